Context: an optimization exercise on an open-source flow, tuned for small area. The choices shown serve that exercise and are no tape-out recipe. RTL that was checked went through simulation tests only; none was proved equivalent to the original. The runs stand in the order in which they began. Some may have run side by side, so a run need not build on the results above it, and the first need not be the original design. The series may have gaps, and a smaller design here may also do less where the tests do not look. No functional check of the RTL was part of runs 1 and 4. No activity file was given, so power comes from the tool's default toggle rates.

==> flow/design.v <==
`timescale 1ns/1ps
module apb_uart (
    input  wire        pclk,
    input  wire        presetn,
    input  wire [31:0] paddr,
    input  wire        psel,
    input  wire        penable,
    input  wire        pwrite,
    input  wire [31:0] pwdata,
    output reg  [31:0] prdata,
    output reg         pready,
    output reg  [31:0] baud_div,
    output reg         tx_start,
    output reg  [31:0] tx_data,
    output reg         rx_reset,
    input  wire [7:0]  rx_data,
    input  wire [4:0]  flags       
);
    reg [31:0] ctrl_reg;
    reg [4:0]  status_reg;
    wire acc    = psel & penable;
    wire a_hi   = ~|paddr[31:3];
    wire a_ctrl = a_hi & (paddr[2:0] == 3'd0);
    wire a_tx   = a_hi & (paddr[2:0] == 3'd2);
    wire a_baud = a_hi & (paddr[2:0] == 3'd4);
    wire wr = acc & pwrite;
    wire rd = acc & ~pwrite;
    reg [31:0] rmux;
    always @(*) begin
        rmux = 32'hDEAD_BEEF;
        if (a_hi) begin
            case (paddr[2:0])
                3'd0: rmux = ctrl_reg;
                3'd1: rmux = {27'd0, status_reg};
                3'd2: rmux = tx_data;
                3'd3: rmux = {24'd0, rx_data};
                3'd4: rmux = baud_div;
                default: rmux = 32'hDEAD_BEEF;
            endcase
        end
    end
    always @(posedge pclk) begin
        if (!presetn) begin
            pready     <= 1'b0;
            prdata     <= 32'd0;
            ctrl_reg   <= 32'd0;
            status_reg <= 5'd0;
            tx_data    <= 32'd0;
            baud_div   <= 32'd868;
            tx_start   <= 1'b0;
            rx_reset   <= 1'b0;
        end else begin
            pready     <= acc;
            status_reg <= flags;
            tx_start   <= wr & a_ctrl & pwdata[0];
            rx_reset   <= wr & a_ctrl & pwdata[3];
            if (wr & a_ctrl) ctrl_reg <= pwdata;
            if (wr & a_tx)   tx_data  <= pwdata;
            if (wr & a_baud) baud_div <= pwdata;
            if (rd)          prdata   <= rmux;
        end
    end
endmodule
`timescale 1ns/1ps
module uart_tx (
    input  wire        clk,
    input  wire        rst,
    input  wire [31:0] baud_div,
    input  wire        tx_start,
    input  wire [7:0]  tx_data,
    output reg         tx,
    output wire        tx_busy,
    output wire        tx_done
);
    reg [9:0]  sr;
    reg [31:0] cnt;
    reg        done, done_d;
    wire sending = |sr;
    wire last    = ~|sr[9:1];
    wire term    = (cnt == 32'd1);
    wire idle    = ~sending & ~done;
    wire [31:0] bit_len = {baud_div[31:2], baud_div[1] | ~|baud_div, baud_div[0]};
    always @(posedge clk) begin
        if (rst) begin
            sr     <= 10'd0;
            done   <= 1'b0;
            done_d <= 1'b0;
            tx     <= 1'b1;
        end else begin
            if (tx_start & idle)
                sr <= {1'b1, tx_data, 1'b0};
            else if (term)
                sr <= {1'b0, sr[9:1]};
            done   <= sending & last & term;
            done_d <= done;
            tx     <= sr[0] | last;
        end
    end
    always @(posedge clk)
        cnt <= (term | ~sending) ? bit_len : cnt - 32'd1;
    assign tx_busy = sending | done;
    assign tx_done = done_d;
endmodule
`timescale 1ns/1ps
module uart_rx (
    input  wire        clk,
    input  wire        rst,
    input  wire [31:0] baud_div,
    input  wire        rx_pin,
    output reg  [7:0]  rx_data,
    output wire        rx_done,
    output wire        rx_busy,
    output wire        rx_error
);
    localparam IDLE    = 3'd0;   
    localparam IDLE_FS = 3'd1;   
    localparam IDLE_AD = 3'd2;   
    localparam START   = 3'd5;
    localparam DATA    = 3'd7;   
    localparam DONE    = 3'd6;
    reg [2:0]  state;
    reg [31:0] cnt;
    reg [8:0]  sr;
    reg        bad;
    reg        rx_sync1, rx_sync2;
    wire term = (cnt == 32'd1);
    wire idle = ~state[2];
    always @(posedge clk) begin
        if (rst) begin
            rx_sync1 <= 1'b1;
            rx_sync2 <= 1'b1;
            state    <= IDLE;
            rx_data  <= 8'd0;
        end else begin
            rx_sync1 <= rx_pin;
            rx_sync2 <= rx_sync1;
            case (state)
                START:   if (term) state <= rx_sync2 ? IDLE_FS : DATA;
                DATA:    if (term & sr[0]) begin
                             state   <= DONE;
                             rx_data <= sr[8:1];
                         end
                DONE:    state <= IDLE_AD;
                default: state <= rx_sync2 ? IDLE : START;
            endcase
        end
    end
    always @(posedge clk) begin
        if (idle)
            cnt <= {1'b0, baud_div[31:1]};
        else if (term)
            cnt <= baud_div;
        else
            cnt <= cnt - 32'd1;
        if (state == START)
            sr <= 9'h100;
        else if (term)
            sr <= {rx_sync2, sr[8:1]};
        if ((state == DATA) & term & sr[0])
            bad <= ~rx_sync2;
    end
    assign rx_busy  = (state == START) | (state == DATA) | (state == DONE) | (state == IDLE_FS);
    assign rx_done  = (state == IDLE_AD);
    assign rx_error = bad & ((state == DONE) | (state == IDLE_AD));
endmodule
`timescale 1ns/1ps
module apb_uart_top (
    input  wire        pclk,
    input  wire        presetn,
    input  wire [31:0] paddr,
    input  wire        psel,
    input  wire        penable,
    input  wire        pwrite,
    input  wire [31:0] pwdata,
    output wire [31:0] prdata,
    output wire        pready,
    input  wire        uart_rx,
    output wire        uart_tx
);
    wire [31:0] baud_div;
    wire        tx_start;
    wire [31:0] tx_data;
    wire        tx_busy;
    wire        tx_done;
    wire        rx_reset;
    wire [7:0]  rx_data;
    wire        rx_done;
    wire        rx_busy;
    wire        rx_error;
    apb_uart u_apb (
        .pclk(pclk),
        .presetn(presetn),
        .paddr(paddr),
        .psel(psel),
        .penable(penable),
        .pwrite(pwrite),
        .pwdata(pwdata),
        .prdata(prdata),
        .pready(pready),
        .baud_div(baud_div),
        .tx_start(tx_start),
        .tx_data(tx_data),
        .rx_reset(rx_reset),
        .rx_data(rx_data),
        .flags({rx_error, tx_done, rx_done, tx_busy, rx_busy})
    );
    uart_tx u_tx (
        .clk(pclk),
        .rst(~presetn),
        .baud_div(baud_div),
        .tx_start(tx_start),
        .tx_data(tx_data[7:0]),
        .tx(uart_tx),
        .tx_busy(tx_busy),
        .tx_done(tx_done)
    );
    uart_rx u_rx (
        .clk(pclk),
        .rst(~presetn | rx_reset),
        .baud_div(baud_div),
        .rx_pin(uart_rx),
        .rx_data(rx_data),
        .rx_done(rx_done),
        .rx_busy(rx_busy),
        .rx_error(rx_error)
    );
endmodule
==> flow/run.sh <==
#!/bin/bash
# synth_recipe.tcl (not shown) runs the flow's synth.tcl, then flattens the netlist and writes it again
# the make line also repeats each setting of config.mk as NAME=value (left out here)
make -C /OpenROAD-flow-scripts/flow DESIGN_CONFIG=/design/flow/config.mk WORK_HOME=/design/flow/orfs CLKGATE_MAP_FILE= SYNTH_SCRIPT=/design/flow/synth_recipe.tcl finish
==> flow/config.mk <==
export PLATFORM = sky130hd
export DESIGN_NAME = apb_uart_top
export DESIGN_NICKNAME = apb_uart_top
export VERILOG_FILES = /design/flow/design.v
export SDC_FILE = /design/flow/constraint.sdc
export NUM_CORES = 4
export LEC_CHECK = 0
export CAP_MARGIN = 20
export CORE_MARGIN = 2
export CORE_UTILIZATION = 40
export SLEW_MARGIN = 20
==> flow/constraint.sdc <==
create_clock -name core_clock -period 5.0 [get_ports {pclk}]
set_input_delay 1.0000 -clock core_clock [delete_from_list [all_inputs] [get_ports {pclk}]]
set_output_delay 1.0000 -clock core_clock [all_outputs]
set_load 0.01 [all_outputs]
==> results of run 1 <==
[worst max-delay path, delay by kind of cell]
kind          cells  cell delay [ps]
buf+inv           2              780
mux               1              140
simple gates      4             1700
[layer usage]
layer / wire length [um] / global-route usage (%) / share of wire (%)
met3: 1430 / 3.45 / 5.0
met1: 14500 / 28.9 / 51
met5: 27 / 0 / 0.094
met4: 283 / 3.57 / 0.99
met2: 12400 / 30.8 / 43
[power by group through the flow]
| stage | Combinational, mW | Clock [mW] | Sequential, mW |
|---|---|---|---|
| floorplan | 0.0998 | 0 | 1.97 |
| global placement | 0.214 | 0 | 1.97 |
| detailed placement | 0.215 | 0 | 1.97 |
| CTS | 0.216 | 1.93 | 1.93 |
| global route | 0.233 | 2.00 | 1.93 |
| finish | 0.214 | 1.88 | 1.93 |
[metrics by stage]
stage | util, % | instance area (um2) | cells | worst slack, ps | hold slack (ps)
floorplan | - | 11000 | 1222 | 2360 | 393
global placement | 45.3 | 12200 | 1599 | 1250 | 400
detailed placement | 45.3 | 12200 | 1599 | 1240 | 400
CTS | 48.4 | 13000 | 1646 | 1770 | 415
global route | 48.4 | 13000 | 1647 | 1540 | 431
finish | 48.4 | 13000 | 1647 | 1750 | 411
[path summary, 6_finish.rpt]
check                     start                 end  slack, ps  cells past startpoint
hold / removal    u_rx.rx_sync1       u_rx.rx_sync2        410                      1
setup / recovery      paddr[19]  u_apb.ctrl_reg[28]       1750                      7
hold reg to reg   u_rx.rx_sync1       u_rx.rx_sync2        410                      1
setup reg to reg   u_rx.cnt[15]         u_rx.cnt[1]       2060                      6
[synth_stat cells, types with 5 or more instances]
| library cell | instances |
|---|---|
| sky130_fd_sc_hd__o2bb2ai_1 | 13 |
| sky130_fd_sc_hd__nand3_1 | 13 |
| sky130_fd_sc_hd__xnor2_1 | 33 |
| sky130_fd_sc_hd__nor3b_1 | 5 |
| sky130_fd_sc_hd__nor2_1 | 83 |
| sky130_fd_sc_hd__nand2_1 | 165 |
| sky130_fd_sc_hd__xor2_1 | 9 |
| sky130_fd_sc_hd__nand4_1 | 12 |
| sky130_fd_sc_hd__or3_1 | 5 |
| sky130_fd_sc_hd__buf_2 | 17 |
| sky130_fd_sc_hd__clkbuf_1 | 54 |
| sky130_fd_sc_hd__dfxtp_1 | 235 |
| sky130_fd_sc_hd__mux2_2 | 6 |
| sky130_fd_sc_hd__a2bb2oi_1 | 5 |
| sky130_fd_sc_hd__nor4_1 | 29 |
| sky130_fd_sc_hd__a22oi_1 | 5 |
| sky130_fd_sc_hd__buf_1 | 6 |
| sky130_fd_sc_hd__o21ai_0 | 70 |
| sky130_fd_sc_hd__and3_1 | 6 |
| sky130_fd_sc_hd__a21oi_1 | 76 |
| sky130_fd_sc_hd__nor2b_1 | 39 |
| sky130_fd_sc_hd__a31oi_1 | 7 |
| sky130_fd_sc_hd__nor3_1 | 39 |
| sky130_fd_sc_hd__nand3b_1 | 12 |
| sky130_fd_sc_hd__or2_2 | 8 |
| sky130_fd_sc_hd__o211a_1 | 17 |
| sky130_fd_sc_hd__nand2b_1 | 6 |
| sky130_fd_sc_hd__inv_1 | 9 |
| sky130_fd_sc_hd__buf_4 | 6 |
| sky130_fd_sc_hd__a21boi_0 | 10 |
| sky130_fd_sc_hd__mux2i_1 | 154 |
[kinds of logic after synthesis]
kind of cell	Yosys count	synth area share, %
AO/OA/AOI/OAI	238	13.8
XOR/XNOR	42	3.35
adder cells (fa/ha/maj)	4	0.456
buffers and inverters	96	3.89
flip-flops	236	43.2
multiplexers	163	15.3
AND/OR/NAND/NOR	443	20.1
[area by class of cell]
class                      count  share of cell area (%)
clock inverter                 9                   0.652
timing repair buffer         123                    9.09
clock buffer                  38                    5.72
sequential                   236                    36.3
inverter                      10                   0.288
tap                          341                    3.27
multi-input combinational    890                    44.7
==> flow_metrics.py, run 1 <==
metrics = {
    "run_status": {
        "run_status": "timing/DRC/antenna clean",
    },
    "yosys": {
        "synthesis.instances": 1222,
        "ys_types": 62,
        "post_synth.cell_area_avg_um2": 8.98,
        "yosys_warnings": 3,
        "synth.area.top_cells": "sky130_fd_sc_hd__dfxtp_1 (43%), sky130_fd_sc_hd__mux2i_1 (14%), sky130_fd_sc_hd__nand2_1 (5.6%)",
        "synth_top_area_share_pct": 42.9,
        "synth.yosys.seq_area_share_pct": 43.2,
        "ys.flop_type": "sky130_fd_sc_hd__dfxtp_1",
        "synthDominantAreaCellType": "sky130_fd_sc_hd__dfxtp_1",
        "yosys_register_bits": 236,
        "synth_edf_count": 1,
        "async_reset_ff_share_pct": 0,
        "synth_area_mm2": 0.0110,
    },
    "global_route": {
        "first_pass_grt_wire_length_um": 46400,
        "grt_start_max_net_pins": 78,
        "antenna_violations_before_repair": 2,
        "grt.overflow.total": 0,
        "global_route.usage.total_pct": 19.8,
        "via_count_of_the_first_global_routing_pass": 8532,
    },
    "setup_path": {
        "cp-end-kind": "flop",
        "critical-path-max-stage-delay_ps": 530,
        "critical_path_top_delay_cell": "sky130_fd_sc_hd__nand3b_1",
        "cp_data_required_time_ps": 5410,
        "crit_chain": "clkdlybuf4s50_1, nor4_1, nand4_1, nor3_1, nand3b_1, buf_12, mux2i_1",
        "path_class": "input port to flop",
        "timing.critical_path.arrival_ps": 3660,
        "start_kind": "input port",
        "timing.critical_path.fanout_max": 24,
    },
    "timing": {
        "setup_repair_after_global_routing_missed_its_margin": "no",
        "drv_slew": 0,
        "layout_min_cycle_time_ps": 3250,
        "worst_slew_margin_pct": 35.6,
        "period_share_pct": 65.0,
        "clock_skews_ps": 20.0,
        "clock.fmax_mhz": 308,
        "worst_tran_pin_value_ps": 958,
        "setup_viol_count_final": 0,
        "report.final.hold_viol_count": 0,
        "finalSetupTns_ps": 0,
    },
    "placement": {
        "gp_congestion": 0.779,
        "numPortBuffers": 103,
        "place_hpwl_um": 19700,
    },
    "power": {
        "switching_share_pct": 22.7,
        "power.internal_mw": 3.11,
        "power.switching_mw": 0.911,
        "p_comb_share_pct": 5.3,
        "leakagePower_nw": 5.26,
        "power-per-cell-area_mw_per_mm2": 308,
        "peakVddDrop_mv": 0.233,
        "seqPwrFrac_pct": 47.9,
        "clock_power_share_pct": 46.7,
        "report.power.total_mw": 4.02,
    },
    "routing": {
        "first_iter_violations": 542,
        "antenna_violating_nets_post_route": 0,
        "drtPass1Iterations": 5,
        "route.detailed.vias_per_inst": 5.38,
        "num_vias": 8867,
        "finalWirelength_um": 28700,
        "post-route-drc-count": 0,
        "post_drt_wl_per_cell_um": 17.4,
    },
    "clock_tree": {
        "max_h_tree_level": 1,
        "worst_skew_pair.late_latency_ps": 530,
        "cts_tree": "yes",
        "holdBufCountCts": 0,
        "cts-root-buf": "sky130_fd_sc_hd__clkbuf_16",
        "cts_inserted_buffers": 27,
        "cts_buffer_depth": 3,
        "cts.repair_timing.setup_buffer_count": 0,
        "clk_pin_slew_worst_paths_ps": 60,
        "clock_sink_count": 236,
        "ctsResizeCount": 0,
    },
    "hold_path": {
        "holdCritPathClass": "flop to flop",
    },
    "final_layout": {
        "layout.cells.most_common_list": "sky130_fd_sc_hd__dfxtp_1 (235), sky130_fd_sc_hd__nand2_1 (165), sky130_fd_sc_hd__mux2i_1 (154)",
        "register_area_mm2": 0.00473,
        "area_growth_synth_to_finish_pct": 18.9,
        "antenna-diode-count": 0,
        "layout.nets": 1362,
        "multiInputGateArea_mm2": 0.00583,
        "layout_commonest_cell": "sky130_fd_sc_hd__dfxtp_1",
        "drive_gt1_share_pct": 7.12,
        "n_fill_cell": 2585,
    },
    "die": {
        "rows": 60,
        "ioPinCount": 104,
        "die_area_mm2": 0.0288,
        "die-height_um": 170,
        "initial_core_util_pct": 40.7,
        "die_w_um": 170,
        "core_mm2": 0.0270,
    },
    "flow_run": {
        "cap_viol_max_count": 0,
    },
}
==> run 2, diff against run 1 <==
--- a/flow/design.v
+++ b/flow/design.v
@@ -25,40 +25,31 @@
     wire a_baud = a_hi & (paddr[2:0] == 3'd4);
     wire wr = acc & pwrite;
     wire rd = acc & ~pwrite;
-    reg [31:0] rmux;
-    always @(*) begin
-        rmux = 32'hDEAD_BEEF;
-        if (a_hi) begin
-            case (paddr[2:0])
-                3'd0: rmux = ctrl_reg;
-                3'd1: rmux = {27'd0, status_reg};
-                3'd2: rmux = tx_data;
-                3'd3: rmux = {24'd0, rx_data};
-                3'd4: rmux = baud_div;
-                default: rmux = 32'hDEAD_BEEF;
-            endcase
-        end
-    end
+    wire lo_ok = a_hi & (paddr[2:0] <= 3'd4);
+    wire s_c = presetn & a_hi & (paddr[2:0] == 3'd0);
+    wire s_s = presetn & a_hi & (paddr[2:0] == 3'd1);
+    wire s_t = presetn & a_hi & (paddr[2:0] == 3'd2);
+    wire s_r = presetn & a_hi & (paddr[2:0] == 3'd3);
+    wire s_b = presetn & a_hi & (paddr[2:0] == 3'd4);
+    wire s_d = presetn & ~lo_ok;
+    wire [31:0] rmux = ({32{s_c}} & ctrl_reg)
+                     | ({32{s_t}} & tx_data)
+                     | ({32{s_b}} & baud_div)
+                     | ({32{s_d}} & 32'hDEAD_BEEF)
+                     | {27'd0, {5{s_s}} & status_reg}
+                     | {24'd0, {8{s_r}} & rx_data};
+    wire        rst  = ~presetn;
+    wire [31:0] wd   = pwdata & {32{presetn}};
+    wire [31:0] wdb  = wd | ({32{rst}} & 32'd868);
     always @(posedge pclk) begin
-        if (!presetn) begin
-            pready     <= 1'b0;
-            prdata     <= 32'd0;
-            ctrl_reg   <= 32'd0;
-            status_reg <= 5'd0;
-            tx_data    <= 32'd0;
-            baud_div   <= 32'd868;
-            tx_start   <= 1'b0;
-            rx_reset   <= 1'b0;
-        end else begin
-            pready     <= acc;
-            status_reg <= flags;
-            tx_start   <= wr & a_ctrl & pwdata[0];
-            rx_reset   <= wr & a_ctrl & pwdata[3];
-            if (wr & a_ctrl) ctrl_reg <= pwdata;
-            if (wr & a_tx)   tx_data  <= pwdata;
-            if (wr & a_baud) baud_div <= pwdata;
-            if (rd)          prdata   <= rmux;
-        end
+        pready     <= presetn & acc;
+        status_reg <= flags & {5{presetn}};
+        tx_start   <= presetn & wr & a_ctrl & pwdata[0];
+        rx_reset   <= presetn & wr & a_ctrl & pwdata[3];
+        if (rst | (wr & a_ctrl)) ctrl_reg <= wd;
+        if (rst | (wr & a_tx))   tx_data  <= wd;
+        if (rst | (wr & a_baud)) baud_div <= wdb;
+        if (rst | rd)            prdata   <= rmux;
     end
 endmodule
 `timescale 1ns/1ps
==> flow/flow/run.sh (new file) <==
#!/bin/bash
# Standard ORFS flow (standard.sh, unchanged synthesis) with two layout knobs:
#  - port buffers are the smallest buffer (buf_1) instead of the default pick;
#  - clock tree built from clkbuf_8 leaves of up to 20 sinks, without dummy loads.
set -euo pipefail
bash standard.sh \
  BUFFER_PORTS_ARGS="-buffer_cell sky130_fd_sc_hd__buf_1" \
  CTS_ARGS="-sink_clustering_enable -repair_clock_nets -buf_list sky130_fd_sc_hd__clkbuf_8 -sink_clustering_size 20 -sink_clustering_max_diameter 60 -dont_use_dummy_load" \
  finish > flow.log 2>&1
==> flow/standard.sh (new file) <==
#!/bin/bash
# synth_recipe.tcl (not shown) runs the flow's synth.tcl, then flattens the netlist and writes it again
# the make line also repeats each setting of config.mk as NAME=value (left out here)
make -C /OpenROAD-flow-scripts/flow DESIGN_CONFIG=/design/flow/config.mk WORK_HOME=/design/flow/orfs CLKGATE_MAP_FILE= SYNTH_SCRIPT=/design/flow/synth_recipe.tcl "${@:-finish}"
removed: flow/run.sh
==> run 2 against run 1 <==
Worst hold slack better by 12 ps. Highest routed layer is now met4. Clock skew is 31 ps higher. Power is 11% lower. Still clean. Register-to-register slack worse by 60 ps. Critical endpoint is now u_apb.ctrl_reg[21].
==> flow_metrics.py, run 2 <==
metrics = {
    "timing": {
        "setup_repair_after_global_routing_missed_its_margin": "no",
        "clock_skews_ps": 50.7,
        "setup_viol_count_final": 0,
        "period_share_pct": 67.4,
        "worst_tran_pin_value_ps": 951,
        "layout_min_cycle_time_ps": 3370,
        "report.final.hold_viol_count": 0,
        "worst_slew_margin_pct": 36.5,
        "clock.fmax_mhz": 297,
        "finalSetupTns_ps": 0,
        "drv_slew": 0,
    },
    "routing": {
        "route.detailed.vias_per_inst": 5.55,
        "first_iter_violations": 443,
        "finalWirelength_um": 26300,
        "drtPass1Iterations": 5,
        "post_drt_wl_per_cell_um": 19.3,
        "post-route-drc-count": 0,
        "num_vias": 7559,
        "antenna_violating_nets_post_route": 0,
    },
    "die": {
        "die_w_um": 165,
        "die_area_mm2": 0.0273,
        "ioPinCount": 104,
        "initial_core_util_pct": 41.0,
        "core_mm2": 0.0253,
        "rows": 58,
        "die-height_um": 165,
    },
    "setup_path": {
        "start_kind": "input port",
        "buffers_inverters_on_critical_path": 3,
        "timing.critical_path.arrival_ps": 3540,
        "cp-end-kind": "flop",
        "timing.critical_path.fanout_max": 28,
        "critical_path_top_delay_cell": "sky130_fd_sc_hd__o31ai_4",
        "cp_data_required_time_ps": 5170,
        "path_class": "input port to flop",
        "critical-path-max-stage-delay_ps": 460,
        "crit_chain": "buf_1, nor4_1, nand4_1, nor2_1, buf_4, nand4_1, o31ai_4, buf_4",
        "path_delay_family": "simple AND/OR/NAND/NOR gates",
    },
    "placement": {
        "numPortBuffers": 103,
        "place_hpwl_um": 18000,
        "gp_congestion": 0.867,
    },
    "global_route": {
        "grt_start_max_net_pins": 65,
        "first_pass_grt_wire_length_um": 41000,
        "via_count_of_the_first_global_routing_pass": 7201,
        "antenna_violations_before_repair": 0,
        "global_route.usage.total_pct": 19.3,
        "grt.overflow.total": 0,
    },
    "clock_tree": {
        "cts.repair_timing.setup_buffer_count": 0,
        "cts_tree": "yes",
        "cts_buffer_depth": 3,
        "cts-root-buf": "sky130_fd_sc_hd__clkbuf_8",
        "holdBufCountCts": 0,
        "clk_pin_slew_worst_paths_ps": 90,
        "max_h_tree_level": 1,
        "ctsResizeCount": 0,
        "cts_inserted_buffers": 19,
        "worst_skew_pair.late_latency_ps": 550,
        "clock_sink_count": 236,
    },
    "yosys": {
        "ys_types": 62,
        "synth.yosys.seq_area_share_pct": 57.9,
        "synth_area_mm2": 0.0104,
        "synthesis.instances": 949,
        "yosys_register_bits": 236,
        "synth_edf_count": 129,
        "synth_top_area_share_pct": 37.3,
        "async_reset_ff_share_pct": 0,
        "synthDominantAreaCellType": "sky130_fd_sc_hd__edfxtp_1",
        "synth.area.top_cells": "sky130_fd_sc_hd__edfxtp_1 (37%), sky130_fd_sc_hd__dfxtp_1 (21%), sky130_fd_sc_hd__mux2i_1 (3.5%)",
        "synthMostInstantiatedCell": "sky130_fd_sc_hd__edfxtp_1",
        "synth_common_cells": "sky130_fd_sc_hd__edfxtp_1 (129), sky130_fd_sc_hd__dfxtp_1 (107), sky130_fd_sc_hd__nor2_1 (81)",
        "ys.flop_type": "sky130_fd_sc_hd__edfxtp_1",
        "post_synth.cell_area_avg_um2": 10.9,
        "yosys_warnings": 3,
    },
    "run_status": {
        "run_status": "timing/DRC/antenna clean",
    },
    "final_layout": {
        "post-route-util_pct": 45.1,
        "layout.cells.most_common_list": "sky130_fd_sc_hd__edfxtp_1 (129), sky130_fd_sc_hd__dfxtp_1 (107), sky130_fd_sc_hd__buf_1 (102)",
        "layout.nets": 1109,
        "drive_gt1_share_pct": 6.10,
        "area_growth_synth_to_finish_pct": 10.0,
        "layout_commonest_cell": "sky130_fd_sc_hd__edfxtp_1",
        "antenna-diode-count": 0,
    },
    "power": {
        "power-per-cell-area_mw_per_mm2": 314,
        "switching_share_pct": 25.4,
        "peakVddDrop_mv": 0.189,
        "clock_power_share_pct": 26.3,
        "p_comb_share_pct": 8.9,
        "seqPwrFrac_pct": 64.8,
        "power.internal_mw": 2.68,
        "leakagePower_nw": 3.90,
        "power.switching_mw": 0.914,
    },
    "flow_run": {
        "cap_viol_max_count": 0,
    },
    "hold_path": {
        "holdCritPathClass": "flop to flop",
    },
}
-- run 2: cell types whose count changed after synthesis, moves of 30 or more --
cell                       before  now
sky130_fd_sc_hd__mux2i_1      154   36
sky130_fd_sc_hd__o21ai_0       70   40
sky130_fd_sc_hd__edfxtp_1       1  129
sky130_fd_sc_hd__dfxtp_1      235  107
sky130_fd_sc_hd__nand2_1      165   63
sky130_fd_sc_hd__nor2b_1       39    3
-- run 2: final timing paths --
path | start | to | slack [ps] | depth (start not counted)
setup / recovery | paddr[19] | u_apb.ctrl_reg[21] | 1630 | 8
hold / removal | u_rx.rx_sync1 | u_rx.rx_sync2 | 420 | 1
setup reg to reg | u_rx.cnt[9] | u_rx.cnt[1] | 2000 | 7
hold reg to reg | u_rx.rx_sync1 | u_rx.rx_sync2 | 420 | 1
-- run 2: worst reg2reg max path, cell delays in order (launching register included) --
cell,delay (ps)
sky130_fd_sc_hd__dfxtp_1,350
sky130_fd_sc_hd__nor3_1,650
sky130_fd_sc_hd__nand3_1,150
sky130_fd_sc_hd__buf_4,240
sky130_fd_sc_hd__or3_1,680
sky130_fd_sc_hd__buf_4,390
sky130_fd_sc_hd__mux2i_1,170
sky130_fd_sc_hd__mux2_2,270
-- run 2: cell families after synthesis --
logic type	after synthesis	share of synthesized area, %
AO/OA/AOI/OAI	202	12.9
XOR/XNOR	49	4.13
adder cells (fa/ha/maj)	4	0.482
buffers and inverters	74	3.03
flip-flops	236	57.9
multiplexers	42	4.55
AND/OR/NAND/NOR	342	17.0
-- run 2: final cells by class --
class | count | area [um2]
Clock buffer | 19 | 262
Multi-Input combinational cell | 639 | 4130
Tap cell | 330 | 413
Timing Repair Buffer | 121 | 543
Inverter | 18 | 67.6
Fill cell | 2371 | 13900
Sequential cell | 236 | 6020
-- run 2: power by group through the flow --
| stage | Clock, mW | Combinational (mW) | Sequential [mW] |
|---|---|---|---|
| detailed placement | 0 | 0.316 | 2.37 |
| global route | 1.03 | 0.358 | 2.35 |
| global placement | 0 | 0.312 | 2.37 |
| floorplan | 0 | 0.208 | 2.33 |
| finish | 0.944 | 0.320 | 2.33 |
| CTS | 0.970 | 0.318 | 2.33 |
-- run 2: routing by layer --
metal	wire length, um	vias up	global-route usage [%]
li1	-	3676	-
met1	12600	3649	27.9
met2	11800	208	30.8
met3	1560	26	2.95
met4	320	0	3.87
met5	0	-	0
-- run 2: per-stage QoR --
step / setup WS, ps / total power, mW / hold slack [ps] / instances / instance area [um2]
finish: 1630 / 3.59 / 422 / 1363 / 11400
detailed placement: 1050 / 2.68 / 402 / 1343 / 11100
floorplan: 200 / 2.54 / 393 / 949 / 10400
global placement: 1170 / 2.68 / 397 / 1343 / 11100
global route: 1400 / 3.74 / 437 / 1363 / 11400
CTS: 1600 / 3.61 / 426 / 1362 / 11400
==> run 3, diff against run 2 <==
==> flow/flow/run.sh (replaced) <==
#!/bin/bash
# Standard ORFS flow (standard.sh, unchanged synthesis) with two layout knobs:
#  - port buffers are the smallest buffer (buf_1) instead of the default pick;
#  - clock tree built from clkbuf_8 leaves of up to 16 sinks, without dummy loads.
set -euo pipefail
bash standard.sh \
  BUFFER_PORTS_ARGS="-buffer_cell sky130_fd_sc_hd__buf_1" \
  CTS_ARGS="-sink_clustering_enable -repair_clock_nets -buf_list sky130_fd_sc_hd__clkbuf_8 -sink_clustering_size 16 -sink_clustering_max_diameter 50 -dont_use_dummy_load" \
  finish > flow.log 2>&1
==> run 3 against run 2 <==
Sequential power about the same. Wire length decreased by 0.10%. Clock skew fell by 11 ps. Global-route usage is essentially flat. Highest routed layer unchanged. Non-clock buffer count is the same. Setup slack lost 6.5 ps. Largest cell class unchanged. Cell count up 0.37%. Largest power group unchanged. Combinational power barely moved. Critical path type unchanged. Synthesized cell count unchanged. Synthesized area is the same. Count of clock-buffer cells in the layout is 5 higher. Maximum frequency is 0.19% lower.
==> flow_metrics.py, run 3 <==
metrics = {
    "run_status": {
        "run_status": "timing/DRC/antenna clean",
    },
    "clock_tree": {
        "cts.repair_timing.setup_buffer_count": 0,
        "cts_tree": "yes",
        "cts-root-buf": "sky130_fd_sc_hd__clkbuf_8",
        "clk_pin_slew_worst_paths_ps": 60,
        "clock_sink_count": 236,
        "max_h_tree_level": 1,
        "ctsResizeCount": 0,
        "cts_inserted_buffers": 24,
        "cts_buffer_depth": 3,
        "worst_skew_pair.late_latency_ps": 550,
        "holdBufCountCts": 0,
    },
    "timing": {
        "hold_ws_ps": 414,
        "post-route-worst-setup-slack_ps": 1630,
        "finalSetupTns_ps": 0,
        "worst_tran_pin_value_ps": 941,
        "period_share_pct": 67.5,
        "report.final.hold_viol_count": 0,
        "drv_slew": 0,
        "setup_repair_after_global_routing_missed_its_margin": "no",
        "setup_viol_count_final": 0,
        "clock.fmax_mhz": 296,
        "clock_skews_ps": 40.1,
        "worst_slew_margin_pct": 37.2,
        "layout_min_cycle_time_ps": 3370,
    },
    "global_route": {
        "first_pass_grt_wire_length_um": 40800,
        "grt.overflow.total": 0,
        "grt_start_max_net_pins": 65,
        "global_route.usage.total_pct": 19.3,
        "antenna_violations_before_repair": 0,
        "via_count_of_the_first_global_routing_pass": 7330,
    },
    "setup_path": {
        "critical_path_top_delay_cell": "sky130_fd_sc_hd__o31ai_4",
        "timing.rr.start": "u_rx.cnt[9]",
        "setup.reg_to_reg.worst_slack_ps": 1970,
        "path_delay_family": "simple AND/OR/NAND/NOR gates",
        "critical-path-max-stage-delay_ps": 450,
        "timing.critical_path.arrival_ps": 3540,
        "timing.critical_path.fanout_max": 28,
        "cp-end-kind": "flop",
        "crit_chain": "buf_1, nor4_1, nand4_1, nor2_1, buf_4, nand4_1, o31ai_4, buf_4",
        "start_kind": "input port",
        "worstReg2RegEnd": "u_rx.cnt[1]",
        "timing.reg2reg.worst_path_depth": 7,
        "buffers_inverters_on_critical_path": 3,
        "cp_data_required_time_ps": 5170,
        "path_class": "input port to flop",
        "timing.critical_path.from": "paddr[19]",
    },
    "yosys": {
        "synth_edf_count": 129,
        "synthMostInstantiatedCell": "sky130_fd_sc_hd__edfxtp_1",
        "synth.yosys.seq_area_share_pct": 57.9,
        "synthesis.instances": 949,
        "synth_area_mm2": 0.0104,
        "async_reset_ff_share_pct": 0,
        "ys.flop_type": "sky130_fd_sc_hd__edfxtp_1",
        "ys_types": 62,
        "post_synth.cell_area_avg_um2": 10.9,
        "synth.area.top_cells": "sky130_fd_sc_hd__edfxtp_1 (37%), sky130_fd_sc_hd__dfxtp_1 (21%), sky130_fd_sc_hd__mux2i_1 (3.5%)",
        "yosys_register_bits": 236,
        "synth_top_area_share_pct": 37.3,
        "synthDominantAreaCellType": "sky130_fd_sc_hd__edfxtp_1",
        "yosys_warnings": 3,
        "synth_common_cells": "sky130_fd_sc_hd__edfxtp_1 (129), sky130_fd_sc_hd__dfxtp_1 (107), sky130_fd_sc_hd__nor2_1 (81)",
    },
    "routing": {
        "post-route-drc-count": 0,
        "first_iter_violations": 491,
        "drtPass1Iterations": 5,
        "antenna_violating_nets_post_route": 0,
        "finalWirelength_um": 26300,
        "num_vias": 7593,
        "post_drt_wl_per_cell_um": 19.2,
        "route.detailed.vias_per_inst": 5.55,
    },
    "placement": {
        "numPortBuffers": 103,
        "gp_congestion": 0.867,
        "placed_cell_area_mm2": 0.0111,
        "detailedPlace.worstSlack_ps": 1050,
        "place_hpwl_um": 18000,
    },
    "die": {
        "die_w_um": 165,
        "core_mm2": 0.0253,
        "initial_core_util_pct": 41.0,
        "die-height_um": 165,
        "die_area_mm2": 0.0273,
        "rows": 58,
        "ioPinCount": 104,
    },
    "power": {
        "peakVddDrop_mv": 0.206,
        "leakagePower_nw": 3.94,
        "power-per-cell-area_mw_per_mm2": 321,
    },
    "hold_path": {
        "hold_start": "u_rx.rx_sync1",
        "timing.hold.worst_path_depth": 1,
        "timing.hold.worst_endpoint": "u_rx.rx_sync2",
        "holdCritPathClass": "flop to flop",
    },
    "final_layout": {
        "antenna-diode-count": 0,
        "layout.cells.most_common_list": "sky130_fd_sc_hd__edfxtp_1 (129), sky130_fd_sc_hd__dfxtp_1 (107), sky130_fd_sc_hd__buf_1 (102)",
        "n_fill_cell": 2360,
        "area_growth_synth_to_finish_pct": 10.7,
        "layout.nets": 1114,
        "drive_gt1_share_pct": 6.55,
        "layout_commonest_cell": "sky130_fd_sc_hd__edfxtp_1",
        "design_area_mm2": 0.0115,
    },
    "flow_run": {
        "cap_viol_max_count": 0,
    },
}
[run 3: cell counts after synthesis]
Identical to the previous run, type by type.
[run 3: stage by stage]
stage | cells | power [mW] | utilization, %
after global routing | 1368 | 3.84 | 45.4
after detailed placement | 1343 | 2.68 | 44.0
final | 1368 | 3.69 | 45.4
after floorplan | 949 | 2.54 | -
after CTS | 1367 | 3.72 | 45.3
after global placement | 1343 | 2.68 | 44.0
[run 3: final cells by class]
cell class / count / area (um2) / share of cell area (%)
timing repair buffer: 121 / 543 / 4.72
tap: 330 / 413 / 3.59
sequential: 236 / 6020 / 52.3
inverter: 18 / 67.6 / 0.588
multi-input combinational: 639 / 4130 / 35.9
clock buffer: 24 / 330 / 2.87
[run 3: routing by layer]
metal	GRT usage [%]	part of all wire (%)
met3	3.30	5.8
met2	29.8	44
met5	0	0
met4	6.01	2.4
met1	27.5	48
[run 3: power breakdown]
| part | switching (mW) | internal (mW) | total, mW |
|---|---|---|---|
| clock | 0.610 | 0.427 | 1.04 |
| sequential | 0.129 | 2.20 | 2.33 |
| combinational | 0.183 | 0.137 | 0.320 |
| total | 0.923 | 2.76 | 3.69 |
[run 3: cells by family after synthesis]
logic type / Yosys count / synth area share [%]
and+or+nand+nor: 342 / 17.0
DFF: 236 / 57.9
AOI/OAI and AO/OA: 202 / 12.9
buffers and inverters: 74 / 3.03
xor gates and xnor gates: 49 / 4.13
muxes: 42 / 4.55
adders and majority gates: 4 / 0.482
[run 3: worst reg2reg max path: cells and delay by family (launching register included)]
family | cells | cell delay (ps)
and+or+nand+nor | 3 | 1490
buffers and inverters | 2 | 630
DFF | 1 | 350
muxes | 2 | 440
[run 3: worst max-delay path by stage]
stage                     slack [ps]                 end  cells past startpoint
after floorplan                  200   u_apb.baud_div[0]                      5
after global placement          1170  u_apb.ctrl_reg[12]                      8
after detailed placement        1050  u_apb.ctrl_reg[19]                      8
after CTS                       1610  u_apb.ctrl_reg[21]                      8
after global routing            1410  u_apb.ctrl_reg[21]                      8
final                           1630  u_apb.ctrl_reg[21]                      8
==> run 4, diff against run 3 <==
--- a/flow/design.v
+++ b/flow/design.v
@@ -32,12 +32,32 @@
     wire s_r = presetn & a_hi & (paddr[2:0] == 3'd3);
     wire s_b = presetn & a_hi & (paddr[2:0] == 3'd4);
     wire s_d = presetn & ~lo_ok;
-    wire [31:0] rmux = ({32{s_c}} & ctrl_reg)
-                     | ({32{s_t}} & tx_data)
-                     | ({32{s_b}} & baud_div)
-                     | ({32{s_d}} & 32'hDEAD_BEEF)
-                     | {27'd0, {5{s_s}} & status_reg}
-                     | {24'd0, {8{s_r}} & rx_data};
+    localparam [31:0] DEAD = 32'hDEAD_BEEF;
+    wire [31:0] rmux;
+    genvar gi;
+    generate for (gi = 0; gi < 32; gi = gi + 1) begin : g_rd
+        if (gi < 4)
+            rd_bit5k u_b (.a(ctrl_reg[gi]), .b(tx_data[gi]), .c(baud_div[gi]),
+                          .d(rx_data[gi]), .e(status_reg[gi]),
+                          .sa(s_c), .sb(s_t), .sc(s_b), .sd(s_r), .se(s_s),
+                          .k(s_d), .y(rmux[gi]));
+        else if (gi == 4)
+            rd_bit5 u_b (.a(ctrl_reg[gi]), .b(tx_data[gi]), .c(baud_div[gi]),
+                         .d(rx_data[gi]), .e(status_reg[gi]),
+                         .sa(s_c), .sb(s_t), .sc(s_b), .sd(s_r), .se(s_s),
+                         .y(rmux[gi]));
+        else if (gi < 8)
+            rd_bit4k u_b (.a(ctrl_reg[gi]), .b(tx_data[gi]), .c(baud_div[gi]),
+                          .d(rx_data[gi]),
+                          .sa(s_c), .sb(s_t), .sc(s_b), .sd(s_r),
+                          .k(s_d), .y(rmux[gi]));
+        else if (DEAD[gi])
+            rd_bit3k u_b (.a(ctrl_reg[gi]), .b(tx_data[gi]), .c(baud_div[gi]),
+                          .sa(s_c), .sb(s_t), .sc(s_b), .k(s_d), .y(rmux[gi]));
+        else
+            rd_bit3 u_b (.a(ctrl_reg[gi]), .b(tx_data[gi]), .c(baud_div[gi]),
+                         .sa(s_c), .sb(s_t), .sc(s_b), .y(rmux[gi]));
+    end endgenerate
     wire        rst  = ~presetn;
     wire [31:0] wd   = pwdata & {32{presetn}};
     wire [31:0] wdb  = wd | ({32{rst}} & 32'd868);
@@ -52,6 +72,21 @@
         if (rst | rd)            prdata   <= rmux;
     end
 endmodule
+module rd_bit3 (input a, b, c, sa, sb, sc, output y);
+    assign y = (a & sa) | (b & sb) | (c & sc);
+endmodule
+module rd_bit3k (input a, b, c, sa, sb, sc, k, output y);
+    assign y = (a & sa) | (b & sb) | (c & sc) | k;
+endmodule
+module rd_bit4k (input a, b, c, d, sa, sb, sc, sd, k, output y);
+    assign y = (a & sa) | (b & sb) | (c & sc) | (d & sd) | k;
+endmodule
+module rd_bit5 (input a, b, c, d, e, sa, sb, sc, sd, se, output y);
+    assign y = (a & sa) | (b & sb) | (c & sc) | (d & sd) | (e & se);
+endmodule
+module rd_bit5k (input a, b, c, d, e, sa, sb, sc, sd, se, k, output y);
+    assign y = (a & sa) | (b & sb) | (c & sc) | (d & sd) | (e & se) | k;
+endmodule
 `timescale 1ns/1ps
 module uart_tx (
     input  wire        clk,
@@ -68,7 +103,7 @@
     reg        done, done_d;
     wire sending = |sr;
     wire last    = ~|sr[9:1];
-    wire term    = (cnt == 32'd1);
+    wire term    = ~|cnt[31:1] & cnt[0];
     wire idle    = ~sending & ~done;
     wire [31:0] bit_len = {baud_div[31:2], baud_div[1] | ~|baud_div, baud_div[0]};
     always @(posedge clk) begin
@@ -87,10 +122,41 @@
             tx     <= sr[0] | last;
         end
     end
+    wire        load = term | ~sending;
+    wire [31:0] cnt_nx;
+    wire [16:0] z;
+    assign z[0] = 1'b1;
+    genvar gi;
+    generate for (gi = 0; gi < 16; gi = gi + 1) begin : g_cnt
+        cnt_slice2 u_s (.c(cnt[2*gi+1:2*gi]), .l(bit_len[2*gi+1:2*gi]), .ld(load),
+                        .zin(z[gi]), .n(cnt_nx[2*gi+1:2*gi]), .zout(z[gi+1]));
+    end endgenerate
     always @(posedge clk)
-        cnt <= (term | ~sending) ? bit_len : cnt - 32'd1;
+        cnt <= cnt_nx;
     assign tx_busy = sending | done;
     assign tx_done = done_d;
+endmodule
+module cnt_slice2 (
+    input  wire [1:0] c,
+    input  wire [1:0] l,
+    input  wire       ld,
+    input  wire       zin,
+    output wire [1:0] n,
+    output wire       zout
+);
+    assign n    = ld ? l : c ^ {zin & ~c[0], zin};
+    assign zout = zin & ~c[1] & ~c[0];
+endmodule
+module cnt_slice1 (
+    input  wire c,
+    input  wire l,
+    input  wire ld,
+    input  wire zin,
+    output wire n,
+    output wire zout
+);
+    assign n    = ld ? l : c ^ zin;
+    assign zout = zin & ~c;
 endmodule
 `timescale 1ns/1ps
 module uart_rx (
@@ -114,8 +180,10 @@
     reg [8:0]  sr;
     reg        bad;
     reg        rx_sync1, rx_sync2;
-    wire term = (cnt == 32'd1);
     wire idle = ~state[2];
+    wire half = (state == START);
+    wire high_zero = ~|cnt[31:2];
+    wire term = high_zero & (half ? (cnt[1] & ~cnt[0]) : (~cnt[1] & cnt[0]));
     always @(posedge clk) begin
         if (rst) begin
             rx_sync1 <= 1'b1;
@@ -137,19 +205,27 @@
         end
     end
     always @(posedge clk) begin
-        if (idle)
-            cnt <= {1'b0, baud_div[31:1]};
-        else if (term)
-            cnt <= baud_div;
-        else
-            cnt <= cnt - 32'd1;
-        if (state == START)
+        if (half)
             sr <= 9'h100;
         else if (term)
             sr <= {rx_sync2, sr[8:1]};
         if ((state == DATA) & term & sr[0])
             bad <= ~rx_sync2;
     end
+    wire        load = idle | term;
+    wire [31:0] cnt_nx;
+    wire [32:1] z;
+    assign z[1] = half | ~cnt[0];
+    genvar gi;
+    generate for (gi = 0; gi < 15; gi = gi + 1) begin : g_cnt
+        cnt_slice2 u_s (.c(cnt[2*gi+2:2*gi+1]), .l(baud_div[2*gi+2:2*gi+1]), .ld(load),
+                        .zin(z[2*gi+1]), .n(cnt_nx[2*gi+2:2*gi+1]), .zout(z[2*gi+3]));
+    end endgenerate
+    cnt_slice1 u_s31 (.c(cnt[31]), .l(baud_div[31]), .ld(load),
+                      .zin(z[31]), .n(cnt_nx[31]), .zout(z[32]));
+    assign cnt_nx[0] = load ? (baud_div[0] & ~idle) : (cnt[0] ^ (~half | z[32]));
+    always @(posedge clk)
+        cnt <= cnt_nx;
     assign rx_busy  = (state == START) | (state == DATA) | (state == DONE) | (state == IDLE_FS);
     assign rx_done  = (state == IDLE_AD);
     assign rx_error = bad & ((state == DONE) | (state == IDLE_AD));
--- a/flow/config.mk
+++ b/flow/config.mk
@@ -9,3 +9,5 @@
 export CORE_MARGIN = 2
 export CORE_UTILIZATION = 40
 export SLEW_MARGIN = 20
+export SYNTH_HIERARCHICAL = 1
+export SYNTH_MINIMUM_KEEP_SIZE = 0
==> run 4 against run 3 <==
Largest cell class unchanged. Sequential share of layout area grew 0.33 points. Cell count shrank 4.8%. Register-to-register slack worse by 1500 ps. Clock power about the same. Sequential power down 2%. Critical path type is now flop to flop.
==> flow_metrics.py, run 4 <==
metrics = {
    "die": {
        "rows": 57,
        "core_mm2": 0.0242,
        "initial_core_util_pct": 40.7,
        "die_w_um": 161,
        "die_area_mm2": 0.0260,
        "ioPinCount": 104,
        "die-height_um": 161,
    },
    "final_layout": {
        "layout_commonest_cell": "sky130_fd_sc_hd__edfxtp_1",
        "layout.cells.most_common_list": "sky130_fd_sc_hd__edfxtp_1 (129), sky130_fd_sc_hd__nand2_1 (111), sky130_fd_sc_hd__dfxtp_1 (107)",
        "antenna-diode-count": 0,
        "layout.nets": 1082,
        "area_growth_synth_to_finish_pct": 15.7,
        "drive_gt1_share_pct": 12.8,
    },
    "routing": {
        "drtPass1Iterations": 5,
        "antenna_violating_nets_post_route": 0,
        "post_drt_wl_per_cell_um": 17.6,
        "first_iter_violations": 378,
        "num_vias": 6713,
        "finalWirelength_um": 22900,
        "post-route-drc-count": 0,
        "route.detailed.vias_per_inst": 5.16,
    },
    "setup_path": {
        "cp_data_required_time_ps": 5380,
        "crit_chain": "nand3b_2, nand2_1, nor3b_2, nor3b_2, nor3b_2, nor3b_2, nor3b_2, nor3b_2, nor3b_2, nor3b_4, nor3b_2, nor3b_2, nor3b_2, nor3b_2, nor3b_2, nor3b_2, nor3b_1, ha_1, o21ai_0, nand3_1, mux2i_1",
        "cp-end-kind": "flop",
        "path_class": "flop to flop",
        "timing.critical_path.arrival_ps": 4940,
        "timing.critical_path.fanout_max": 2,
        "path_delay_family": "simple AND/OR/NAND/NOR gates",
        "start_kind": "flop",
        "critical_path_top_delay_cell": "sky130_fd_sc_hd__dfxtp_1",
        "buffers_inverters_on_critical_path": 0,
        "timing.critical_path.mode_cell": "sky130_fd_sc_hd__nor3b_2",
        "critical-path-max-stage-delay_ps": 320,
    },
    "timing": {
        "worst_tran_pin_value_ps": 1010,
        "layout_min_cycle_time_ps": 4550,
        "hold_ws_ps": 420,
        "setup_viol_count_final": 0,
        "report.final.hold_viol_count": 0,
        "worst_slew_margin_pct": 32.4,
        "period_share_pct": 91.1,
        "clock.fmax_mhz": 220,
        "drv_slew": 0,
        "clock_skews_ps": 46.9,
    },
    "placement": {
        "numPortBuffers": 103,
        "gp_congestion": 0.794,
        "place_hpwl_um": 15200,
    },
    "power": {
        "power.internal_mw": 2.75,
        "report.power.total_mw": 3.61,
        "peakVddDrop_mv": 0.238,
        "seqPwrFrac_pct": 63.5,
        "clock_power_share_pct": 29.6,
        "power.switching_mw": 0.858,
        "switching_share_pct": 23.8,
        "p_comb_share_pct": 6.9,
        "leakagePower_nw": 4.33,
        "power-per-cell-area_mw_per_mm2": 316,
    },
    "global_route": {
        "antenna_violations_before_repair": 0,
        "grt_use_met1_pct": 23.6,
        "grt_start_max_net_pins": 65,
        "global_route.usage.total_pct": 17.5,
        "grt.overflow.total": 0,
        "via_count_of_the_first_global_routing_pass": 6707,
        "global_route.peak_usage_layer": "met2",
        "use_met2_pct": 29.9,
        "first_pass_grt_wire_length_um": 35900,
        "gr-usage-met3_pct": 2.36,
    },
    "flow_run": {
        "cap_viol_max_count": 0,
    },
    "clock_tree": {
        "cts.repair_timing.setup_buffer_count": 0,
        "max_h_tree_level": 1,
        "worst_skew_pair.late_latency_ps": 550,
        "holdBufCountCts": 0,
        "clk_pin_slew_worst_paths_ps": 80,
        "cts_inserted_buffers": 26,
        "cts_tree": "yes",
        "clock_sink_count": 236,
        "cts_buffer_depth": 3,
        "cts-root-buf": "sky130_fd_sc_hd__clkbuf_8",
    },
    "run_status": {
        "run_status": "timing/DRC/antenna clean",
    },
    "yosys": {
        "synthesis.instances": 827,
        "post_synth.cell_area_avg_um2": 11.9,
        "synth_area_mm2": 0.00987,
        "yosys_warnings": 9,
    },
    "hold_path": {
        "holdCritPathClass": "flop to flop",
    },
}
-- run 4: power groups by stage --
| stage | registers, mW | clock network (mW) | logic [mW] |
|---|---|---|---|
| finish | 2.29 | 1.07 | 0.250 |
| global route | 2.31 | 1.16 | 0.284 |
| CTS | 2.29 | 1.10 | 0.254 |
| detailed placement | 2.33 | 0 | 0.252 |
| global placement | 2.32 | 0 | 0.249 |
| floorplan | 2.31 | 0 | 0.141 |
-- run 4: worst register-to-register path: cells and delay by family (launching register included) --
kind / cells / cell delay [ps]
multiplexers: 1 / 60
AND/OR/NAND/NOR: 18 / 3730
flip-flops: 1 / 320
adder cells (fa/ha/maj): 1 / 200
AO/OA/AOI/OAI: 1 / 90
-- run 4: area by class of cell --
type | instances | area [um2]
Multi-Input combinational cell | 530 | 3810
Sequential cell | 236 | 6020
Timing Repair Buffer | 139 | 658
Fill cell | 2233 | 12800
Inverter | 47 | 176
Tap cell | 324 | 405
Clock buffer | 26 | 358
-- run 4: metrics by stage --
step	utilization, %	std cells	TNS (ps)	setup WS [ps]	cell area, um2
floorplan	-	828	0	12.3	9890
global placement	45.1	1276	-641	-277	10900
detailed placement	45.1	1276	-1290	-385	10900
CTS	46.8	1302	0	9.10	11400
global route	47.1	1302	-72.6	-40.2	11400
finish	47.1	1302	0	446	11400
-- run 4: final timing paths --
check,from,endpoint,slack (ps),cells after the start
min,u_rx.rx_sync1,u_rx.rx_sync2,420,1
max,u_rx.state[1],u_rx.cnt[0],450,21
max reg2reg,u_rx.state[1],u_rx.cnt[0],450,21
min reg2reg,u_rx.rx_sync1,u_rx.rx_sync2,420,1
-- run 4: layer usage --
layer  up-vias  wire length, um  share of wire [%]
met5         -                0                  0
li1       3314                -                  -
met4         0              345                1.5
met1      3202            10600                 46
met2       171            10800                 47
met3        26             1110                4.8
-- run 4: what timing repair did --
item	4_1_cts	5_1_grt
pin swaps	0	0
resized for setup	10	14
setup endpoints to repair	8	10
gates cloned	0	0
==> run 5, diff against run 4 <==
--- a/flow/design.v
+++ b/flow/design.v
@@ -124,39 +124,39 @@
     end
     wire        load = term | ~sending;
     wire [31:0] cnt_nx;
-    wire [16:0] z;
+    wire [8:0]  z;
     assign z[0] = 1'b1;
     genvar gi;
-    generate for (gi = 0; gi < 16; gi = gi + 1) begin : g_cnt
-        cnt_slice2 u_s (.c(cnt[2*gi+1:2*gi]), .l(bit_len[2*gi+1:2*gi]), .ld(load),
-                        .zin(z[gi]), .n(cnt_nx[2*gi+1:2*gi]), .zout(z[gi+1]));
+    generate for (gi = 0; gi < 8; gi = gi + 1) begin : g_cnt
+        cnt_slice4 u_s (.c(cnt[4*gi+3:4*gi]), .l(bit_len[4*gi+3:4*gi]), .ld(load),
+                        .zin(z[gi]), .n(cnt_nx[4*gi+3:4*gi]), .zout(z[gi+1]));
     end endgenerate
     always @(posedge clk)
         cnt <= cnt_nx;
     assign tx_busy = sending | done;
     assign tx_done = done_d;
 endmodule
-module cnt_slice2 (
-    input  wire [1:0] c,
-    input  wire [1:0] l,
+module cnt_slice4 (
+    input  wire [3:0] c,
+    input  wire [3:0] l,
     input  wire       ld,
     input  wire       zin,
-    output wire [1:0] n,
+    output wire [3:0] n,
     output wire       zout
 );
-    assign n    = ld ? l : c ^ {zin & ~c[0], zin};
-    assign zout = zin & ~c[1] & ~c[0];
-endmodule
-module cnt_slice1 (
-    input  wire c,
-    input  wire l,
-    input  wire ld,
-    input  wire zin,
-    output wire n,
-    output wire zout
-);
-    assign n    = ld ? l : c ^ zin;
-    assign zout = zin & ~c;
+    wire [3:0] z = {zin & ~c[2] & ~c[1] & ~c[0], zin & ~c[1] & ~c[0], zin & ~c[0], zin};
+    assign n    = ld ? l : c ^ z;
+    assign zout = zin & ~|c;
+endmodule
+module cnt_slice3 (
+    input  wire [2:0] c,
+    input  wire [2:0] l,
+    input  wire       ld,
+    input  wire       zin,
+    output wire [2:0] n
+);
+    wire [2:0] z = {zin & ~c[1] & ~c[0], zin & ~c[0], zin};
+    assign n = ld ? l : c ^ z;
 endmodule
 `timescale 1ns/1ps
 module uart_rx (
@@ -184,46 +184,45 @@
     wire half = (state == START);
     wire high_zero = ~|cnt[31:2];
     wire term = high_zero & (half ? (cnt[1] & ~cnt[0]) : (~cnt[1] & cnt[0]));
+    wire stop_end = (state == DATA) & term & sr[0];
     always @(posedge clk) begin
         if (rst) begin
             rx_sync1 <= 1'b1;
             rx_sync2 <= 1'b1;
             state    <= IDLE;
-            rx_data  <= 8'd0;
         end else begin
             rx_sync1 <= rx_pin;
             rx_sync2 <= rx_sync1;
             case (state)
                 START:   if (term) state <= rx_sync2 ? IDLE_FS : DATA;
-                DATA:    if (term & sr[0]) begin
-                             state   <= DONE;
-                             rx_data <= sr[8:1];
-                         end
+                DATA:    if (term & sr[0]) state <= DONE;
                 DONE:    state <= IDLE_AD;
                 default: state <= rx_sync2 ? IDLE : START;
             endcase
         end
     end
+    always @(posedge clk)
+        if (rst | stop_end)
+            rx_data <= sr[8:1] & {8{~rst}};
     always @(posedge clk) begin
-        if (half)
-            sr <= 9'h100;
-        else if (term)
-            sr <= {rx_sync2, sr[8:1]};
-        if ((state == DATA) & term & sr[0])
+        if (half | term)
+            sr <= {half | rx_sync2, sr[8:1] & {8{~half}}};
+        if (stop_end)
             bad <= ~rx_sync2;
     end
     wire        load = idle | term;
     wire [31:0] cnt_nx;
-    wire [32:1] z;
+    wire [8:1]  z;
     assign z[1] = half | ~cnt[0];
     genvar gi;
-    generate for (gi = 0; gi < 15; gi = gi + 1) begin : g_cnt
-        cnt_slice2 u_s (.c(cnt[2*gi+2:2*gi+1]), .l(baud_div[2*gi+2:2*gi+1]), .ld(load),
-                        .zin(z[2*gi+1]), .n(cnt_nx[2*gi+2:2*gi+1]), .zout(z[2*gi+3]));
+    generate for (gi = 0; gi < 7; gi = gi + 1) begin : g_cnt
+        cnt_slice4 u_s (.c(cnt[4*gi+4:4*gi+1]), .l(baud_div[4*gi+4:4*gi+1]), .ld(load),
+                        .zin(z[gi+1]), .n(cnt_nx[4*gi+4:4*gi+1]), .zout(z[gi+2]));
     end endgenerate
-    cnt_slice1 u_s31 (.c(cnt[31]), .l(baud_div[31]), .ld(load),
-                      .zin(z[31]), .n(cnt_nx[31]), .zout(z[32]));
-    assign cnt_nx[0] = load ? (baud_div[0] & ~idle) : (cnt[0] ^ (~half | z[32]));
+    cnt_slice3 u_s29 (.c(cnt[31:29]), .l(baud_div[31:29]), .ld(load),
+                      .zin(z[8]), .n(cnt_nx[31:29]));
+    assign cnt_nx[0] = load ? (baud_div[0] & ~idle)
+                            : (cnt[0] ^ (~half | (high_zero & ~cnt[1])));
     always @(posedge clk)
         cnt <= cnt_nx;
     assign rx_busy  = (state == START) | (state == DATA) | (state == DONE) | (state == IDLE_FS);
==> run 5 against run 4 <==
Power down 2.1%. Synthesized cell count decreased by 3.6%. Register-to-register slack improved by 70 ps. Setup slack better by 65 ps. Die area fell by 0.76%. Maximum frequency increased by 1.4%. Critical path depth shrank 2.
==> flow_metrics.py, run 5 <==
metrics = {
    "power": {
        "p_comb_share_pct": 6.7,
        "power-per-cell-area_mw_per_mm2": 315,
        "clock_power_share_pct": 27.3,
        "power.switching_mw": 0.845,
        "switching_share_pct": 23.9,
        "power.internal_mw": 2.69,
        "leakagePower_nw": 3.95,
        "seqPwrFrac_pct": 66.0,
        "peakVddDrop_mv": 0.159,
    },
    "final_layout": {
        "layout.nets": 1016,
        "multiInputGateArea_mm2": 0.00369,
        "drive_gt1_share_pct": 9.16,
        "layout_commonest_cell": "sky130_fd_sc_hd__edfxtp_1",
        "layout.cells.most_common_list": "sky130_fd_sc_hd__edfxtp_1 (146), sky130_fd_sc_hd__buf_1 (102), sky130_fd_sc_hd__nand2_1 (99)",
        "n_fill_cell": 2247,
        "antenna-diode-count": 0,
        "register_area_mm2": 0.00619,
        "design_area_mm2": 0.0112,
        "post-route-util_pct": 46.3,
        "area_growth_synth_to_finish_pct": 14.3,
    },
    "setup_path": {
        "critical-path-max-stage-delay_ps": 380,
        "timing.rr.start": "u_rx.state[0]",
        "worstReg2RegEnd": "u_rx.cnt[31]",
        "cp-end-kind": "flop",
        "critical_path_top_delay_cell": "sky130_fd_sc_hd__dfxtp_1",
        "path_class": "flop to flop",
        "crit_chain": "nand2_1, o21ai_1, nor4b_4, nor2b_2, nor4b_4, nor2b_2, nor4b_4, nor2b_2, nor4b_4, nor2b_2, nor4b_4, nor2b_2, nor4b_4, nor2b_2, nor4b_4, nor2b_2, nor3b_2, xnor2_1, o21ai_1",
        "timing.critical_path.fanout_max": 5,
        "buffers_inverters_on_critical_path": 0,
        "path_delay_family": "simple AND/OR/NAND/NOR gates",
        "cp_data_required_time_ps": 5360,
        "setup.reg_to_reg.worst_slack_ps": 510,
        "timing.reg2reg.worst_path_depth": 19,
        "timing.critical_path.arrival_ps": 4850,
        "start_kind": "flop",
    },
    "global_route": {
        "gr-usage-met3_pct": 2.61,
        "global_route.usage.total_pct": 17.0,
        "antenna_violations_before_repair": 0,
        "via_count_of_the_first_global_routing_pass": 6406,
        "grt_start_max_net_pins": 65,
        "global_route.peak_usage_layer": "met2",
        "first_pass_grt_wire_length_um": 34600,
        "use_met2_pct": 27.6,
        "grt.overflow.total": 0,
        "grt_use_met1_pct": 24.3,
    },
    "routing": {
        "route.detailed.vias_per_inst": 5.21,
        "antenna_violating_nets_post_route": 0,
        "drtPass1Iterations": 8,
        "post-route-drc-count": 0,
        "finalWirelength_um": 22000,
        "post_drt_wl_per_cell_um": 17.5,
        "num_vias": 6523,
        "first_iter_violations": 591,
    },
    "clock_tree": {
        "max_h_tree_level": 1,
        "clk_pin_slew_worst_paths_ps": 90,
        "cts_buffer_depth": 3,
        "cts.repair_timing.setup_buffer_count": 0,
        "worst_skew_pair.late_latency_ps": 530,
        "cts-root-buf": "sky130_fd_sc_hd__clkbuf_8",
        "clock_sink_count": 236,
        "cts_tree": "yes",
        "cts_inserted_buffers": 21,
    },
    "die": {
        "die_area_mm2": 0.0258,
        "rows": 57,
        "initial_core_util_pct": 40.5,
        "die-height_um": 161,
        "core_mm2": 0.0242,
        "die_w_um": 161,
        "ioPinCount": 104,
    },
    "timing": {
        "drv_slew": 0,
        "period_share_pct": 89.8,
        "layout_min_cycle_time_ps": 4490,
        "worst_tran_pin_value_ps": 963,
        "clock_skews_ps": 40.1,
        "report.final.hold_viol_count": 0,
        "worst_slew_margin_pct": 35.3,
        "setup_viol_count_final": 0,
        "clock.fmax_mhz": 223,
    },
    "hold_path": {
        "timing.hold.worst_endpoint": "u_rx.rx_sync2",
        "timing.hold.worst_path_depth": 1,
        "hold_start": "u_rx.rx_sync1",
        "holdCritPathClass": "flop to flop",
    },
    "yosys": {
        "yosys_warnings": 9,
        "synth_area_mm2": 0.00980,
        "post_synth.cell_area_avg_um2": 12.3,
        "synthesis.instances": 797,
    },
    "placement": {
        "numPortBuffers": 103,
        "place_hpwl_um": 14300,
        "gp_congestion": 0.817,
        "placed_cell_area_mm2": 0.0108,
    },
    "run_status": {
        "run_status": "timing/DRC/antenna clean",
    },
    "flow_run": {
        "cap_viol_max_count": 0,
    },
}
==> run 5: worst reg2reg max path: stages (launching register included) <==
cell	delay (ps)
sky130_fd_sc_hd__dfxtp_1	380
sky130_fd_sc_hd__nand2_1	90
sky130_fd_sc_hd__o21ai_1	200
sky130_fd_sc_hd__nor4b_4	270
sky130_fd_sc_hd__nor2b_2	230
sky130_fd_sc_hd__nor4b_4	240
sky130_fd_sc_hd__nor2b_2	240
sky130_fd_sc_hd__nor4b_4	240
sky130_fd_sc_hd__nor2b_2	220
sky130_fd_sc_hd__nor4b_4	230
sky130_fd_sc_hd__nor2b_2	230
sky130_fd_sc_hd__nor4b_4	240
sky130_fd_sc_hd__nor2b_2	230
sky130_fd_sc_hd__nor4b_4	240
sky130_fd_sc_hd__nor2b_2	230
sky130_fd_sc_hd__nor4b_4	240
sky130_fd_sc_hd__nor2b_2	210
sky130_fd_sc_hd__nor3b_2	200
sky130_fd_sc_hd__xnor2_1	140
sky130_fd_sc_hd__o21ai_1	70
==> run 5: worst max-delay path by stage <==
stage / start / slack (ps) / end / depth (start not counted)
2_1_floorplan: u_rx.state[2] / 380 / u_rx.cnt[31] / 19
3_3_place_gp: u_rx.state[0] / 170 / u_rx.cnt[31] / 19
3_5_place_dp: u_rx.state[0] / -30 / u_rx.cnt[31] / 19
4_1_cts: u_rx.state[0] / 8 / u_rx.cnt[31] / 19
5_1_grt: u_rx.state[0] / -2 / u_rx.cnt[31] / 19
6_report: u_rx.state[0] / 510 / u_rx.cnt[31] / 19
==> run 5: cell type report <==
class | instances | area share (%)
flip-flops and latches | 236 | 55.3
multi-input cells | 521 | 33.0
repair buffers | 119 | 4.54
well taps | 324 | 3.62
clock buffers | 21 | 2.58
inverters | 31 | 1.04
==> run 5: through the flow <==
| step | hold slack [ps] | worst slack (ps) | cells | TNS [ps] | total power [mW] |
|---|---|---|---|---|---|
| after floorplan | 389 | 377 | 799 | 0 | 2.48 |
| after global placement | 402 | 169 | 1230 | 0 | 2.60 |
| after detailed placement | 402 | -28.8 | 1230 | -28.8 | 2.60 |
| after CTS | 424 | 8.39 | 1251 | 0 | 3.56 |
| after global routing | 447 | -2.25 | 1252 | -2.25 | 3.69 |
| final | 425 | 511 | 1252 | 0 | 3.53 |
==> run 5: layer usage <==
metal | part of all wire (%) | vias up
li1 | - | 3200
met1 | 47 | 3132
met2 | 47 | 164
met3 | 5.1 | 27
met4 | 1.3 | 0
met5 | 0 | -
==> run 5: timing repair <==
| item | CTS | global route |
|---|---|---|
| hold buffers | 0 | 0 |
| endpoints found under the setup margin | 2 | 8 |
| resized for setup | 2 | 24 |
==> run 5: power groups by stage <==
| stage | logic (mW) | registers [mW] | clock network (mW) |
|---|---|---|---|
| 2_1_floorplan | 0.140 | 2.34 | 0 |
| 3_3_place_gp | 0.235 | 2.36 | 0 |
| 3_5_place_dp | 0.238 | 2.36 | 0 |
| 4_1_cts | 0.239 | 2.32 | 1.00 |
| 5_1_grt | 0.271 | 2.35 | 1.07 |
| 6_report | 0.238 | 2.33 | 0.963 |
==> run 6, diff against run 5 <==
==> flow/flow/run.sh (replaced) <==
#!/bin/bash
# Standard ORFS flow (standard.sh, unchanged synthesis) with two layout knobs:
#  - port buffers are the smallest buffer (buf_1) instead of the default pick;
#  - clock tree built from clkbuf_8 leaves of up to 16 sinks (a clkbuf_4 at the root), without dummy loads.
set -euo pipefail
bash standard.sh \
  BUFFER_PORTS_ARGS="-buffer_cell sky130_fd_sc_hd__buf_1" \
  CTS_ARGS="-sink_clustering_enable -repair_clock_nets -buf_list sky130_fd_sc_hd__clkbuf_8 -root_buf sky130_fd_sc_hd__clkbuf_4 -sink_clustering_size 16 -sink_clustering_max_diameter 80 -dont_use_dummy_load" \
  finish > flow.log 2>&1
==> run 6 against run 5 <==
Utilization shrank 0.31 points. Register-to-register slack lost 20 ps. Wire length up 0.10%. Critical path type unchanged.
==> flow_metrics.py, run 6 <==
metrics = {
    "die": {
        "die_area_mm2": 0.0258,
        "core_mm2": 0.0242,
        "die_w_um": 161,
        "initial_core_util_pct": 40.5,
        "rows": 57,
        "ioPinCount": 104,
        "die-height_um": 161,
    },
    "placement": {
        "numPortBuffers": 103,
        "placed_cell_area_mm2": 0.0108,
        "gp_congestion": 0.817,
        "place_hpwl_um": 14300,
        "place.detailed.instances": 1230,
    },
    "setup_path": {
        "cp_data_required_time_ps": 5520,
        "cp-end-kind": "flop",
        "setup.reg_to_reg.worst_slack_ps": 490,
        "timing.critical_path.fanout_max": 5,
        "timing.critical_path.arrival_ps": 5030,
        "timing.rr.start": "u_rx.state[0]",
        "start_kind": "flop",
        "timing.critical_path.from": "u_rx.state[0]",
        "path_class": "flop to flop",
    },
    "final_layout": {
        "layout.cells.most_common_list": "sky130_fd_sc_hd__edfxtp_1 (146), sky130_fd_sc_hd__buf_1 (102), sky130_fd_sc_hd__nand2_1 (99)",
        "layout.nets": 1013,
        "area_growth_synth_to_finish_pct": 13.5,
        "layout_commonest_cell": "sky130_fd_sc_hd__edfxtp_1",
        "design_area_mm2": 0.0111,
        "finish.cell_count_without_fillers": 1250,
        "drive_gt1_share_pct": 8.76,
        "post-route-util_pct": 46.0,
    },
    "global_route": {
        "grt_start_max_net_pins": 65,
        "via_count_of_the_first_global_routing_pass": 6389,
        "first_pass_grt_wire_length_um": 34700,
        "global_route.usage.total_pct": 17.1,
        "use_met2_pct": 27.9,
        "antenna_violations_before_repair": 1,
        "global_route.peak_usage_layer": "met2",
        "grt_use_met1_pct": 24.3,
        "gr-usage-met3_pct": 2.58,
        "grt.overflow.total": 0,
    },
    "routing": {
        "antenna_violating_nets_post_route": 0,
        "post_drt_wl_per_cell_um": 17.6,
        "drtPass1Iterations": 6,
        "post-route-drc-count": 0,
        "first_iter_violations": 556,
        "route.detailed.vias_per_inst": 5.21,
        "finalWirelength_um": 22000,
        "num_vias": 6514,
    },
    "clock_tree": {
        "cts-root-buf": "sky130_fd_sc_hd__clkbuf_4",
        "holdBufCountCts": 0,
        "cts_inserted_buffers": 18,
        "clk_pin_slew_worst_paths_ps": 100,
        "max_h_tree_level": 1,
        "cts.repair_timing.setup_buffer_count": 0,
        "ctsResizeCount": 2,
        "worst_skew_pair.late_latency_ps": 640,
        "cts_tree": "yes",
        "cts_buffer_depth": 3,
        "clock_sink_count": 236,
    },
    "power": {
        "power.internal_mw": 2.61,
        "power.switching_mw": 0.836,
        "clock_power_share_pct": 25.4,
        "p_comb_share_pct": 6.9,
        "peakVddDrop_mv": 0.119,
        "leakagePower_nw": 3.92,
        "power-per-cell-area_mw_per_mm2": 309,
        "seqPwrFrac_pct": 67.7,
        "switching_share_pct": 24.3,
    },
    "hold_path": {
        "holdCritPathClass": "flop to flop",
        "hold_start": "u_rx.rx_sync1",
    },
    "flow_run": {
        "cap_viol_max_count": 0,
    },
    "yosys": {
        "yosys_warnings": 9,
        "post_synth.cell_area_avg_um2": 12.3,
        "synthesis.instances": 797,
        "synth_area_mm2": 0.00980,
    },
    "timing": {
        "setup_viol_count_final": 0,
        "drv_slew": 0,
        "clock.fmax_mhz": 222,
        "layout_min_cycle_time_ps": 4510,
        "worst_tran_pin_value_ps": 960,
        "worst_slew_margin_pct": 35.5,
        "setup_repair_after_global_routing_missed_its_margin": "no",
        "period_share_pct": 90.2,
        "report.final.hold_viol_count": 0,
        "clock_skews_ps": 45.5,
    },
    "run_status": {
        "run_status": "timing/DRC/antenna clean",
    },
}
[run 6: per-stage QoR]
step | setup TNS [ps] | hold slack (ps) | total power [mW] | setup WS [ps]
2_1_floorplan | 0 | 389 | 2.48 | 377
3_3_place_gp | 0 | 402 | 2.60 | 169
3_5_place_dp | -28.8 | 402 | 2.60 | -28.8
4_1_cts | 0 | 426 | 3.47 | 64.0
5_1_grt | 0 | 450 | 3.60 | 16.8
6_report | 0 | 427 | 3.44 | 491
[run 6: area by class of cell]
type	instances	area (um2)
clock buffers	18	229
multi-input cells	521	3670
flip-flops and latches	236	6190
diodes	1	2.50
inverters	31	116
fillers	2255	13100
well taps	324	405
repair buffers	119	508
[run 6: metal layers]
layer | up-vias | routed length (um)
li1 | 3191 | -
met1 | 3128 | 10300
met2 | 169 | 10300
met3 | 26 | 1050
met4 | 0 | 288
met5 | - | 0
[run 6: power by group through the flow]
stage | sequential, mW | clock, mW | combinational, mW
after floorplan | 2.34 | 0 | 0.140
after global placement | 2.36 | 0 | 0.235
after detailed placement | 2.36 | 0 | 0.238
after CTS | 2.32 | 0.914 | 0.239
after global routing | 2.35 | 0.984 | 0.271
final | 2.33 | 0.875 | 0.237
[run 6: worst paths after layout]
kind	endpoint	cells after the start
hold / removal	u_rx.rx_sync2	1
setup / recovery	u_rx.cnt[31]	19
hold reg to reg	u_rx.rx_sync2	1
setup reg to reg	u_rx.cnt[31]	19
[run 6: critical path, stage by stage, from the launching register on]
cell,delay (ps)
sky130_fd_sc_hd__dfxtp_1,390
sky130_fd_sc_hd__nand2_1,90
sky130_fd_sc_hd__o21ai_1,200
sky130_fd_sc_hd__nor4b_4,270
sky130_fd_sc_hd__nor2b_2,230
sky130_fd_sc_hd__nor4b_4,240
sky130_fd_sc_hd__nor2b_2,250
sky130_fd_sc_hd__nor4b_4,250
sky130_fd_sc_hd__nor2b_2,220
sky130_fd_sc_hd__nor4b_4,230
sky130_fd_sc_hd__nor2b_2,230
sky130_fd_sc_hd__nor4b_4,240
sky130_fd_sc_hd__nor2b_2,240
sky130_fd_sc_hd__nor4b_4,250
sky130_fd_sc_hd__nor2b_2,230
sky130_fd_sc_hd__nor4b_4,250
sky130_fd_sc_hd__nor2b_1,220
sky130_fd_sc_hd__nor3b_2,210
sky130_fd_sc_hd__xnor2_1,130
sky130_fd_sc_hd__o21ai_1,70

==> re-timing with driven ports <==
How much do the figures lean on ideal ports? The routed layouts below were timed once more, with nothing changed but the port constraints. Step 1 sets driving cells, clkbuf_16 on the clock port and buf_2 on the other inputs (assumed; they add their load-dependent delay and slew). Step 2 times the ports against the registers' clock, not the clock port: input delays grow and output delays shrink by t, the midpoint of the rising clock arrivals with the driver on. Slacks: ideal ports / drivers / drivers and shift; pairs: ideal ports / drivers.
run | t, ns | setup WS [ns] | worst setup path at the end | worst data-port slew with drivers (ns)
run 1 | 0.568 | 1.750 / 1.774 / 1.206 | input to register | 0.07
run 2 | 0.572 | 1.632 / 1.655 / 1.083 | input to register | 0.04
run 3 | 0.576 | 1.626 / 1.648 / 1.072 | input to register | 0.05
run 4 | 0.572 | 0.446 / 0.446 / 0.446 | register to register | 0.03
run 5 | 0.552 | 0.511 / 0.511 / 0.511 | register to register | 0.05
run 6 | 0.659 | 0.491 / 0.491 / 0.491 | register to register | 0.04
After both steps every run listed still meets setup and hold. For run 3, which loses most, drivers alone change the setup slack by +0.022 ns; drivers and shift together by -0.554 ns.
